This design comes from an exercise in tuning for small area and a short achievable clock period on the open sky130 flow, not from production work. At most, simulation tests tie the RTL to the original design; equivalence was not proved. The runs stand in the order in which they began. Some may have run side by side, so a run need not build on the results above it, and the first need not be the original design. Some runs may be left out. An edit can pass the tests and still lose a function that they never use. Function not checked in runs 2 and 3: the RTL went through the layout flow alone. In runs 5 to 8 the design's own scripts or RTL, not TritonCTS, make the clock network. The clock port is modelled as an ideal driver, which makes a skipped or thinned clock tree look cheaper than it is; a real chip needs a root buffer or a tree. Power figures rest on the tool's default switching activity, not on a simulated workload.

==> flow/design.v <==
`default_nettype none
`default_nettype none
module fifo #(
    parameter WIDTH    = 16,
    parameter HEAD_REG = 1
)
(
    input   wire                clk,
    input   wire                rst,
    input   wire                re,
    input   wire                we,
    input   wire [WIDTH-1:0]    dataIn,
    output  wire [WIDTH-1:0]    dataOut,
    output  reg                 full_flag,
    output  reg                 almost_full,
    output  reg                 empty_flag,
    output  reg                 almost_empty
);
    reg [6:0] front;
    reg [6:0] back;
    reg [WIDTH-1:0] buffer [63:0];
    always @(posedge clk)
        if (we)
            buffer[back[5:0]] <= dataIn;
    wire [6:0] front_p1 = front + 7'd1;
    wire [6:0] back_p1  = back + 7'd1;
    wire [6:0] front_p2 = front + 7'd2;
    wire [6:0] front_n = re ? front_p1 : front;
    wire [6:0] back_n  = we ? back_p1  : back;
    always @(posedge clk) begin
        if (rst) begin
            front <= 7'd0;
            back  <= 7'd0;
        end else begin
            front <= front_n;
            back  <= back_n;
        end
    end
    wire [6:0] fill    = back - front;         
    wire [6:0] fill_n  = fill + {6'd0, we} - {6'd0, re};
    always @(posedge clk) begin
        empty_flag   <= rst || fill_n == 7'd0;
        full_flag    <= !rst && fill_n == 7'd64;
        almost_full  <= (7'd64 - fill) <= 7'd2;
        almost_empty <= rst || front_p2 >= back_n;
    end
    generate
        if (HEAD_REG) begin : g_head
            reg  [WIDTH-1:0] r_head;
            reg  [5:0]       r_front_p1;    
            wire [WIDTH-1:0] w_next = buffer[r_front_p1];
            wire bypass = we && back[5:0] == front_n[5:0];
            always @(posedge clk) begin
                if (bypass)
                    r_head <= dataIn;
                else if (re)
                    r_head <= w_next;
                if (rst)
                    r_front_p1 <= 6'd1;
                else
                    r_front_p1 <= front_n[5:0] + 6'd1;
            end
            assign dataOut = r_head;
        end else begin : g_comb
            assign dataOut = buffer[front[5:0]];
        end
    endgenerate
endmodule
`default_nettype none
`default_nettype none
module uart_rx (
    input   wire                            clk,
    input   wire                            ce,
    input   wire                            uart_rxpin,
    output  reg  [15:0]                     dataout,
    output  reg                             uart_rx_ready,
    output  wire                            uart_rx_busy,
    input   wire                            rst,
    input   wire [25-1:0]   settings
);
    localparam IDLE = 0, START = 1, READ = 2, PARITY = 3, STOP = 4;
    reg [4:0]   r_rx_state;
    reg         r_rx_state_changed;
    reg [14:0]  r_sample_clk_rst_value;
    reg         r_sample_buffer;
    reg [25-1:0] r_current_settings;
    reg [15:0]  r_data_frame;
    reg [4:0]   r_rx_bit_number;
    reg         r_rx_bit_number_I2;
    reg [1:0]   r_sync;
    reg [14:0]  r_bit_counter;
    reg         r_bit_ce;
    reg [14:0]  r_sample_counter;
    reg         r_sample_ce;
    reg [3:0]   r_goto_next_state;
    reg [2:0]   r_goto_idle_state;
    wire [14:0] delay_frames = r_current_settings[14:0];
    wire        stopbits     = r_current_settings[15];
    wire [1:0]  parity       = r_current_settings[17:16];
    wire [3:0]  databits     = r_current_settings[21:18];
    wire w_idle         = r_rx_state[IDLE];
    wire w_rx_pin_syn   = r_sync[0];
    wire w_sample_value = r_sample_buffer;
    assign uart_rx_busy = !w_idle;
    always @(posedge clk)
        r_sync <= {uart_rxpin, r_sync[1]};
    wire w_bit_trigger    = r_bit_counter == delay_frames;
    wire w_sample_trigger = r_sample_counter == r_sample_clk_rst_value;
    always @(posedge clk) begin
        if (w_idle) begin
            r_bit_counter    <= 15'd1;
            r_bit_ce         <= 1'b0;
            r_sample_counter <= 15'd1;
            r_sample_ce      <= 1'b0;
        end else begin
            r_bit_counter    <= (ce && w_bit_trigger) ? 15'd1 : r_bit_counter + {14'd0, ce};
            r_bit_ce         <= ce && w_bit_trigger;
            r_sample_counter <= (ce && w_sample_trigger) ? 15'd1 : r_sample_counter + {14'd0, ce};
            r_sample_ce      <= ce && w_sample_trigger;
        end
    end
    always @(posedge clk)
        r_sample_clk_rst_value <= {1'b0, delay_frames[14:1]};
    always @(posedge clk)
        if (r_sample_ce)
            r_sample_buffer <= w_rx_pin_syn;
    wire w_bit_number_eq = r_rx_bit_number == {1'b0, databits};
    always @(posedge clk) begin
        if (w_idle)
            r_current_settings <= settings;
        else if (r_rx_state_changed) begin
            if (r_rx_state[PARITY])
                r_current_settings[21:18] <= {3'd0, parity != 2'b00};
            if (r_rx_state[STOP])
                r_current_settings[21:18] <= stopbits ? 4'd2 : 4'd1;
        end
    end
    wire [3:0] w_goto_next_state = { w_idle && ce && !w_rx_pin_syn,
                                     r_rx_state[START] && r_bit_ce && !w_sample_value,
                                     r_rx_state[READ] && w_bit_number_eq,
                                     r_rx_state[PARITY] && (r_bit_ce || parity == 2'b00) };
    wire [2:0] w_goto_idle_state = { r_rx_state[START] && r_bit_ce && w_sample_value,
                                     r_rx_state[STOP] && ce,
                                     rst };
    always @(posedge clk) begin
        r_rx_state_changed <= 1'b0;
        if (r_rx_state_changed) begin
            r_goto_next_state <= 4'd0;
            r_goto_idle_state <= 3'd0;
        end else begin
            r_goto_next_state <= w_goto_next_state;
            r_goto_idle_state <= w_goto_idle_state;
            if (|r_goto_idle_state) begin
                r_rx_state         <= 5'd1;
                r_rx_state_changed <= 1'b1;
            end else if (|r_goto_next_state) begin
                r_rx_state         <= r_rx_state << 1;
                r_rx_state_changed <= 1'b1;
            end
        end
    end
    always @(posedge clk) begin
        if (w_idle)
            r_data_frame <= 16'd0;
        else if (r_rx_state[READ] && r_bit_ce)
            r_data_frame <= r_data_frame | ({15'd0, w_sample_value} << r_rx_bit_number[3:0]);
    end
    always @(posedge clk) begin
        r_rx_bit_number    <= r_rx_bit_number + {4'd0, r_rx_bit_number_I2};
        r_rx_bit_number_I2 <= 1'b0;
        if (r_rx_state_changed)
            r_rx_bit_number <= 5'd0;
        else if (r_bit_ce)
            r_rx_bit_number_I2 <= 1'b1;
    end
    always @(posedge clk)
        uart_rx_ready <= r_rx_state[STOP] && ce;
    always @(posedge clk) begin
        if (rst)
            dataout <= 16'd0;
        else if (r_rx_state[STOP] && ce)
            dataout <= r_data_frame;
    end
endmodule
`default_nettype none
`default_nettype none
module uart_tx (
    input   wire                            clk,
    input   wire                            ce,
    input   wire                            rst,
    input   wire [15:0]                     datain,
    input   wire                            send_tx,
    input   wire [25-1:0]   settings,
    output  wire                            uart_tx_ready,
    output  wire                            uart_txpin
);
    reg [1:0]   r_tx_state;
    reg         r_tx_state_changed;
    reg [1:0]   r_tx_pin;
    reg [15:0]  r_tx_data;
    reg [25-1:0] r_current_settings;
    reg [4:0]   r_tx_bit_number;
    reg         r_tx_bit_number_I2;
    reg         r_parity;
    reg [2:0]   r_goto_next_state;
    reg         r_goto_idle_state;
    reg [14:0]  r_counter;
    reg         r_bit_ce;
    wire [14:0] delay_frames = r_current_settings[14:0];
    wire        stopbits     = r_current_settings[15];
    wire [1:0]  parity       = r_current_settings[17:16];
    wire [3:0]  databits     = r_current_settings[21:18];
    wire w_idle  = r_tx_state == 2'd0;
    wire w_start = w_idle && send_tx;
    assign uart_tx_ready = w_idle && !rst;
    assign uart_txpin    = r_tx_pin[1];
    wire [16:0] w_mux_in = {r_tx_data, 1'b0};
    wire w_next_tx_data = (r_tx_bit_number <= 5'd16) ? w_mux_in[r_tx_bit_number] : 1'b0;
    reg  w_next_tx_pin;
    always @(*) begin
        case (r_tx_state)
            2'd1:    w_next_tx_pin = w_next_tx_data;
            2'd2:    w_next_tx_pin = r_parity;
            default: w_next_tx_pin = 1'b1;
        endcase
    end
    wire w_bit_number_eq = r_tx_bit_number == {1'b0, databits};
    wire w_trigger = r_counter == delay_frames;
    always @(posedge clk) begin
        if (w_idle) begin
            r_counter <= 15'd1;
            r_bit_ce  <= 1'b0;
        end else begin
            r_counter <= (ce && w_trigger) ? 15'd1 : r_counter + {14'd0, ce};
            r_bit_ce  <= ce && w_trigger;
        end
    end
    wire [2:0] w_goto_next_state = { w_start,
                                     r_bit_ce && w_bit_number_eq,
                                     r_tx_state == 2'd2 && parity == 2'b00 };
    always @(posedge clk) begin
        r_tx_state_changed <= 1'b0;
        r_goto_next_state  <= w_goto_next_state;
        r_goto_idle_state  <= rst;
        if (|r_goto_next_state) begin
            r_tx_state         <= r_tx_state + 1'b1;
            r_tx_state_changed <= 1'b1;
            r_goto_next_state  <= 3'd0;
            r_goto_idle_state  <= 1'b0;
        end
        if (r_goto_idle_state)
            r_tx_state <= 2'd0;
    end
    always @(posedge clk) begin
        r_tx_bit_number_I2 <= r_bit_ce;
        r_tx_bit_number    <= r_tx_bit_number + {4'd0, r_tx_bit_number_I2};
        if (w_idle || r_tx_state_changed)
            r_tx_bit_number <= 5'd0;
    end
    always @(posedge clk) begin
        if (rst)
            r_tx_data <= 16'd0;
        else if (w_start)
            r_tx_data <= datain;
    end
    always @(posedge clk) begin
        if (rst)
            r_tx_pin <= 2'b11;
        else begin
            r_tx_pin[1] <= r_tx_pin[0];
            if (ce)
                r_tx_pin[0] <= w_next_tx_pin;
        end
    end
    always @(posedge clk) begin
        if (w_start)
            r_parity <= parity == 2'b01;
        else if (r_tx_state == 2'd1 && r_bit_ce && w_next_tx_pin)
            r_parity <= ~r_parity;
    end
    always @(posedge clk) begin
        if (w_idle)
            r_current_settings <= settings;
        case (r_tx_state)
            2'd2: r_current_settings[21:18] <= 4'd1;
            2'd3: r_current_settings[21:18] <= {3'd0, stopbits};
            default: ;
        endcase
    end
endmodule
`default_nettype none
`default_nettype none
module uart
#(
    parameter   COUNTER_WIDTH   = 15,
    parameter   DATA_WIDTH      = 16,
    parameter   RX_BUF_SIZE     = 64,
    parameter   TX_BUF_SIZE     = 64,
    parameter   RX_CONFIG_INIT  = {   1'b0, 
                                            2'b00,    
                                            4'd8,
                                            2'b00,      
                                            1'b0,       
                                            15'd2604 },
    parameter   TX_CONFIG_INIT  = {   1'b0, 
                                            2'b00,    
                                            4'd8,
                                            2'b00,      
                                            1'b0,       
                                            15'd2604 },
    parameter   LATENCY         = 0
)
(
    input   wire                        clk,
    input   wire                        ce,
    input   wire                        rst,
    input   wire                        rx_pin,
    output  wire                        tx_pin,
    output  wire    [DATA_WIDTH - 1:0]  rx_data,
    input   wire                        rx_read,
    output  wire                        rx_empty,
    output  wire                        rx_almost_empty,
    output  wire                        rx_full,
    output  wire                        rx_almost_full,
    input   wire    [DATA_WIDTH - 1:0]  tx_data,
    input   wire                        tx_write,
    output  wire                        tx_empty,
    output  wire                        tx_almost_empty,
    output  wire                        tx_full,
    output  wire                        tx_almost_full,
    input   wire [25-1:0] config_value,
    input   wire                        tx_config_valid,
    input   wire                        rx_config_valid
);
    reg [25-1:0] tx_config;
    reg [25-1:0] rx_config;
    always @(posedge clk) begin
        if (rst) begin
            tx_config <= TX_CONFIG_INIT;
            rx_config <= RX_CONFIG_INIT;
        end else begin
            if (tx_config_valid)
                tx_config <= config_value;
            if (rx_config_valid)
                rx_config <= config_value;
        end
    end
    wire [15:0] uart_rx_dataOut;
    wire        uart_rx_ready;
    wire        uart_rx_busy;
    uart_rx rx (
        .clk(           clk ),
        .ce(            ce ),
        .uart_rxpin(    rx_pin ),
        .dataout(       uart_rx_dataOut ),
        .uart_rx_ready( uart_rx_ready ),
        .uart_rx_busy(  uart_rx_busy ),
        .rst(           rst ),
        .settings(      rx_config )
    );
    fifo #( .WIDTH(16), .HEAD_REG(1) ) rxBuffer (
        .clk(           clk ),
        .rst(           rst ),
        .re(            rx_read ),
        .we(            uart_rx_ready ),
        .dataIn(        uart_rx_dataOut ),
        .dataOut(       rx_data ),
        .full_flag(     rx_full ),
        .almost_full(   rx_almost_full ),
        .empty_flag(    rx_empty ),
        .almost_empty(  rx_almost_empty )
    );
    wire        uart_tx_txReady;
    reg         send_tx;
    wire [15:0] w_uart_tx_dataIn;
    uart_tx tx (
        .clk(           clk ),
        .ce(            ce ),
        .rst(           rst ),
        .datain(        w_uart_tx_dataIn ),
        .send_tx(       send_tx ),
        .settings(      tx_config ),
        .uart_tx_ready( uart_tx_txReady ),
        .uart_txpin(    tx_pin )
    );
    fifo #( .WIDTH(16), .HEAD_REG(0) ) txBuffer (
        .clk(           clk ),
        .rst(           rst ),
        .re(            send_tx ),
        .we(            tx_write ),
        .dataIn(        tx_data ),
        .dataOut(       w_uart_tx_dataIn ),
        .full_flag(     tx_full ),
        .almost_full(   tx_almost_full ),
        .empty_flag(    tx_empty ),
        .almost_empty(  tx_almost_empty )
    );
    reg [2:0] r_tx_empty;
    reg       r_tx_ready;
    reg       r_tx_lockout;
    reg [1:0] r_tx_lockout_wait;
    always @(posedge clk) begin
        r_tx_empty <= {tx_empty, r_tx_empty[2:1]};
        r_tx_ready <= uart_tx_txReady;
        send_tx    <= 1'b0;
        if (tx_config[24] == 1'b1 && uart_rx_busy) begin
            r_tx_lockout      <= 1'b1;
            r_tx_lockout_wait <= 2'd0;
        end else if (ce) begin
            r_tx_lockout_wait <= r_tx_lockout_wait - 1'b1;
            if (r_tx_lockout_wait == 2'd0)
                r_tx_lockout <= 1'b0;
        end
        if (r_tx_ready && !r_tx_empty[0] && ce && !r_tx_lockout) begin
            send_tx      <= 1'b1;
            r_tx_lockout <= 1'b1;
        end
        if (rst) begin
            send_tx           <= 1'b0;
            r_tx_lockout      <= 1'b0;
            r_tx_lockout_wait <= 2'd0;
        end
    end
endmodule
==> flow/run.sh <==
#!/bin/bash
# synth_recipe.tcl (not shown) runs the flow's synth.tcl, then flattens the netlist and writes it again
# the make line also repeats each setting of config.mk as NAME=value (left out here)
make -C /OpenROAD-flow-scripts/flow DESIGN_CONFIG=/design/flow/config.mk WORK_HOME=/design/flow/orfs CLKGATE_MAP_FILE= SYNTH_SCRIPT=/design/flow/synth_recipe.tcl finish
==> flow/config.mk <==
export PLATFORM = sky130hd
export DESIGN_NAME = uart
export DESIGN_NICKNAME = uart
export VERILOG_FILES = /design/flow/design.v
export SDC_FILE = /design/flow/constraint.sdc
export NUM_CORES = 4
export LEC_CHECK = 0
export CAP_MARGIN = 20
export CORE_MARGIN = 2
export CORE_UTILIZATION = 40
export SLEW_MARGIN = 20
==> flow/constraint.sdc <==
create_clock -name core_clock -period 8.0 [get_ports {clk}]
set_input_delay 1.6000 -clock core_clock [delete_from_list [all_inputs] [get_ports {clk}]]
set_output_delay 1.6000 -clock core_clock [all_outputs]
set_load 0.01 [all_outputs]
==> flow_summary.yaml, run 1 <==
outcome:
  status: "no timing/DRC/antenna violations"
setup_path:
  rrSetupSlack_ns: 3.58
  cp.buffers_inverters: 2
  rr_startpoint: "txBuffer.back[0]"
  cp_num_cells: 13
  slowest_stage: "dfxtp_1"
  critPathTopFamily: "adder cells"
  worstRegToRegCells: 13
  path_common_cell: "ha_1"
  crit_type: "flop to flop"
  cp-start-kind: "flop"
  end_kind: "flop"
  required_ns: 8.72
  slowest_delay_ns: 0.96
  cp-endpoint: "txBuffer.empty_flag"
  r2r_end: "txBuffer.empty_flag"
  startpoint: "txBuffer.back[0]"
  cp_max_fo: 20
  cp.arrival_ns: 5.14
  crit_chain: "inv_1 -> ha_1 -> ha_1 -> inv_1 -> ha_1 -> fa_1 -> a21oi_1 -> nor2_1 -> a211oi_1 -> o22ai_1 -> a2111oi_0 -> nor3_1 -> a21boi_1"
global_route:
  grt_pass1_wl_um: 326000
  grt_max_degree: 111
  antenna_found_initial: 9
  grt_pass1_vias: 46460
  track_usage: 0.189
  grt-ovfl-total: 0
route:
  antenna_left: 0
  num_vias: 46310
  wl_per_cell_um: 27.0
  drtIter0Drc: 4800
  routed_wl_um: 224000
  via_per_inst: 5.59
  drcViolationCount: 0
  firstDrtPassIters: 6
clocking:
  cts_buffer_depth: 3
  clk_pin_slew_ns: 0.06
  cts_setup_buffers: 0
  post_cts_resized: 0
  cts_htree_levels: 4
  hold_buffers: 0
  cts_tree: "done"
  cts_made_buffers: 230
  clock_latency_ns: 0.86
  cts.sinks: 2352
  clock-root-buffer: "clkbuf_16"
power:
  pwr-share-seq: 0.531
  peakVddDrop_mv: 0.246
  p_clk_frac: 0.395
  leakagePower_nw: 32.8
  switching_share: 0.227
  p_int_mw: 20.0
  cellPowerDensity_nw_per_um2: 250
  power_frac_comb: 0.074
  p_sw_mw: 5.88
timing:
  fin_hold_ws_ns: 0.326
  tns_ns: 0
  finalCriticalPeriod_ns: 4.42
  setup_viol: 0
  rsz0062_at_grt: "no"
  relSlewSlack: 0.250
  post-route-period-util: 0.553
  fin_skew_ns: 0.0568
  finalHoldViolCount: 0
  drv_slew: 0
  tightest_slew_ns: 1.13
  max_freq_mhz: 226
yosys:
  ys_ff_latch: 2352
  yosysUniqueCellTypes: 79
  yosys_warnings: 5
  synth_area_um2: 91800
  syn_area_per_cell_um2: 18.9
  synth-edff-count: 2115
  async_flop_share: 0
  synth_top_flop_cell: "edfxtp_1"
  synth.yosys.seq_area_share: 0.744
  synthCells: 4845
  syn_nets: 4963
placed_design:
  hpwlAfterDp_um: 129000
  port_buffers: 71
  place.gp.congestion: 0.809
floorplanning:
  rows: 175
  dieArea_um2: 233000
  coreArea_um2: 228000
  die_w_um: 483
  die_h_um: 483
  pin_count: 74
  start_util: 0.403
cells_and_area:
  n_fill_cell: 19364
  syn_to_final_growth_pct: 12.8
  multi_input_area_um2: 22100
  nets: 5201
  final_cell_mix: "edfxtp_1, mux4_2, nor2_1, clkbuf_16, mux2i_1"
  final_common_cell: "edfxtp_1"
  seq_area_um2: 68300
  drive_above_1_share: 0.206
flow_run:
  cap_violations: 0
hold_path:
  hold_class: "flop to flop"
[cells by family after synthesis]
group,share of synthesized area
compound gates,0.0351
xor+xnor,0.0147
fa+ha+maj,0.00973
buf+inv,0.0172
flops,0.744
mux,0.141
simple gates,0.0390
[layout make-up]
| type | instances | area share |
|---|---|---|
| clock buffers | 295 | 0.0597 |
| repair buffers | 260 | 0.0204 |
| diodes | 5 | 0.000121 |
| flip-flops and latches | 2352 | 0.659 |
| well taps | 3009 | 0.0363 |
| inverters | 54 | 0.00196 |
| multi-input cells | 2185 | 0.213 |
| clock inverters | 129 | 0.00860 |
[how the worst min path moves through the flow]
stage	start	end	cells after the start
6_report	rx.r_sync[1]	rx.r_sync[0]	0
5_1_grt	rx.r_sync[1]	rx.r_sync[0]	0
4_1_cts	rx.r_sync[1]	rx.r_sync[0]	0
2_1_floorplan	r_tx_empty[1]	r_tx_empty[0]	0
3_5_place_dp	rx.r_sync[1]	rx.r_sync[0]	0
3_3_place_gp	r_tx_empty[1]	r_tx_empty[0]	0
[power groups by stage]
| stage | Sequential, mW | Combinational [mW] | Clock (mW) |
|---|---|---|---|
| 6_report | 13.8 | 1.91 | 10.2 |
| 5_1_grt | 13.8 | 2.07 | 10.9 |
| 4_1_cts | 13.8 | 1.94 | 10.4 |
| 3_5_place_dp | 14.0 | 1.93 | 0 |
| 3_3_place_gp | 14.0 | 1.91 | 0 |
| 2_1_floorplan | 13.9 | 1.37 | 0 |
[synthesized netlist by cell type, drive strengths merged (14+ instances only)]
library cell	number	share of area
a21oi	149	0.0082
a221oi	14	0.0013
a22o	22	0.0021
a32oi	25	0.0024
and2	17	0.0012
buf	129	0.0099
clkbuf	125	0.0052
dfxtp	237	0.052
edfxtp	2115	0.69
ha	65	0.0089
inv	52	0.0021
mux2i	224	0.024
mux4	473	0.12
nand2	190	0.0078
nand3	66	0.0036
nand4	28	0.0019
nor2	317	0.013
nor2b	28	0.0019
nor3	34	0.0019
nor4	14	0.00095
o21ai	87	0.0048
o221ai	55	0.0052
o22ai	39	0.0027
or3	25	0.0017
xnor2	78	0.0077
xor2	70	0.0068
[worst reg2reg max path, stage by stage (launching register included)]
cell	delay, ns
dfxtp_1	0.96
inv_1	0.37
ha_1	0.48
ha_1	0.31
inv_1	0.04
ha_1	0.21
fa_1	0.47
a21oi_1	0.27
nor2_1	0.07
a211oi_1	0.28
o22ai_1	0.13
a2111oi_0	0.43
nor3_1	0.14
a21boi_1	0.15
[flip-flops by register name, indices dropped and copies added (netlist names), 5 cells and up, named ones only]
register and cells:
tx.r_counter 15, tx.r_tx_bit_number 5, rx.r_rx_state 5, txBuffer.front 7, txBuffer.buffer 1024, rxBuffer.back 7
rx.r_data_frame 16, rx.r_bit_counter 15, rxBuffer.buffer 1024, rxBuffer.g_head.r_head 16, rx_config 22, tx_config 23
tx.r_tx_data 16, txBuffer.back 7, rx.r_current_settings 22, rx.r_sample_counter 15, rx.r_sample_clk_rst_value 14, rxBuffer.front 7
rx.dataout 16, tx.r_current_settings 22, rx.r_rx_bit_number 5
[metrics by stage]
step	instance area, µm²	util	worst slack [ns]	total power, mW	instances
final	104000	0.455	3.58	25.9	8289
after global routing	104000	0.455	3.26	26.8	8286
after CTS	104000	0.455	3.61	26.1	8283
after detailed placement	96500	0.424	2.87	16.0	7859
after global placement	96400	0.424	2.86	15.9	7859
after floorplan	91800	-	4.26	15.3	4845
[routing by layer]
| layer | up-vias | wire length, µm | track usage |
|---|---|---|---|
| li1 | 19997 | - | - |
| met1 | 24432 | 94900 | 0.261 |
| met2 | 1509 | 109000 | 0.308 |
| met3 | 364 | 13400 | 0.0307 |
| met4 | 8 | 6230 | 0.0563 |
| met5 | - | 53 | 0 |
==> inputs of run 2 (changes only) <==
--- a/flow/design.v
+++ b/flow/design.v
@@ -18,38 +18,51 @@
 );
     reg [6:0] front;
     reg [6:0] back;
+    reg [6:0] fill;         
+    reg [6:0] front_p2;     
     reg [WIDTH-1:0] buffer [63:0];
     always @(posedge clk)
         if (we)
             buffer[back[5:0]] <= dataIn;
-    wire [6:0] front_p1 = front + 7'd1;
-    wire [6:0] back_p1  = back + 7'd1;
-    wire [6:0] front_p2 = front + 7'd2;
-    wire [6:0] front_n = re ? front_p1 : front;
-    wire [6:0] back_n  = we ? back_p1  : back;
     always @(posedge clk) begin
         if (rst) begin
-            front <= 7'd0;
-            back  <= 7'd0;
+            front    <= 7'd0;
+            back     <= 7'd0;
+            fill     <= 7'd0;
+            front_p2 <= 7'd2;
         end else begin
-            front <= front_n;
-            back  <= back_n;
+            if (re) begin
+                front    <= front + 7'd1;
+                front_p2 <= front_p2 + 7'd1;
+            end
+            if (we)
+                back <= back + 7'd1;
+            if (we && !re)
+                fill <= fill + 7'd1;
+            else if (re && !we)
+                fill <= fill - 7'd1;
         end
     end
-    wire [6:0] fill    = back - front;         
-    wire [6:0] fill_n  = fill + {6'd0, we} - {6'd0, re};
+    wire fill_0   = fill == 7'd0;
+    wire fill_1   = fill == 7'd1;
+    wire fill_127 = fill == 7'd127;
+    wire fill_63  = fill == 7'd63;
+    wire fill_64  = fill == 7'd64;
+    wire fill_65  = fill == 7'd65;
+    wire ae_0     = front_p2 >= back;                       
+    wire ae_1     = back == 7'd127 || front_p2 > back;      
     always @(posedge clk) begin
-        empty_flag   <= rst || fill_n == 7'd0;
-        full_flag    <= !rst && fill_n == 7'd64;
-        almost_full  <= (7'd64 - fill) <= 7'd2;
-        almost_empty <= rst || front_p2 >= back_n;
+        empty_flag   <= rst || (we == re ? fill_0  : we ? fill_127 : fill_1);
+        full_flag    <= !rst && (we == re ? fill_64 : we ? fill_63  : fill_65);
+        almost_full  <= fill == 7'd62 || fill_63 || fill_64;
+        almost_empty <= rst || (we ? ae_1 : ae_0);
     end
     generate
         if (HEAD_REG) begin : g_head
             reg  [WIDTH-1:0] r_head;
             reg  [5:0]       r_front_p1;    
             wire [WIDTH-1:0] w_next = buffer[r_front_p1];
-            wire bypass = we && back[5:0] == front_n[5:0];
+            wire bypass = we && (re ? back[5:0] == r_front_p1 : back[5:0] == front[5:0]);
             always @(posedge clk) begin
                 if (bypass)
                     r_head <= dataIn;
@@ -57,8 +70,8 @@
                     r_head <= w_next;
                 if (rst)
                     r_front_p1 <= 6'd1;
-                else
-                    r_front_p1 <= front_n[5:0] + 6'd1;
+                else if (re)
+                    r_front_p1 <= r_front_p1 + 6'd1;
             end
             assign dataOut = r_head;
         end else begin : g_comb
--- a/flow/config.mk
+++ b/flow/config.mk
@@ -8,4 +8,5 @@
 export CAP_MARGIN = 20
 export CORE_MARGIN = 2
 export CORE_UTILIZATION = 40
+export SETUP_SLACK_MARGIN = 5
 export SLEW_MARGIN = 20
==> flow_summary.yaml, run 2 <==
placed_design:
  hpwlAfterDp_um: 122000
  place.gp.congestion: 0.792
  place_inst: 7842
  port_buffers: 71
cells_and_area:
  instances_no_fill: 8376
  final_cell_mix: "edfxtp_1, mux4_2, mux2i_1, nor2_1, dfxtp_1"
  drive_above_1_share: 0.244
  n_fill_cell: 19146
  nets: 5243
  syn_to_final_growth_pct: 15.7
  final_common_cell: "edfxtp_1"
global_route:
  antenna_found_initial: 6
  grt_pass1_wl_um: 319000
  track_usage: 0.184
  grt_pass1_vias: 46325
  grt-ovfl-total: 0
  grt_max_degree: 74
power:
  p_sw_mw: 5.75
  p_clk_frac: 0.408
  pwr-share-seq: 0.530
  cellPowerDensity_nw_per_um2: 245
  p_int_mw: 20.5
  leakagePower_nw: 32.5
  power_frac_comb: 0.062
  peakVddDrop_mv: 0.249
  switching_share: 0.219
yosys:
  yosys_warnings: 5
  synthAdderAreaFrac: 0.00664
  netlist_top_cells_count: "edfxtp_1, mux4_2, mux2i_1, nor2_1, dfxtp_1"
  synth_compound_area_frac: 0.0309
  yosysTopAreaCell: "edfxtp_1"
  async_flop_share: 0
  yosys.area_share.simple: 0.0350
  synth.yosys.seq_area_share: 0.747
  ys_ff_latch: 2384
  syn_nets: 4968
  synth.most_common_cell: "edfxtp_1"
  muxShareOfSynthArea: 0.151
  synthTopCellsByArea: "edfxtp_1, mux4_2, dfxtp_1, mux2i_1, nor2_1"
  synth_top_cell_area_share: 0.688
  yosysUniqueCellTypes: 62
  synth_top_family_by_area: "multiplexers"
  synthCells: 4870
  synth_top_flop_cell: "edfxtp_1"
  synth_area_um2: 92300
  synth-xor-area-share: 0.0140
  synth-edff-count: 2115
  syn_area_per_cell_um2: 18.9
timing:
  drv_slew: 0
  tightest_slew_ns: 1.06
  fin_hold_ws_ns: 0.334
  fin_skew_ns: 0.0277
  post-route-period-util: 0.389
  setup_viol: 0
  finalCriticalPeriod_ns: 3.11
  relSlewSlack: 0.293
  rsz0062_at_grt: "yes"
  tns_ns: 0
  finalHoldViolCount: 0
  max_freq_mhz: 321
floorplanning:
  pin_count: 74
  die_w_um: 484
  dieArea_um2: 235000
  coreArea_um2: 230000
  start_util: 0.402
  die_h_um: 484
  rows: 176
setup_path:
  cp.buffers_inverters: 1
  required_ns: 6.40
  cp_max_fo: 1
  end_kind: "output port"
  slowest_stage: "edfxtp_1"
  r2r_end: "tx.r_tx_data[4]"
  rrSetupSlack_ns: 5.05
  worstRegToRegCells: 6
  slowest_delay_ns: 0.46
  startpoint: "rxBuffer.g_head.r_head[2]"
  rr_startpoint: "txBuffer.front[2]"
  crit_type: "flop to output port"
  crit_chain: "buf_2"
  cp-start-kind: "flop"
  cp.arrival_ns: 1.51
  critPathTopFamily: "flip-flops"
hold_path:
  whs_path_depth: 0
  holdPathEnd: "r_tx_empty[1]"
  hold_class: "flop to flop"
  worstHoldStart: "r_tx_empty[2]"
clocking:
  cts_tree: "done"
  clock_latency_ns: 0.86
  clock-root-buffer: "clkbuf_16"
  cts.sinks: 2384
  cts_made_buffers: 231
  cts_buffer_depth: 3
  hold_buffers: 0
  cts_htree_levels: 4
  clk_pin_slew_ns: 0.07
route:
  via_per_inst: 5.49
  antenna_left: 0
  drcViolationCount: 0
  drtIter0Drc: 4766
  num_vias: 45952
  routed_wl_um: 218000
  wl_per_cell_um: 26.0
  firstDrtPassIters: 5
flow_run:
  cap_violations: 0
outcome:
  status: "no timing/DRC/antenna violations"
-- run 2: cell count changes after synthesis, sizes merged, moves of 16 or more --
| cell | before | now |
|---|---|---|
| o22ai | 39 | 70 |
| ha | 65 | 49 |
| o221ai | 55 | 34 |
| a22o | 22 | 0 |
| nand2 | 190 | 151 |
| o21ai | 87 | 66 |
| dfxtp | 237 | 269 |
| mux2 | 1 | 43 |
| mux4 | 473 | 450 |
| mux2i | 224 | 330 |
| a211oi | 12 | 32 |
| a21oi | 149 | 112 |
-- run 2: layout make-up --
type                            instances  area (µm²)  area share
Antenna cell                            7        17.5    0.000164
Clock buffer                          295        6160      0.0577
Clock inverter                        136        1290      0.0121
Inverter                               52         203     0.00190
Multi-Input combinational cell       2170       22800       0.214
Sequential cell                      2384       69000       0.646
Tap cell                             3026        3790      0.0355
Timing Repair Buffer                  306        3540      0.0331
-- run 2: layer usage --
layer | share of wire | up-vias | global-route usage
li1 | - | 20128 | -
met5 | 0 | - | 0
met2 | 0.50 | 1242 | 0.309
met3 | 0.052 | 280 | 0.0258
met4 | 0.022 | 0 | 0.0462
met1 | 0.43 | 24302 | 0.252
-- run 2: power by group through the flow --
stage	logic [mW]	registers [mW]	clock network [mW]
CTS	1.64	13.9	10.9
finish	1.62	13.9	10.7
detailed placement	1.56	14.2	0
global placement	1.54	14.2	0
global route	1.77	13.9	11.4
floorplan	1.08	14.1	0
-- run 2: worst register-to-register path: stages (launching register included) --
cell and delay (ns):
dfxtp_4 0.62, clkbuf_8 0.55, mux4_2 0.45, mux2i_1 0.56
a22oi_1 0.19, a32oi_1 0.30, o21ai_0 0.14
-- run 2: cells by family (layout without fill, tap and decap cells) --
group                      count (synthesis)  in the layout
AOI/OAI and AO/OA                        437            437
xor gates and xnor gates                 147            147
adders and majority gates                 49             49
buffers and inverters                    316            789
DFF                                     2384           2384
muxes                                    823            823
other                                      0              7
and+or+nand+nor                          714            714
-- run 2: metrics by stage --
stage	instance area (µm²)	setup WS, ns	utilization	power, mW
floorplan	92900	4.78	-	15.2
global placement	97200	3.17	0.423	15.7
detailed placement	97200	3.10	0.423	15.7
CTS	106000	4.81	0.464	26.5
global route	107000	4.83	0.465	27.1
finish	107000	4.89	0.465	26.2
-- run 2: repair_timing --
action	4_1_cts	5_1_grt
endpoints found under the setup margin	1068	580
cloned	8	0
setup buffers	76	12
pin swaps	40	11
resized for setup	207	33
-- run 2: worst max-delay path by stage --
stage / cells past startpoint / slack (ns) / endpoint
floorplan: 7 / 4.78 / rxBuffer.g_head.r_head[13]
global placement: 8 / 3.17 / rxBuffer.g_head.r_head[13]
detailed placement: 8 / 3.10 / rxBuffer.g_head.r_head[13]
CTS: 1 / 4.81 / rx_data[2]
global route: 1 / 4.83 / rx_data[2]
finish: 1 / 4.89 / rx_data[2]
==> inputs of run 3 (changes only) <==
--- a/flow/design.v
+++ b/flow/design.v
@@ -61,7 +61,13 @@
         if (HEAD_REG) begin : g_head
             reg  [WIDTH-1:0] r_head;
             reg  [5:0]       r_front_p1;    
-            wire [WIDTH-1:0] w_next = buffer[r_front_p1];
+            reg  [WIDTH-1:0] w_next;
+            integer i;
+            always @(*) begin
+                w_next = {WIDTH{1'b0}};
+                for (i = 0; i < 64; i = i + 1)
+                    w_next = w_next | (buffer[i] & {WIDTH{r_front_p1 == i}});
+            end
             wire bypass = we && (re ? back[5:0] == r_front_p1 : back[5:0] == front[5:0]);
             always @(posedge clk) begin
                 if (bypass)
@@ -75,7 +81,14 @@
             end
             assign dataOut = r_head;
         end else begin : g_comb
-            assign dataOut = buffer[front[5:0]];
+            reg  [WIDTH-1:0] w_head;
+            integer i;
+            always @(*) begin
+                w_head = {WIDTH{1'b0}};
+                for (i = 0; i < 64; i = i + 1)
+                    w_head = w_head | (buffer[i] & {WIDTH{front[5:0] == i}});
+            end
+            assign dataOut = w_head;
         end
     endgenerate
 endmodule
--- a/flow/config.mk
+++ b/flow/config.mk
@@ -7,6 +7,6 @@
 export LEC_CHECK = 0
 export CAP_MARGIN = 20
 export CORE_MARGIN = 2
-export CORE_UTILIZATION = 40
+export CORE_UTILIZATION = 60
 export SETUP_SLACK_MARGIN = 5
 export SLEW_MARGIN = 20
==> flow_summary.yaml, run 3 <==
yosys:
  yosysTopAreaCell: "edfxtp_1"
  synthTopCellsByArea: "edfxtp_1, dfxtp_1, a22oi_1, nor2_1, a22o_1"
  synth_top_flop_cell: "edfxtp_1"
  synth_area_um2: 87900
  synth-edff-count: 2115
  yosysUniqueCellTypes: 67
  syn_nets: 5505
  synthCells: 5401
  synth_top_cell_area_share: 0.723
  async_flop_share: 0
  ys_ff_latch: 2378
  yosys_warnings: 5
  synth.yosys.seq_area_share: 0.783
  netlist_top_cells_count: "edfxtp_1, a22oi_1, nor2_1, dfxtp_1, nand2_1"
  syn_area_per_cell_um2: 16.3
  synth.most_common_cell: "edfxtp_1"
global_route:
  track_usage: 0.442
  grt_pass1_vias: 53698
  antenna_found_initial: 7
  grt-ovfl-total: 0
  grt_max_degree: 87
  grt_pass1_wl_um: 445000
route:
  num_vias: 58328
  antenna_left: 0
  wl_per_cell_um: 41.6
  via_per_inst: 7.22
  drtIter0Drc: 10894
  routed_wl_um: 336000
  drcViolationCount: 0
  firstDrtPassIters: 8
floorplanning:
  coreArea_um2: 146000
  die_h_um: 387
  rows: 140
  dieArea_um2: 150000
  pin_count: 74
  start_util: 0.604
  die_w_um: 387
setup_path:
  crit_chain: "buf_6 -> ha_4 -> buf_12 -> buf_12 -> nand3_4 -> nor2_1 -> buf_6 -> a22oi_2 -> nand4_1 -> nor4_2 -> nand4_1 -> mux2_4"
  end_kind: "flop"
  slowest_stage: "nand4_1"
  cp_max_fo: 9
  crit_type: "flop to flop"
  cp-start-kind: "flop"
  required_ns: 8.60
  slowest_delay_ns: 0.60
  cp.arrival_ns: 3.90
hold_path:
  hold_class: "flop to flop"
placed_design:
  place.gp.congestion: 0.973
  pre_cts_slack_ns: 2.98
  hpwlAfterDp_um: 193000
  port_buffers: 71
clocking:
  hold_buffers: 0
  cts_tree: "done"
  cts_htree_levels: 4
  clock-root-buffer: "clkbuf_16"
  clock_latency_ns: 0.88
  cts_buffer_depth: 3
  cts.sinks: 2378
  clk_pin_slew_ns: 0.06
  cts_made_buffers: 229
power:
  leakagePower_nw: 35.0
  p_clk_frac: 0.418
  peakVddDrop_mv: 0.224
  p_int_mw: 20.3
  cellPowerDensity_nw_per_um2: 246
  p_sw_mw: 5.65
  power_frac_comb: 0.047
  pwr-share-seq: 0.535
  switching_share: 0.218
timing:
  drv_slew: 0
  relSlewSlack: 0.194
  tns_ns: 0
  post-route-period-util: 0.412
  setup_slack_ns: 4.70
  fin_skew_ns: 0.0393
  tightest_slew_ns: 1.21
  setup_viol: 0
  finalCriticalPeriod_ns: 3.30
  finalHoldViolCount: 0
  max_freq_mhz: 303
  rsz0062_at_grt: "yes"
cells_and_area:
  syn_to_final_growth_pct: 19.9
  nets: 6060
  final_common_cell: "edfxtp_1"
  final_cell_mix: "edfxtp_1, a22oi_1, buf_4, nor2_1, clkbuf_16"
  drive_above_1_share: 0.209
outcome:
  status: "no timing/DRC/antenna violations"
flow_run:
  cap_violations: 0
==> run 3: worst max-delay path, delay by kind of cell (launching register included) <==
family          cells  cell delay, ns
buf+inv             4            0.58
fa+ha+maj           1            0.16
mux                 1            0.31
flops               1            0.36
compound gates      1            0.18
simple gates        5            1.45
==> run 3: area by class of cell <==
| class | count | area [µm²] |
|---|---|---|
| diodes | 5 | 12.5 |
| clock buffers | 290 | 6160 |
| clock inverters | 138 | 1310 |
| fillers | 9060 | 40200 |
| inverters | 43 | 166 |
| multi-input cells | 2738 | 20400 |
| flip-flops and latches | 2378 | 68800 |
| well taps | 1917 | 2400 |
| repair buffers | 566 | 6090 |
==> run 3: per-stage QoR <==
step | power [mW] | cells | util | hold WS (ns) | area, µm²
5_1_grt | 26.5 | 8070 | 0.724 | 0.332 | 105000
3_5_place_dp | 15.2 | 7378 | 0.637 | 0.315 | 92700
6_report | 25.9 | 8075 | 0.724 | 0.327 | 105000
2_1_floorplan | 14.7 | 5401 | - | 0.310 | 88300
4_1_cts | 25.8 | 7998 | 0.714 | 0.329 | 104000
3_3_place_gp | 15.2 | 7377 | 0.637 | 0.314 | 92700
==> run 3: logic make-up after synthesis <==
group                    share of synthesized area
XOR/XNOR                                    0.0146
AO/OA/AOI/OAI                                0.102
flip-flops                                   0.783
adder cells (fa/ha/maj)                    0.00783
AND/OR/NAND/NOR                             0.0713
multiplexers                               0.00733
buffers and inverters                       0.0140
==> run 3: routing by layer <==
layer	GRT usage	vias to the layer above	wire length (µm)
met5	0	-	34
met2	0.661	5368	147000
li1	-	22797	-
met4	0.358	6	34900
met1	0.539	28667	106000
met3	0.129	1490	47700
==> run 3: path summary, 6_finish.rpt <==
| check | slack (ns) | depth (start not counted) | end | from |
|---|---|---|---|---|
| worst min-delay path | 0.33 | 0 | r_tx_empty[0] | r_tx_empty[1] |
| worst min register to register | 0.33 | 0 | r_tx_empty[0] | r_tx_empty[1] |
| worst max-delay path | 4.70 | 12 | rxBuffer.g_head.r_head[7] | rxBuffer.g_head.r_front_p1[0] |
| worst max register to register | 4.70 | 12 | rxBuffer.g_head.r_head[7] | rxBuffer.g_head.r_front_p1[0] |
==> run 3: repair_timing <==
action	CTS	global route
endpoints found under the setup margin	1397	593
gates cloned	2	2
gates resized for setup	394	106
setup buffers	190	67
pin swaps	129	67
==> run 3: power groups by stage <==
stage | Sequential [mW] | Clock [mW] | Combinational (mW)
2_1_floorplan | 14.1 | 0 | 0.596
6_report | 13.9 | 10.8 | 1.21
3_5_place_dp | 14.1 | 0 | 1.06
4_1_cts | 13.9 | 10.8 | 1.13
5_1_grt | 13.9 | 11.3 | 1.27
3_3_place_gp | 14.1 | 0 | 1.04
==> inputs of run 4 (changes only) <==
--- a/flow/design.v
+++ b/flow/design.v
@@ -57,38 +57,39 @@
         almost_full  <= fill == 7'd62 || fill_63 || fill_64;
         almost_empty <= rst || (we ? ae_1 : ae_0);
     end
+    localparam [5:0] RA0 = HEAD_REG ? 6'd1 : 6'd0;
+    reg [7:0] r_ra_lo;
+    reg [7:0] r_ra_hi;
+    always @(posedge clk) begin
+        if (rst) begin
+            r_ra_lo <= 8'd1 << RA0[2:0];
+            r_ra_hi <= 8'd1 << RA0[5:3];
+        end else if (re) begin
+            r_ra_lo <= {r_ra_lo[6:0], r_ra_lo[7]};
+            if (r_ra_lo[7])
+                r_ra_hi <= {r_ra_hi[6:0], r_ra_hi[7]};
+        end
+    end
+    reg [WIDTH-1:0] w_read;
+    integer i;
+    always @(*) begin
+        w_read = {WIDTH{1'b0}};
+        for (i = 0; i < 64; i = i + 1)
+            w_read = w_read | (buffer[i] & {WIDTH{r_ra_lo[i % 8] & r_ra_hi[i / 8]}});
+    end
     generate
         if (HEAD_REG) begin : g_head
             reg  [WIDTH-1:0] r_head;
-            reg  [5:0]       r_front_p1;    
-            reg  [WIDTH-1:0] w_next;
-            integer i;
-            always @(*) begin
-                w_next = {WIDTH{1'b0}};
-                for (i = 0; i < 64; i = i + 1)
-                    w_next = w_next | (buffer[i] & {WIDTH{r_front_p1 == i}});
-            end
-            wire bypass = we && (re ? back[5:0] == r_front_p1 : back[5:0] == front[5:0]);
+            wire bypass = we && (re ? fill[5:0] == 6'd1 : fill[5:0] == 6'd0);
             always @(posedge clk) begin
                 if (bypass)
                     r_head <= dataIn;
                 else if (re)
-                    r_head <= w_next;
-                if (rst)
-                    r_front_p1 <= 6'd1;
-                else if (re)
-                    r_front_p1 <= r_front_p1 + 6'd1;
+                    r_head <= w_read;
             end
             assign dataOut = r_head;
         end else begin : g_comb
-            reg  [WIDTH-1:0] w_head;
-            integer i;
-            always @(*) begin
-                w_head = {WIDTH{1'b0}};
-                for (i = 0; i < 64; i = i + 1)
-                    w_head = w_head | (buffer[i] & {WIDTH{front[5:0] == i}});
-            end
-            assign dataOut = w_head;
+            assign dataOut = w_read;
         end
     endgenerate
 endmodule
--- a/flow/config.mk
+++ b/flow/config.mk
@@ -7,6 +7,8 @@
 export LEC_CHECK = 0
 export CAP_MARGIN = 20
 export CORE_MARGIN = 2
-export CORE_UTILIZATION = 60
+export CORE_UTILIZATION = 45
+export CTS_CLUSTER_DIAMETER = 60
+export CTS_CLUSTER_SIZE = 25
 export SETUP_SLACK_MARGIN = 5
 export SLEW_MARGIN = 20
==> flow_summary.yaml, run 4 <==
timing:
  tns_ns: 0
  setup_viol: 0
  drv_slew: 0
  finalHoldViolCount: 0
  max_freq_mhz: 313
  fin_skew_ns: 0.0410
  rsz0062_at_grt: "yes"
  post-route-period-util: 0.399
  relSlewSlack: 0.199
  fin_hold_ws_ns: 0.327
  tightest_slew_ns: 1.20
  finalCriticalPeriod_ns: 3.19
global_route:
  track_usage: 0.297
  antenna_found_initial: 5
  grt-ovfl-total: 0
  top_usage_layer: "met2"
  grt_pass1_wl_um: 423000
  met1_usage: 0.420
  use_met3: 0.0780
  grt_pass1_vias: 52846
  met2_usage: 0.440
  grt_max_degree: 75
setup_path:
  rr_startpoint: "rxBuffer.r_ra_hi[6]"
  worstRegToRegCells: 7
  crit_chain: "buf_2"
  rrSetupSlack_ns: 4.96
  cp_num_cells: 1
  end_kind: "output port"
  critPathTopFamily: "flip-flops"
  cp.arrival_ns: 1.59
  cp-endpoint: "rx_data[12]"
  cp_max_fo: 1
  cp-start-kind: "flop"
  slowest_delay_ns: 0.54
  startpoint: "rxBuffer.g_head.r_head[12]"
  crit_type: "flop to output port"
  slowest_stage: "edfxtp_1"
  cp.buffers_inverters: 1
  required_ns: 6.40
  r2r_end: "rxBuffer.g_head.r_head[11]"
yosys:
  syn_nets: 5745
  synth.most_common_cell: "edfxtp_1"
  synth-edff-count: 2115
  yosys_warnings: 5
  yosysUniqueCellTypes: 69
  synth_top_flop_cell: "edfxtp_1"
  yosysTopAreaCell: "edfxtp_1"
  ys_ff_latch: 2392
  syn_area_per_cell_um2: 15.7
  netlist_top_cells_count: "edfxtp_1, a22oi_1, nor2_1, dfxtp_1, a21oi_1"
  synth_area_um2: 89000
  synth.yosys.seq_area_share: 0.776
  synthCells: 5651
  async_flop_share: 0
  synthTopCellsByArea: "edfxtp_1, dfxtp_1, a22oi_1, nor2_1, a21oi_1"
  synth_top_cell_area_share: 0.714
route:
  routed_wl_um: 308000
  firstDrtPassIters: 7
  antenna_left: 0
  wl_per_cell_um: 36.0
  drtIter0Drc: 10543
  drcViolationCount: 0
  via_per_inst: 6.70
  num_vias: 57300
cells_and_area:
  final_cell_mix: "edfxtp_1, a22oi_1, a21oi_1, nor2_1, nand3_1"
  final_common_cell: "edfxtp_1"
  seq_area_um2: 69200
  multi_input_area_um2: 19300
  drive_above_1_share: 0.141
  syn_to_final_growth_pct: 14.0
  n_fill_cell: 15955
  nets: 5871
  instances_no_fill: 8551
hold_path:
  hold_class: "flop to flop"
floorplanning:
  rows: 163
  die_w_um: 449
  die_h_um: 449
  pin_count: 74
  coreArea_um2: 197000
  start_util: 0.452
  dieArea_um2: 201000
power:
  peakVddDrop_mv: 0.228
  leakagePower_nw: 31.3
  cellPowerDensity_nw_per_um2: 236
clocking:
  clock-root-buffer: "clkbuf_16"
  cts_htree_levels: 4
  cts_buffer_depth: 3
  hold_buffers: 0
  cts_tree: "done"
  cts_made_buffers: 154
  clk_pin_slew_ns: 0.08
  cts.sinks: 2392
  clock_latency_ns: 0.86
placed_design:
  hpwlAfterDp_um: 168000
  place.gp.congestion: 0.859
  place_inst: 8148
  port_buffers: 71
outcome:
  status: "no timing/DRC/antenna violations"
flow_run:
  cap_violations: 0
## run 4: changes by cell type after synthesis, moves of 88 or more
cell      previous run  this run
a21oi_1            104       269
nand3_1            117       259
clkbuf_1           138       258
o22ai_1              2       121
a221oi_1           142        27
nor2_1             479       371
a222oi_1             3       105
a22o_1             148        60
## run 4: metrics by stage
step	total power [mW]	setup WS, ns	utilization	cell area, µm²
final	24.0	4.81	0.515	101000
after global routing	24.5	4.77	0.515	101000
after CTS	24.0	4.76	0.512	101000
after detailed placement	15.2	3.32	0.476	93700
after global placement	15.2	3.38	0.476	93600
after floorplan	14.7	4.76	-	89400
## run 4: where the power goes
group,internal [mW],leakage (nW),switching (mW)
Clock,4.15,2.67,4.77
Combinational,0.369,6.68,0.717
Sequential,13.7,21.9,0.222
Total,18.2,31.3,5.71
## run 4: kinds of logic after synthesis
kind of cell / share of synthesized area
AOI/OAI and AO/OA: 0.116
xor gates and xnor gates: 0.0125
adders and majority gates: 0.00633
buffers and inverters: 0.0197
DFF: 0.776
muxes: 0.00834
and+or+nand+nor: 0.0604
## run 4: worst min path at each step
stage	from	end	slack, ns	cells after the start
finish	r_tx_empty[1]	r_tx_empty[0]	0.33	0
global route	r_tx_empty[1]	r_tx_empty[0]	0.33	0
CTS	r_tx_empty[1]	r_tx_empty[0]	0.32	0
detailed placement	r_tx_empty[2]	r_tx_empty[1]	0.31	0
global placement	r_tx_empty[2]	r_tx_empty[1]	0.31	0
floorplan	r_tx_empty[1]	r_tx_empty[0]	0.31	0
## run 4: metal layers
metal | share of wire | up-vias | routed length, µm
li1 | - | 22908 | -
met4 | 0.043 | 8 | 13300
met2 | 0.44 | 4485 | 135000
met1 | 0.38 | 29227 | 116000
met3 | 0.14 | 672 | 43900
met5 | 0.00019 | - | 59
## run 4: area by class of cell
type,count,share of cell area
Antenna cell,5,0.000123
Inverter,72,0.00285
Timing Repair Buffer,345,0.0372
Clock buffer,169,0.0398
Tap cell,2640,0.0326
Sequential cell,2392,0.682
Multi-Input combinational cell,2812,0.190
Clock inverter,116,0.0151
## run 4: repair_timing
item,CTS,global route
setup buffers,81,29
setup endpoints to repair,1142,707
resized for setup,174,39
pin swaps,47,21
gates cloned,1,0
==> inputs of run 5 (changes only) <==
--- a/flow/design.v
+++ b/flow/design.v
@@ -52,8 +52,8 @@
     wire ae_0     = front_p2 >= back;                       
     wire ae_1     = back == 7'd127 || front_p2 > back;      
     always @(posedge clk) begin
-        empty_flag   <= rst || (we == re ? fill_0  : we ? fill_127 : fill_1);
-        full_flag    <= !rst && (we == re ? fill_64 : we ? fill_63  : fill_65);
+        empty_flag   <= rst || (re ? (we ? fill_0  : fill_1)  : (we ? fill_127 : fill_0));
+        full_flag    <= !rst && (re ? (we ? fill_64 : fill_65) : (we ? fill_63  : fill_64));
         almost_full  <= fill == 7'd62 || fill_63 || fill_64;
         almost_empty <= rst || (we ? ae_1 : ae_0);
     end
@@ -80,13 +80,12 @@
     generate
         if (HEAD_REG) begin : g_head
             reg  [WIDTH-1:0] r_head;
-            wire bypass = we && (re ? fill[5:0] == 6'd1 : fill[5:0] == 6'd0);
-            always @(posedge clk) begin
-                if (bypass)
-                    r_head <= dataIn;
-                else if (re)
-                    r_head <= w_read;
-            end
+            wire bypass0 = we && fill[5:0] == 6'd0;    
+            wire bypass1 = we && fill[5:0] == 6'd1;    
+            wire [WIDTH-1:0] w_head_re  = bypass1 ? dataIn : w_read;
+            wire [WIDTH-1:0] w_head_nre = bypass0 ? dataIn : r_head;
+            always @(posedge clk)
+                r_head <= re ? w_head_re : w_head_nre;
             assign dataOut = r_head;
         end else begin : g_comb
             assign dataOut = w_read;
==> flow/flow/run.sh (new file) <==
#!/bin/bash
# Layout flow: the standard flow (standard.sh), with the clock tree built
# by flow/mycts.tcl in place of TritonCTS. mycts.tcl is sourced by ORFS's
# cts.tcl through the PRE_CTS_TCL hook; it replaces only the clock tree
# construction (clock port -> 4 region roots -> leaf buffers -> registers),
# and cts.tcl then legalises and repairs timing as usual.
set -e
here=$(pwd)
export PRE_CTS_TCL=$here/flow/mycts.tcl
export MYCTS_CLOCK_PORT=clk
export MYCTS_NROOT=4
export MYCTS_LEAF_MAX=${MYCTS_LEAF_MAX:-24}
export MYCTS_LEAF_CELL=${MYCTS_LEAF_CELL:-sky130_fd_sc_hd__clkbuf_16}
export MYCTS_NMID=${MYCTS_NMID:-4}
bash standard.sh finish > $here/standard_flow.log 2>&1
==> flow/flow/mycts.tcl (new file) <==
# Clock tree built by hand in place of TritonCTS: the clock port drives
# NROOT root buffers (one per region), each root drives the leaf buffers of
# its region, each leaf buffer drives a cluster of at most LEAF_MAX sinks.
# Sourced as PRE_CTS_TCL: it replaces clock_tree_synthesis, and the rest of
# ORFS's cts.tcl (legalisation, timing repair) runs as usual.

proc mycts_split {items depth maxn} {
  # items: list of {x y payload}; recursive bisection at the median of the
  # wider coordinate until each group has at most maxn items
  if {[llength $items] <= $maxn} { return [list $items] }
  set xs {}; set ys {}
  foreach it $items { lappend xs [lindex $it 0]; lappend ys [lindex $it 1] }
  set xs [lsort -integer $xs]; set ys [lsort -integer $ys]
  set dx [expr {[lindex $xs end] - [lindex $xs 0]}]
  set dy [expr {[lindex $ys end] - [lindex $ys 0]}]
  set k [expr {$dx >= $dy ? 0 : 1}]
  set sorted [lsort -integer -index $k $items]
  set h [expr {[llength $sorted] / 2}]
  set a [lrange $sorted 0 [expr {$h - 1}]]
  set b [lrange $sorted $h end]
  return [concat [mycts_split $a [expr {$depth + 1}] $maxn] [mycts_split $b [expr {$depth + 1}] $maxn]]
}

proc mycts_centroid {items} {
  set sx 0; set sy 0
  foreach it $items { set sx [expr {$sx + [lindex $it 0]}]; set sy [expr {$sy + [lindex $it 1]}] }
  set n [llength $items]
  return [list [expr {$sx / $n}] [expr {$sy / $n}]]
}

proc mycts_place {inst xy} {
  set block [ord::get_db_block]
  set core [$block getCoreArea]
  set m [$inst getMaster]
  set w [$m getWidth]; set h [$m getHeight]
  set x [expr {[lindex $xy 0] - $w / 2}]
  set y [expr {[lindex $xy 1] - $h / 2}]
  set x [expr {max([$core xMin], min($x, [$core xMax] - $w))}]
  set y [expr {max([$core yMin], min($y, [$core yMax] - $h))}]
  $inst setLocation $x $y
  $inst setPlacementStatus PLACED
}

proc mycts_build {} {
  set leaf_max  [expr {[info exists ::env(MYCTS_LEAF_MAX)]  ? $::env(MYCTS_LEAF_MAX)  : 24}]
  set nroot     [expr {[info exists ::env(MYCTS_NROOT)]     ? $::env(MYCTS_NROOT)     : 4}]
  set leaf_cell [expr {[info exists ::env(MYCTS_LEAF_CELL)] ? $::env(MYCTS_LEAF_CELL) : "sky130_fd_sc_hd__clkbuf_8"}]
  set root_cell [expr {[info exists ::env(MYCTS_ROOT_CELL)] ? $::env(MYCTS_ROOT_CELL) : "sky130_fd_sc_hd__clkbuf_16"}]
  set db [ord::get_db]
  set block [ord::get_db_block]
  set clk_name [expr {[info exists ::env(MYCTS_CLOCK_PORT)] ? $::env(MYCTS_CLOCK_PORT) : "clk"}]
  set clk_net [$block findNet $clk_name]
  set leaf_master [$db findMaster $leaf_cell]
  set root_master [$db findMaster $root_cell]

  # sinks: every instance pin on the clock net
  set sinks {}
  foreach it [$clk_net getITerms] {
    set bb [[$it getInst] getBBox]
    lappend sinks [list [expr {([$bb xMin] + [$bb xMax]) / 2}] [expr {([$bb yMin] + [$bb yMax]) / 2}] $it]
  }
  puts "mycts: [llength $sinks] sinks"

  # leaf clusters
  set clusters [mycts_split $sinks 0 $leaf_max]
  set leaves {}
  set i 0
  foreach cl $clusters {
    set xy [mycts_centroid $cl]
    set inst [odb::dbInst_create $block $leaf_master "clkbuf_leaf_${i}_clk"]
    mycts_place $inst $xy
    set net [odb::dbNet_create $block "clknet_leaf_${i}_clk"]
    $net setSigType CLOCK
    foreach s $cl {
      set it [lindex $s 2]
      $it disconnect
      $it connect $net
    }
    [$inst findITerm X] connect $net
    lappend leaves [list [lindex $xy 0] [lindex $xy 1] $inst]
    incr i
  }
  puts "mycts: [llength $leaves] leaf buffers"

  # optional middle level: groups of leaves, each driven by a mid buffer
  set nmid [expr {[info exists ::env(MYCTS_NMID)] ? $::env(MYCTS_NMID) : 0}]
  set mid_cell [expr {[info exists ::env(MYCTS_MID_CELL)] ? $::env(MYCTS_MID_CELL) : "sky130_fd_sc_hd__clkbuf_16"}]
  if {$nmid > 0} {
    set mid_master [$db findMaster $mid_cell]
    set per_mid [expr {int(ceil(double([llength $leaves]) / ($nmid * $nroot)))}]
    set mgroups [mycts_split $leaves 0 $per_mid]
    set mids {}
    set k 0
    foreach g $mgroups {
      set xy [mycts_centroid $g]
      set inst [odb::dbInst_create $block $mid_master "clkbuf_mid_${k}_clk"]
      mycts_place $inst $xy
      set net [odb::dbNet_create $block "clknet_mid_${k}_clk"]
      $net setSigType CLOCK
      foreach l $g { [[lindex $l 2] findITerm A] connect $net }
      [$inst findITerm X] connect $net
      lappend mids [list [lindex $xy 0] [lindex $xy 1] $inst]
      incr k
    }
    puts "mycts: [llength $mids] mid buffers"
    set leaves $mids
  }

  # root groups
  set per_root [expr {int(ceil(double([llength $leaves]) / $nroot))}]
  set groups [mycts_split $leaves 0 $per_root]
  set j 0
  foreach g $groups {
    set xy [mycts_centroid $g]
    set inst [odb::dbInst_create $block $root_master "clkbuf_root_${j}_clk"]
    mycts_place $inst $xy
    set net [odb::dbNet_create $block "clknet_root_${j}_clk"]
    $net setSigType CLOCK
    foreach l $g { [[lindex $l 2] findITerm A] connect $net }
    [$inst findITerm X] connect $net
    [$inst findITerm A] connect $clk_net
    incr j
  }
  puts "mycts: [llength $groups] root buffers"
  $clk_net setSigType CLOCK
  global_connect
}

rename clock_tree_synthesis mycts_orig_clock_tree_synthesis
proc clock_tree_synthesis {args} {
  mycts_build
  set_propagated_clock [all_clocks]
}
==> flow/standard.sh (new file) <==
#!/bin/bash
# synth_recipe.tcl (not shown) runs the flow's synth.tcl, then flattens the netlist and writes it again
# the make line also repeats each setting of config.mk as NAME=value (left out here)
make -C /OpenROAD-flow-scripts/flow DESIGN_CONFIG=/design/flow/config.mk WORK_HOME=/design/flow/orfs CLKGATE_MAP_FILE= SYNTH_SCRIPT=/design/flow/synth_recipe.tcl "${@:-finish}"
--- a/flow/config.mk
+++ b/flow/config.mk
@@ -8,7 +8,5 @@
 export CAP_MARGIN = 20
 export CORE_MARGIN = 2
 export CORE_UTILIZATION = 45
-export CTS_CLUSTER_DIAMETER = 60
-export CTS_CLUSTER_SIZE = 25
 export SETUP_SLACK_MARGIN = 5
 export SLEW_MARGIN = 20
removed: flow/run.sh
==> flow_summary.yaml, run 5 <==
route:
  via_per_inst: 6.76
  firstDrtPassIters: 7
  drtIter0Drc: 10272
  wl_per_cell_um: 36.4
  antenna_left: 0
  routed_wl_um: 308000
  num_vias: 57317
  drcViolationCount: 0
global_route:
  grt_pass1_vias: 52852
  grt-ovfl-total: 0
  grt_max_degree: 92
  grt_pass1_wl_um: 421000
  track_usage: 0.293
  antenna_found_initial: 12
power:
  peakVddDrop_mv: 0.156
  p_total_mw: 22.1
  leakagePower_nw: 30.8
  cellPowerDensity_nw_per_um2: 221
setup_path:
  crit_type: "flop to flop"
  crit_chain: "buf_4 -> buf_4 -> a222oi_1 -> o22ai_1 -> or3_1 -> nor4_2 -> a311oi_1"
  path_common_cell: "buf_4"
  slowest_stage: "a222oi_1"
  worstRegToRegCells: 7
  r2r_end: "tx.r_tx_data[5]"
  rr_startpoint: "txBuffer.r_ra_hi[2]"
  slowest_delay_ns: 0.52
  cp.buffers_inverters: 2
  cp-endpoint: "tx.r_tx_data[5]"
  required_ns: 8.44
  cp_max_fo: 29
  rrSetupSlack_ns: 4.95
  cp-start-kind: "flop"
  startpoint: "txBuffer.r_ra_hi[2]"
  cp_num_cells: 7
  critPathTopFamily: "compound AO/OA/AOI/OAI gates"
  end_kind: "flop"
  cp.arrival_ns: 3.49
cells_and_area:
  syn_to_final_growth_pct: 12.2
  final_common_cell: "edfxtp_1"
  multi_input_area_um2: 19500
  drive_above_1_share: 0.123
  stdcell_area_um2: 100000
  nets: 5935
  seq_area_um2: 69200
  final_cell_mix: "edfxtp_1, a22oi_1, nand3_1, nor2_1, a21oi_1"
  final_util: 0.508
  n_fill_cell: 16240
floorplanning:
  pin_count: 74
  start_util: 0.453
  coreArea_um2: 197000
  rows: 163
  die_w_um: 449
  die_h_um: 449
  dieArea_um2: 202000
yosys:
  synth_top_cell_area_share: 0.711
  synth-edff-count: 2115
  yosysUniqueCellTypes: 71
  netlist_top_cells_count: "edfxtp_1, a22oi_1, nor2_1, nand3_1, dfxtp_1"
  synth_area_um2: 89300
  async_flop_share: 0
  synthCells: 5697
  synthTopCellsByArea: "edfxtp_1, dfxtp_1, a22oi_1, nand3_1, nor2_1"
  ys_ff_latch: 2392
  yosys_warnings: 5
  syn_area_per_cell_um2: 15.7
  yosysTopAreaCell: "edfxtp_1"
  synth.yosys.seq_area_share: 0.773
  syn_nets: 5792
  synth_top_flop_cell: "edfxtp_1"
  synth.most_common_cell: "edfxtp_1"
placed_design:
  placed_cell_area_um2: 93900
  place.gp.congestion: 0.878
  pre_cts_slack_ns: 3.52
  port_buffers: 71
  hpwlAfterDp_um: 172000
clocking:
  hold_buffers: 0
  clk_pin_slew_ns: 0.09
  clock_latency_ns: 0.60
timing:
  finalHoldViolCount: 0
  max_freq_mhz: 328
  fin_skew_ns: 0.0273
  drv_slew: 0
  relSlewSlack: 0.163
  finalCriticalPeriod_ns: 3.05
  setup_viol: 0
  post-route-period-util: 0.381
  setup_slack_ns: 4.95
  tns_ns: 0
  tightest_slew_ns: 1.25
  rsz0062_at_grt: "yes"
flow_run:
  cap_violations: 0
hold_path:
  hold_class: "flop to flop"
outcome:
  status: "no timing/DRC/antenna violations"
run 5: cell types whose count changed in the layout (fill, tap and decap cells not counted), sizes merged, moves of 27 or more:
cell / change
a21oi: -31
a22o: +27
a22oi: -86
clkinv: -36
inv: -70
nand3: +67
run 5: cell families (layout without fill, tap and decap cells):
logic type	Yosys count	after routing	share of synthesized area
XOR/XNOR	128	128	0.0126
AO/OA/AOI/OAI	1390	1390	0.113
buffers and inverters	448	589	0.0207
multiplexers	71	71	0.00855
other	0	6	0
AND/OR/NAND/NOR	1222	1222	0.0649
flip-flops	2392	2392	0.773
adder cells (fa/ha/maj)	46	46	0.00645
run 5: worst min path at each step:
stage,startpoint,endpoint,slack [ns],cells past startpoint
2_1_floorplan,r_tx_empty[1],r_tx_empty[0],0.31,0
3_3_place_gp,r_tx_empty[2],r_tx_empty[1],0.32,0
3_5_place_dp,r_tx_empty[2],r_tx_empty[1],0.32,0
4_1_cts,r_tx_empty[2],r_tx_empty[1],0.34,0
5_1_grt,r_tx_empty[2],r_tx_empty[1],0.35,0
6_report,r_tx_empty[2],r_tx_empty[1],0.34,0
run 5: cell type report:
| type | instances | share of cell area |
|---|---|---|
| Multi-Input combinational cell | 2857 | 0.194 |
| Antenna cell | 6 | 0.000150 |
| Buffer | 148 | 0.0370 |
| Timing Repair Buffer | 371 | 0.0417 |
| Tap cell | 2640 | 0.0330 |
| Inverter | 70 | 0.00285 |
| Sequential cell | 2392 | 0.691 |
run 5: report_power, final:
part / switching [mW] / internal (mW) / total, mW
Sequential: 0.195 / 13.7 / 13.9
Combinational: 0.670 / 0.346 / 1.02
Clock: 3.87 / 3.30 / 7.17
run 5: what timing repair did:
item / in CTS / in global routing
setup endpoints to repair: 1932 / 854
setup buffers: 98 / 24
cloned: 2 / 1
gates resized for setup: 140 / 35
pin swaps: 60 / 19
run 5: stage by stage:
step	hold WS [ns]	cells
finish	0.337	8484
detailed placement	0.318	8203
CTS	0.339	8451
floorplan	0.310	5697
global placement	0.318	8202
global route	0.348	8478
run 5: per-layer routing:
layer,share of wire,track usage,vias to the layer above
met1,0.37,0.405,29201
met2,0.44,0.444,4378
met4,0.060,0.136,10
met3,0.13,0.0632,821
met5,0.00019,0,-
li1,-,-,22907
==> inputs of run 6 (changes only) <==
--- a/flow/flow/run.sh
+++ b/flow/flow/run.sh
@@ -4,8 +4,10 @@
 # cts.tcl through the PRE_CTS_TCL hook; it replaces only the clock tree
 # construction (clock port -> 4 region roots -> leaf buffers -> registers),
 # and cts.tcl then legalises and repairs timing as usual.
+# Timing repair aims for 5.1 ns of setup slack at the 8 ns clock.
 set -e
 here=$(pwd)
+export SETUP_SLACK_MARGIN=5.1
 export PRE_CTS_TCL=$here/flow/mycts.tcl
 export MYCTS_CLOCK_PORT=clk
 export MYCTS_NROOT=4
--- a/flow/config.mk
+++ b/flow/config.mk
@@ -8,5 +8,4 @@
 export CAP_MARGIN = 20
 export CORE_MARGIN = 2
 export CORE_UTILIZATION = 45
-export SETUP_SLACK_MARGIN = 5
 export SLEW_MARGIN = 20
==> flow_summary.yaml, run 6 <==
power:
  p_total_mw: 22.1
  peakVddDrop_mv: 0.194
  leakagePower_nw: 31.2
  cellPowerDensity_nw_per_um2: 219
setup_path:
  cp.buffers_inverters: 3
  end_kind: "flop"
  slowest_delay_ns: 0.68
  cp.arrival_ns: 3.31
  rr_startpoint: "rxBuffer.r_ra_hi[0]"
  critPathTopFamily: "buffers and inverters"
  rrSetupSlack_ns: 5.04
  cp_max_fo: 22
  path_common_cell: "buf_4"
  required_ns: 8.35
  crit_type: "flop to flop"
  crit_chain: "buf_4 -> inv_1 -> buf_4 -> a21oi_1 -> nor3_1 -> nand4_1 -> mux2_2"
  worstRegToRegCells: 7
  r2r_end: "rxBuffer.g_head.r_head[1]"
  cp-start-kind: "flop"
  slowest_stage: "nor3_1"
yosys:
  async_flop_share: 0
  ys_ff_latch: 2392
  synth-xor-area-share: 0.0126
  synth_top_cell_area_share: 0.711
  yosys.area_share.simple: 0.0649
  synth.most_common_cell: "edfxtp_1"
  syn_nets: 5792
  synth_compound_area_frac: 0.113
  syn_area_per_cell_um2: 15.7
  yosysTopAreaCell: "edfxtp_1"
  netlist_top_cells_count: "edfxtp_1, a22oi_1, nor2_1, nand3_1, dfxtp_1"
  synthTopCellsByArea: "edfxtp_1, dfxtp_1, a22oi_1, nand3_1, nor2_1"
  synth_area_um2: 89300
  synth-edff-count: 2115
  synthCells: 5697
  yosysUniqueCellTypes: 71
  yosys_warnings: 5
  synthAdderAreaFrac: 0.00645
  muxShareOfSynthArea: 0.00855
  synth_top_flop_cell: "edfxtp_1"
  synth.yosys.seq_area_share: 0.773
  synth_top_family_by_area: "compound AO/OA/AOI/OAI gates"
global_route:
  grt_max_degree: 77
  antenna_found_initial: 9
  track_usage: 0.297
  grt_pass1_vias: 53584
  grt-ovfl-total: 0
  grt_pass1_wl_um: 427000
route:
  firstDrtPassIters: 6
  routed_wl_um: 312000
  dr_wl_met2_um: 140000
  met3WireLength_um: 39900
  drcViolationCount: 0
  wl_per_cell_um: 36.7
  met1Wirelength_um: 114000
  antenna_left: 0
  via_per_inst: 6.76
  num_vias: 57546
  top_layer_used: "met5"
  drtIter0Drc: 10677
timing:
  setup_viol: 0
  drv_slew: 0
  max_freq_mhz: 338
  post-route-period-util: 0.370
  relSlewSlack: 0.214
  tightest_slew_ns: 1.18
  tns_ns: 0
  rsz0062_at_grt: "yes"
  finalCriticalPeriod_ns: 2.96
  fin_skew_ns: 0.0414
  finalHoldViolCount: 0
flow_run:
  cap_violations: 0
floorplanning:
  start_util: 0.453
  die_h_um: 449
  coreArea_um2: 197000
  rows: 163
  dieArea_um2: 202000
  die_w_um: 449
  pin_count: 74
clocking:
  clk_pin_slew_ns: 0.08
  clock_latency_ns: 0.61
  hold_buffers: 0
outcome:
  status: "no timing/DRC/antenna violations"
placed_design:
  hpwlAfterDp_um: 171000
  place.gp.congestion: 0.895
  placed_cell_area_um2: 94000
  port_buffers: 71
cells_and_area:
  final_cell_mix: "edfxtp_1, a22oi_1, nand3_1, nor2_1, a21oi_1"
  final_common_cell: "edfxtp_1"
  syn_to_final_growth_pct: 13.3
  drive_above_1_share: 0.132
  stdcell_area_um2: 101000
  nets: 5970
hold_path:
  holdPathEnd: "r_tx_empty[1]"
  worstHoldStart: "r_tx_empty[2]"
  hold_class: "flop to flop"
  whs_path_depth: 0
-- run 6: worst max path at each step --
stage,slack (ns),endpoint,cells past startpoint,startpoint
global route,5.02,rxBuffer.buffer[10][9],4,rxBuffer.back[1]
finish,5.04,rxBuffer.g_head.r_head[1],7,rxBuffer.r_ra_hi[0]
global placement,3.45,rxBuffer.g_head.r_head[9],9,rx_read
floorplan,4.81,txBuffer.buffer[17][0],4,tx_write
CTS,5.04,rx_data[12],1,rxBuffer.g_head.r_head[12]
detailed placement,3.41,rxBuffer.g_head.r_head[9],9,rx_read
-- run 6: through the flow --
stage,util,hold WS (ns),instances,worst slack [ns]
after global placement,0.476,0.313,8179,3.45
after global routing,0.513,0.346,8513,5.02
after detailed placement,0.477,0.316,8181,3.41
after CTS,0.509,0.340,8481,5.04
after floorplan,-,0.310,5697,4.81
final,0.513,0.339,8517,5.04
-- run 6: cell families (layout without fill, tap and decap cells) --
logic type,count (synthesis),after routing
AOI/OAI and AO/OA,1390,1390
and+or+nand+nor,1222,1222
muxes,71,71
xor gates and xnor gates,128,128
adders and majority gates,46,46
DFF,2392,2392
buffers and inverters,448,624
other,0,4
-- run 6: final cells by class --
class,instances,area [µm²]
Fill cell,16043,96100
Sequential cell,2392,69200
Multi-Input combinational cell,2857,19700
Timing Repair Buffer,406,4980
Buffer,148,3700
Tap cell,2640,3300
Inverter,70,295
Antenna cell,4,10.0
-- run 6: power breakdown --
group / switching, mW / internal [mW] / leakage, nW
Sequential: 0.210 / 13.7 / 21.9
Clock: 3.89 / 3.30 / 1.82
Combinational: 0.674 / 0.364 / 7.45
Total: 4.77 / 17.4 / 31.2
-- run 6: routing by layer --
layer,up-vias,global-route usage
li1,23006,-
met1,29352,0.408
met4,8,0.136
met3,813,0.0576
met5,-,0
met2,4367,0.458
-- run 6: repair_timing --
action | CTS | global route
setup endpoints to repair | 1392 | 318
buffers inserted | 148 | 31
gates cloned | 4 | 0
resized for setup | 163 | 46
pin swaps | 80 | 30
==> inputs of run 7 (changes only) <==
--- a/flow/design.v
+++ b/flow/design.v
@@ -80,13 +80,15 @@
     generate
         if (HEAD_REG) begin : g_head
             reg  [WIDTH-1:0] r_head;
+            reg  [WIDTH-1:0] r_head_out;
             wire bypass0 = we && fill[5:0] == 6'd0;    
             wire bypass1 = we && fill[5:0] == 6'd1;    
-            wire [WIDTH-1:0] w_head_re  = bypass1 ? dataIn : w_read;
-            wire [WIDTH-1:0] w_head_nre = bypass0 ? dataIn : r_head;
-            always @(posedge clk)
-                r_head <= re ? w_head_re : w_head_nre;
-            assign dataOut = r_head;
+            wire [WIDTH-1:0] w_head_re = bypass1 ? dataIn : w_read;
+            always @(posedge clk) begin
+                r_head     <= re ? w_head_re : (bypass0 ? dataIn : r_head_out);
+                r_head_out <= re ? w_head_re : (bypass0 ? dataIn : r_head);
+            end
+            assign dataOut = r_head_out;
         end else begin : g_comb
             assign dataOut = w_read;
         end
--- a/flow/flow/run.sh
+++ b/flow/flow/run.sh
@@ -4,10 +4,10 @@
 # cts.tcl through the PRE_CTS_TCL hook; it replaces only the clock tree
 # construction (clock port -> 4 region roots -> leaf buffers -> registers),
 # and cts.tcl then legalises and repairs timing as usual.
-# Timing repair aims for 5.1 ns of setup slack at the 8 ns clock.
+# Timing repair aims for 5.3 ns of setup slack at the 8 ns clock.
 set -e
 here=$(pwd)
-export SETUP_SLACK_MARGIN=5.1
+export SETUP_SLACK_MARGIN=5.3
 export PRE_CTS_TCL=$here/flow/mycts.tcl
 export MYCTS_CLOCK_PORT=clk
 export MYCTS_NROOT=4
==> flow_summary.yaml, run 7 <==
route:
  drtIter0Drc: 10193
  routed_wl_um: 323000
  firstDrtPassIters: 9
  drcViolationCount: 0
  antenna_left: 0
  via_per_inst: 6.80
  wl_per_cell_um: 37.2
  num_vias: 59084
cells_and_area:
  final_common_cell: "edfxtp_1"
  stdcell_area_um2: 103000
  nets: 6131
  final_util: 0.519
  final_cell_mix: "edfxtp_1, a22oi_1, nand3_1, a21oi_1, dfxtp_1"
  drive_above_1_share: 0.150
  syn_to_final_growth_pct: 14.8
  instances_no_fill: 8694
yosys:
  synth.most_common_cell: "edfxtp_1"
  synthCells: 5796
  synth_top_cell_area_share: 0.700
  synth_area_um2: 90100
  synthTopCellsByArea: "edfxtp_1, dfxtp_1, a22oi_1, nand3_1, nor2_1"
  netlist_top_cells_count: "edfxtp_1, a22oi_1, nor2_1, dfxtp_1, nand3_1"
  yosysTopAreaCell: "edfxtp_1"
  synth-edff-count: 2099
  ys_ff_latch: 2408
  synth.yosys.seq_area_share: 0.768
  yosysUniqueCellTypes: 70
  syn_nets: 5890
  yosys_warnings: 5
  synth_top_flop_cell: "edfxtp_1"
  syn_area_per_cell_um2: 15.5
  async_flop_share: 0
timing:
  post-route-period-util: 0.351
  tns_ns: 0
  drv_slew: 0
  relSlewSlack: 0.287
  rsz0062_at_grt: "yes"
  max_freq_mhz: 356
  tightest_slew_ns: 1.07
  setup_viol: 0
  finalHoldViolCount: 0
  setup_slack_ns: 5.19
  fin_skew_ns: 0.0461
  finalCriticalPeriod_ns: 2.81
placed_design:
  placed_cell_area_um2: 94800
  place.gp.congestion: 0.866
  hpwlAfterDp_um: 167000
  pre_cts_slack_ns: 3.26
  place_inst: 8267
  port_buffers: 71
hold_path:
  hold_class: "flop to flop"
power:
  leakagePower_nw: 31.8
  peakVddDrop_mv: 0.235
  cellPowerDensity_nw_per_um2: 217
setup_path:
  cp.arrival_ns: 3.28
  end_kind: "flop"
  required_ns: 8.48
  crit_type: "flop to flop"
  cp_max_fo: 16
  cp-start-kind: "flop"
floorplanning:
  start_util: 0.452
  rows: 164
  die_w_um: 451
  coreArea_um2: 199000
  pin_count: 74
  die_h_um: 451
  dieArea_um2: 204000
global_route:
  grt-ovfl-total: 0
  track_usage: 0.304
  grt_max_degree: 96
  grt_pass1_vias: 54553
  antenna_found_initial: 8
  grt_pass1_wl_um: 438000
clocking:
  clock_latency_ns: 0.61
  clk_pin_slew_ns: 0.08
  hold_buffers: 0
flow_run:
  cap_violations: 0
outcome:
  status: "no timing/DRC/antenna violations"
## run 7: layout make-up
class	count	area, µm²
diodes	3	7.51
fillers	16119	96000
multi-input cells	2930	20500
plain buffers	148	3700
flip-flops and latches	2408	69400
well taps	2656	3320
repair buffers	478	6230
inverters	71	317
## run 7: power by group
| part | total (mW) | leakage (nW) | internal (mW) | switching [mW] |
|---|---|---|---|---|
| sequential | 14.0 | 21.6 | 13.8 | 0.196 |
| combinational | 1.24 | 8.42 | 0.451 | 0.792 |
| clock | 7.18 | 1.82 | 3.30 | 3.88 |
| total | 22.4 | 31.8 | 17.6 | 4.87 |
## run 7: worst max-delay path, cell delays in order (launching register included)
cell and delay, ns:
dfxtp_4 0.48, inv_1 0.10, buf_4 0.38, o22ai_1 0.17, nor4_1 0.88, nand4_1 0.39
o211a_1 0.22
## run 7: worst paths after layout
| path | cells after the start | slack, ns | end | from |
|---|---|---|---|---|
| min reg2reg | 0 | 0.34 | r_tx_empty[1] | r_tx_empty[2] |
| max reg2reg | 6 | 5.19 | rxBuffer.g_head.r_head_out[0] | rxBuffer.r_ra_hi[2] |
| min | 0 | 0.34 | r_tx_empty[1] | r_tx_empty[2] |
| max | 6 | 5.19 | rxBuffer.g_head.r_head_out[0] | rxBuffer.r_ra_hi[2] |
## run 7: repair_timing
action	4_1_cts	5_1_grt
buffers inserted	230	35
gates cloned	6	4
pin swaps	113	17
gates resized for setup	292	57
endpoints found under the hold margin	0	0
endpoints found under the setup margin	1879	369
## run 7: per-layer routing
layer  GRT usage  wire length, µm  part of all wire
met1       0.405           114000              0.35
met5           0               54           0.00017
met4       0.160            22300             0.069
met3      0.0645            42200              0.13
met2       0.471           145000              0.45
## run 7: metrics by stage
stage	hold slack (ns)	power, mW
floorplan	0.310	14.9
global placement	0.311	15.4
detailed placement	0.322	15.4
CTS	0.335	22.4
global route	0.346	23.0
finish	0.337	22.4
## run 7: kinds of logic (layout without fill, tap and decap cells)
kind of cell	Yosys count	count (layout)	synth area share
flip-flops	2408	2408	0.768
AO/OA/AOI/OAI	1489	1489	0.121
AND/OR/NAND/NOR	1209	1209	0.0637
buffers and inverters	458	697	0.0211
XOR/XNOR	128	128	0.0124
multiplexers	59	59	0.00711
adder cells (fa/ha/maj)	45	45	0.00625
other	0	3	0
==> inputs of run 8 (changes only) <==
--- a/flow/flow/run.sh
+++ b/flow/flow/run.sh
@@ -4,10 +4,10 @@
 # cts.tcl through the PRE_CTS_TCL hook; it replaces only the clock tree
 # construction (clock port -> 4 region roots -> leaf buffers -> registers),
 # and cts.tcl then legalises and repairs timing as usual.
-# Timing repair aims for 5.3 ns of setup slack at the 8 ns clock.
+# Timing repair aims for 5.4 ns of setup slack at the 8 ns clock.
 set -e
 here=$(pwd)
-export SETUP_SLACK_MARGIN=5.3
+export SETUP_SLACK_MARGIN=5.4
 export PRE_CTS_TCL=$here/flow/mycts.tcl
 export MYCTS_CLOCK_PORT=clk
 export MYCTS_NROOT=4
==> flow_summary.yaml, run 8 <==
global_route:
  grt-ovfl-total: 0
  antenna_found_initial: 6
  grt_max_degree: 90
  grt_pass1_wl_um: 437000
  track_usage: 0.303
  grt_pass1_vias: 54648
yosys:
  yosys.area_share.simple: 0.0637
  muxShareOfSynthArea: 0.00711
  synth_compound_area_frac: 0.121
  yosysUniqueCellTypes: 70
  synth_top_cell_area_share: 0.700
  yosysTopAreaCell: "edfxtp_1"
  synthAdderAreaFrac: 0.00625
  synth_top_family_by_area: "compound AO/OA/AOI/OAI gates"
  synth-edff-count: 2099
  synth_top_flop_cell: "edfxtp_1"
  syn_nets: 5890
  yosys_warnings: 5
  synth.yosys.seq_area_share: 0.768
  synthCells: 5796
  synth.most_common_cell: "edfxtp_1"
  syn_area_per_cell_um2: 15.5
  netlist_top_cells_count: "edfxtp_1, a22oi_1, nor2_1, dfxtp_1, nand3_1"
  synth_area_um2: 90100
  ys_ff_latch: 2408
  synthTopCellsByArea: "edfxtp_1, dfxtp_1, a22oi_1, nand3_1, nor2_1"
  synth-xor-area-share: 0.0124
  async_flop_share: 0
floorplanning:
  rows: 164
  start_util: 0.452
  die_h_um: 451
  pin_count: 74
  coreArea_um2: 199000
  die_w_um: 451
  dieArea_um2: 204000
timing:
  tightest_slew_ns: 1.19
  fin_skew_ns: 0.0383
  max_freq_mhz: 357
  post-route-period-util: 0.350
  setup_viol: 0
  fin_hold_ws_ns: 0.331
  relSlewSlack: 0.208
  tns_ns: 0
  finalCriticalPeriod_ns: 2.80
  rsz0062_at_grt: "yes"
  finalHoldViolCount: 0
  drv_slew: 0
cells_and_area:
  drive_above_1_share: 0.169
  nets: 6206
  final_cell_mix: "edfxtp_1, a22oi_1, nand3_1, buf_4, a21oi_1"
  stdcell_area_um2: 105000
  syn_to_final_growth_pct: 16.4
  instances_no_fill: 8767
  seq_area_um2: 69400
  n_fill_cell: 15936
  final_common_cell: "edfxtp_1"
  multi_input_area_um2: 20800
setup_path:
  startpoint: "rxBuffer.g_head.r_head_out[1]"
  end_kind: "output port"
  slowest_delay_ns: 0.47
  cp-start-kind: "flop"
  crit_type: "flop to output port"
  cp.arrival_ns: 1.20
  cp.buffers_inverters: 1
  cp_max_fo: 2
  critPathTopFamily: "flip-flops"
  slowest_stage: "dfxtp_4"
  crit_chain: "buf_6"
  required_ns: 6.40
  rr_startpoint: "rxBuffer.r_ra_hi[6]"
placed_design:
  place_inst: 8279
  placed_cell_area_um2: 94800
  port_buffers: 71
  place.gp.congestion: 0.919
  hpwlAfterDp_um: 169000
flow_run:
  cap_violations: 0
route:
  wl_per_cell_um: 37.3
  num_vias: 59227
  drtIter0Drc: 10763
  via_per_inst: 6.76
  routed_wl_um: 327000
  drcViolationCount: 0
  firstDrtPassIters: 7
  antenna_left: 0
hold_path:
  hold_class: "flop to flop"
  worstHoldStart: "r_tx_empty[2]"
power:
  peakVddDrop_mv: 0.182
  cellPowerDensity_nw_per_um2: 215
  leakagePower_nw: 32.5
  p_total_mw: 22.5
clocking:
  hold_buffers: 0
  clk_pin_slew_ns: 0.08
  clock_latency_ns: 0.60
outcome:
  status: "no timing/DRC/antenna violations"
[run 8: layout make-up]
type                    count  area share
well taps                2656      0.0317
plain buffers             148      0.0353
repair buffers            552      0.0691
diodes                      1   0.0000239
inverters                  71     0.00315
flip-flops and latches   2408       0.662
multi-input cells        2931       0.199
[run 8: kinds of logic after synthesis]
family,count (synthesis)
compound gates,1489
xor+xnor,128
fa+ha+maj,45
buf+inv,458
flops,2408
mux,59
simple gates,1209
[run 8: where the power goes]
part	internal (mW)	switching, mW
logic	0.487	0.788
clock network	3.30	3.90
registers	13.8	0.236
total	17.6	4.92
[run 8: repair_timing]
item	CTS	global route
gates cloned	8	11
endpoints found under the setup margin	2138	432
setup buffers	239	80
pin swaps	121	33
resized for setup	396	97
[run 8: per-stage QoR]
step / worst slack, ns / utilization
after CTS: 5.20 / 0.518
after floorplan: 4.81 / -
after detailed placement: 3.19 / 0.476
after global placement: 3.26 / 0.475
final: 5.20 / 0.526
after global routing: 5.20 / 0.526
[run 8: final timing paths]
| check | endpoint | slack, ns | cells after the start |
|---|---|---|---|
| hold / removal | r_tx_empty[1] | 0.33 | 0 |
| setup / recovery | rx_data[1] | 5.20 | 1 |
| hold reg to reg | r_tx_empty[1] | 0.33 | 0 |
| setup reg to reg | rxBuffer.g_head.r_head_out[6] | 5.32 | 8 |
[run 8: routing by layer]
layer	GRT usage	up-vias	wire (µm)
met4	0.158	10	22600
li1	-	23613	-
met1	0.397	29967	115000
met3	0.0680	990	42900
met5	0	-	64
met2	0.475	4647	147000

-- re-timing with driven ports --
In the flow no input, the clock included, has a driving cell. The finished layouts below were timed again as built, in two steps. Step 1 assumes that a clkbuf_16 drives the clock port and a buf_2 every other input. Step 2 adds t to the input delays and takes it off the output delays; t is the mean of the earliest and latest rising clock arrival at the registers after step 1. Input paths then give back, and output paths get back, about the clock's delay inside the block. Three values: ideal, step 1, step 2; two values: the first two.
run	t, ns	setup WS [ns]	clock arrival spread, ns	slew at the worst register clock pin (ns)	pins driven straight from the clock port
run 1	0.922	3.579 / 3.579 / 2.840	0.063 / 0.064	0.07 / 0.07	1
run 2	0.942	4.886 / 4.790 / 4.112	0.031 / 0.031	0.07 / 0.07	1
run 3	0.947	4.704 / 4.704 / 4.084	0.041 / 0.041	0.07 / 0.07	1
run 4	0.918	4.810 / 4.733 / 4.150	0.048 / 0.048	0.10 / 0.10	1
run 5	0.772	4.953 / 4.856 / 4.422	0.033 / 0.033	0.09 / 0.09	4
run 6	0.770	5.042 / 4.869 / 4.390	0.050 / 0.051	0.09 / 0.09	4
run 7	0.784	5.193 / 5.106 / 4.600	0.050 / 0.050	0.09 / 0.09	4
run 8	0.782	5.199 / 5.000 / 4.680	0.042 / 0.042	0.09 / 0.09	4
After both steps setup and hold are still met in every run listed. The setup slack of run 2, which loses most, moves by -0.096 ns with the drivers and by -0.774 ns with both steps.
